Background: an optimization exercise with open tools, aiming at small area. Do not read the settings as production practice. Only simulation tests tie the RTL to the original design; equivalence was not proved. Order is by start time. A run may have started before the one above it ended, and the first run may already hold edits. Not every run is shown, and edits may drop behaviour that the tests do not exercise. The clock cells of runs 6 and 7 come from the design's own scripts or RTL, not from TritonCTS. The flow treats the clock pin as an ideal source. Dropping or thinning the clock tree relies on that and would not hold on a real chip. Power figures rest on the tool's default switching activity, not on a simulated workload.

## design.v

```verilog
`timescale 1ns / 1ps
module parking_meter(
    input add1,  
    input add2,  
    input add3,  
    input add4,  
    input rst1,  
    input rst2,  
    input clk,   
    input rst,   
    output reg [6:0] led_seg,  
    output reg a1,
    output reg a2,
    output reg a3,
    output reg a4,
    output reg [3:0] val1,
    output reg [3:0] val2,
    output reg [3:0] val3,
    output reg [3:0] val4
    );
    parameter ZERO = 2'b00;      
    parameter LT_180 = 2'b01;    
    parameter GTE_180 = 2'b10;   
    reg [2:0] current_state;
    reg [2:0] next_state;
    reg [13:0] tm;  
    reg [6:0] count_100;  
    reg [1:0] digit_idx;  
    reg display_on;  
    always @ (posedge clk)
    begin
        if (rst) begin
			current_state <= ZERO;
        end else begin
            current_state <= next_state;
		end
    end
    always @ (*)
    begin
        if (tm == 0)
            next_state = ZERO;
        else if (tm < 180)
            next_state = LT_180;
        else 
            next_state = GTE_180;
    end
    always @ (posedge clk)
    begin
        if (rst) begin
            tm <= 0;
            count_100 <= 0;
            display_on <= 0;
            digit_idx <= 0;
        end else if (add1) begin
            if (tm + 60 < 9999)
                tm <= tm + 60;
            else 
                tm <= 9999;
        end else if (add2) begin
            if (tm + 120 < 9999) 
                tm <= tm + 120;
            else 
                tm <= 9999;
        end else if (add3) begin
            if (tm + 180 < 9999) 
                tm <= tm + 180;
            else 
                tm <= 9999;
        end else if (add4) begin
            if (tm + 300 < 9999) 
                tm <= tm + 300;
            else 
                tm <= 9999;
        end else if (rst1) begin
            tm <= 16;
        end else if (rst2) begin
            tm <= 150;
        end else begin
            if (count_100 == 100) begin
                count_100 <= 0;
                if (tm > 0) tm <= tm - 1;
                else tm <= tm;
            end else begin
                count_100 <= count_100 + 1;
            end
        end
        if (current_state == ZERO) begin    
            if (count_100 <= 12)
                digit_idx <= 0;
            else if (count_100 <= 25)
                digit_idx <= 1;
            else if (count_100 <= 37)
                digit_idx <= 2;
            else if (count_100 <= 50)
                digit_idx <= 3;
            else 
                digit_idx <= 0;
        end
        else begin  
            if (count_100 <= 25)
                digit_idx <= 0;
            else if (count_100 <= 50)
                digit_idx <= 1;
            else if (count_100 <= 75)
                digit_idx <= 2;
            else 
                digit_idx <= 3;            
        end
        if (current_state == ZERO) begin
            if (count_100 <= 50)
                display_on <= 1;
            else 
                display_on <= 0;
        end else if (current_state == LT_180) begin
            if (tm % 2 == 0)
                display_on <= 1;
            else 
                display_on <= 0;
        end else begin  
            display_on <= 1;
        end
    end
    always @(*)
    begin
        val1 = tm % 10;
        val2 = (tm / 10) % 10;
        val3 = (tm / 100) % 10;
        val4 = (tm / 1000) % 10;
        a1 = 0;
        a2 = 0;
        a3 = 0;
        a4 = 0;
        if (display_on) begin
            case (digit_idx)
                0:  begin
                    a1 = 1;
                    led_seg = illuminate(val1);
                end
                1:  begin
                    a2 = 1;
                    led_seg = illuminate(val2);
                end
                2:  begin
                    a3 = 1;
                    led_seg = illuminate(val3);
                end
                3:  begin
                    a4 = 1;
                    led_seg = illuminate(val4);
                end
                default: led_seg = 7'b0000001;
            endcase
        end else begin
            led_seg = 7'b0000001;
        end
    end
    function [6:0] illuminate (input [3:0] digit);
    begin
        case (digit)
            1: illuminate = 7'b1001111;
            2: illuminate = 7'b0010010;
            3: illuminate = 7'b0000110;
            4: illuminate = 7'b1001100;
            5: illuminate = 7'b0100100;
            6: illuminate = 7'b0100000;
            7: illuminate = 7'b0001111;
            8: illuminate = 7'b0000000;
            9: illuminate = 7'b0000100;
            default: illuminate = 7'b0000001;  
        endcase
    end 
    endfunction
endmodule
```

## run.sh

```bash
#!/bin/bash
# synth_recipe.tcl (not shown) runs the flow's synth.tcl, then flattens the netlist and writes it again
# the make line also repeats each setting of config.mk as NAME=value (left out here)
make -C /OpenROAD-flow-scripts/flow DESIGN_CONFIG=/design/flow/config.mk WORK_HOME=/design/flow/orfs CLKGATE_MAP_FILE= SYNTH_SCRIPT=/design/flow/synth_recipe.tcl finish
```

## config.mk

```make
export PLATFORM = sky130hd
export DESIGN_NAME = parking_meter
export DESIGN_NICKNAME = parking_meter
export VERILOG_FILES = /design/flow/design.v
export SDC_FILE = /design/flow/constraint.sdc
export NUM_CORES = 4
export LEC_CHECK = 0
export CAP_MARGIN = 20
export CORE_MARGIN = 2
export CORE_UTILIZATION = 40
export SLEW_MARGIN = 20
```

## constraint.sdc

```tcl
create_clock -name core_clock -period 20.0 [get_ports {clk}]
set_input_delay 4.0000 -clock core_clock [delete_from_list [all_inputs] [get_ports {clk}]]
set_output_delay 4.0000 -clock core_clock [all_outputs]
set_load 0.01 [all_outputs]
```

==> impl.org, run 1 <==
** Drt
- DRC :: 0
- The routed design has 36140 µm of wire.
- Mean routed wirelength per cell :: 19.43 µm
- In the routed layout, each cell is associated on average with a via count of 6.620.
- For this block, the via count after detailed routing is 12310.
- Number of nets with antenna violations after detailed routing :: 0
- Iteration-0 DRC count of the detailed router :: 1117
- Detailed-router iteration count before antenna repair :: 5

** Floorplanning
- Area of the die :: 27020 µm²
- Core footprint :: 25250 µm²
- The floorplan step set the die width to 164.4 µm.
- Ports placed on the boundary :: 35
- Initial core utilization :: 40.75%
- The die is 164.4 µm tall.
- The floorplan has 58 rows.

** STA
- Number of failing hold endpoints at the final stage :: 0
- In this run the tightest slew margin relative to its limit is 30.45%.
- Setup repair after global routing left no endpoint under its margin.
- The number of pins exceeding their max-slew limit in the final report was 0.
- Clock skew on the completed layout was measured at 0.01449 ns.
- Maximum clock frequency :: 60.83 MHz
- Slew at the pin with the worst max-slew slack :: 1.035 ns
- Post-Route Setup TNS :: 0 ns
- On the final layout, the worst hold slack is 0.5190 ns.
- Share of the clock period used by the worst path after layout :: 82.20%
- Minimum period implied by the final worst setup slack :: 16.44 ns
- Setup Viol. Count Final :: 0

** Yosys
- The mapped netlist covers 10290 µm².
- Synthesized area divided by synthesized cell count :: 6.529 µm²
- Synthesis handed over a netlist of 1576 instances.
- Most common flop cell mapped by yosys :: dfxtp_1
- The synthesized netlist contains 122 unique library cells.
- For this run, the number of Yosys warnings is 1.
- In the synthesized netlist the async set-or-reset flop fraction comes to 0%.
- Synthesis inferred 26 register bits.
- For this run, the register share of the synthesized area comes to 5.058%.
- When the netlist entered floorplanning its net count stood at 1637.
- In this run, synthesis inferred 0 flip-flops with an integrated enable.

** Power
- Logic pwr share :: 92.8%
- Power spread over the standard cell area amounts to 154.6 nW/µm².
- Worst VDD drop :: 0.1395 mV
- In this run the static leakage power is 3.931 nW.
- Net switching share of the total power :: 57.29%
- Clock Power Share :: 3.7%
- Internal power comes to 0.7162 mW.
- Sequential share of power :: 3.5%
- Summed over all nets, the switching power comes to 0.9608 mW.

** Placement
- Input and output buffers added on the ports amount to 34.
- Cell Area, Placed :: 10720 µm²
- Detailed placement ended at an HPWL of 27260 µm.
- Routability-driven placement finished with a final weighted congestion of 0.9746.

** Clocking
- Counting along the longest clock path gives a buffer depth of 2.
- The clock drives 26 sinks.
- CTS built an H-tree with a depth of 1.
- Clock latency of the later-clocked register in the worst-skew pair :: 0.28 ns
- Buffers added to address setup during post-CTS repair amount to 0.
- Gates resized during post-CTS repair numbered 0.
- CTS tree :: done
- In this run, CTS created clock tree buffers numbering 3.
- After clock tree synthesis, the clock-pin slew on the worst setup and hold paths is 0.08 ns.
- Clock Tree Root :: clkbuf_16
- Hold_buf cts :: 0

** Finish
- Area delta synth->final :: 5.399%
- Fraction of final layout cells with drive strength greater than 1 :: 7.320%
- The net count of the finished layout is 1592.
- ANT cells :: 0
- The layout has 2699 filler cells.
- Sequential cell area :: 520.5 µm²
- Non-Filler Cell Area, Final :: 10850 µm²
- In the final layout, the multi-input gates occupy 9104 µm².

** Setup path
- Data on the critical path is required at its endpoint by 16.00 ns.
- Class of the most critical setup path :: flip-flop to output port
- In this run the critical register-to-register path is captured at tm[11].
- The setup check on the worst reg-to-reg path leaves a slack of 14.97 ns.
- Arrival time at the worst endpoint :: 12.44 ns
- Longest individual stage delay on the worst path :: 0.97 ns
- Cells on worst reg2reg path :: 19
- Crit-path max FO :: 42
- In this run the critical register-to-register path is launched from tm[4].
- CP max stage cell :: nor4_4
- The worst setup path is captured at an output port.
- Crit path launch type :: flip-flop

** GRT
- Global routing used 25.78% of the available tracks across all layers.
- The first global-routing pass estimated 57350 µm of wire.
- Maximum number of pins on one net before global-route repair :: 46
- The number of global-route vias before repair came to 11030.
- The number of antenna violations at the first check in global routing is 1.
- Overall overflow remaining after global route :: 0

** Worst hold path
- The tightest min-delay check is of the flip-flop to flip-flop type.
- For hold timing, the worst endpoint is display_on.
- Worst hold path cell count :: 1
- Worst hold path startpoint :: current_state[1]

** Run
- The tool flagged a number of max-cap violations equal to 0.

** Status
- Status :: timing/DRC/antenna clean
per-layer routing:
metal	vias to the layer above	part of all wire, %	GRT usage [%]
met4	2	3.6	9.209
li1	5863	-	-
met2	528	45	42.72
met1	5823	45	35.07
met5	-	0.033	0
met3	98	6.3	2.034
through the flow:
step | utilization [%] | total power [mW] | cells | setup slack [ns]
after floorplan | - | 1.224 | 1576 | 7.165
after global placement | 42.46 | 1.593 | 1855 | 4.234
after detailed placement | 42.46 | 1.592 | 1855 | 3.790
after CTS | 42.88 | 1.663 | 1859 | 3.426
after global routing | 42.94 | 1.839 | 1860 | 2.604
final | 42.94 | 1.677 | 1860 | 3.560
power groups by stage:
| stage | Combinational [mW] | Clock, mW | Sequential (mW) |
|---|---|---|---|
| after global placement | 1.53 | 0 | 0.0596 |
| after global routing | 1.72 | 0.0648 | 0.0590 |
| after detailed placement | 1.53 | 0 | 0.0597 |
| final | 1.56 | 0.0622 | 0.0586 |
| after floorplan | 1.16 | 0 | 0.0599 |
| after CTS | 1.54 | 0.0637 | 0.0585 |
cell usage in the layout (no fill, tap or decap), types with 29 or more instances in the layout:
master	count
a211oi_1	29
a21oi_1	126
clkdlybuf4s50_1	34
ha_1	53
inv_1	50
nand2_1	154
nand3_1	59
nor2_1	183
nor3_1	57
o21ai_0	117
xnor2_1	61
Yosys cell counts (17+ instances only):
| cell | n | area [µm²] |
|---|---|---|
| nand2_1 | 154 | 578.1 |
| o21ai_0 | 117 | 585.6 |
| a21oi_1 | 126 | 630.6 |
| nand3_1 | 59 | 295.3 |
| xnor2_1 | 61 | 534.3 |
| and3_1 | 20 | 125.1 |
| nor3_1 | 58 | 290.3 |
| dfxtp_1 | 26 | 520.5 |
| mux2i_1 | 23 | 230.2 |
| inv_1 | 50 | 187.7 |
| ha_1 | 53 | 663.1 |
| clkbuf_1 | 63 | 236.5 |
| a21o_1 | 17 | 127.6 |
| nor2_1 | 183 | 686.9 |
| a211oi_1 | 29 | 217.7 |
| and2_1 | 23 | 143.9 |
| a31oi_1 | 21 | 131.4 |
| nor2b_1 | 17 | 106.4 |
| nand4_1 | 21 | 131.4 |
flip-flops by register name (all words and copies together) (netlist names):
signal,flops
display_on,1
count_100,7
tm,14
current_state,2
digit_idx,2
logic make-up (layout without fill, tap and decap cells):
| group | after synthesis | in the layout | synth area share, % |
|---|---|---|---|
| flip-flops | 26 | 26 | 5.058 |
| adder cells (fa/ha/maj) | 64 | 64 | 7.527 |
| XOR/XNOR | 79 | 79 | 6.943 |
| AND/OR/NAND/NOR | 645 | 645 | 31.47 |
| buffers and inverters | 163 | 117 | 6.578 |
| multiplexers | 33 | 33 | 3.368 |
| AO/OA/AOI/OAI | 566 | 566 | 39.06 |
how the worst max path moves through the flow:
stage                     startpoint          to  slack [ns]
after CTS                     tm[11]  led_seg[2]        3.43
final                         tm[11]  led_seg[2]        3.56
after floorplan               tm[12]  led_seg[2]        7.16
after global routing          tm[11]  led_seg[2]        2.60
after detailed placement      tm[11]  led_seg[2]        3.79
after global placement        tm[11]  led_seg[2]        4.23
area by class of cell:
cell class	instances	area share, %
multi-input combinational	1387	83.94
tap	330	3.807
inverter	61	2.123
clock inverter	1	0.2769
sequential	26	4.799
timing repair buffer	52	4.361
clock buffer	3	0.6922
critical path, delay by kind of cell, from the launching register on:
| kind | cells | cell delay, ns |
|---|---|---|
| compound gates | 13 | 3.16 |
| xor+xnor | 1 | 0.28 |
| fa+ha+maj | 2 | 0.61 |
| buf+inv | 3 | 1.04 |
| flops | 1 | 0.31 |
| mux | 4 | 1.05 |
| simple gates | 12 | 5.66 |
==> inputs of run 2 (changes only) <==
==> design.v (replaced) <==
module parking_meter(
    input add1,  
    input add2,  
    input add3,  
    input add4,  
    input rst1,  
    input rst2,  
    input clk,
    input rst,
    output reg [6:0] led_seg,  
    output reg a1,
    output reg a2,
    output reg a3,
    output reg a4,
    output [3:0] val1,
    output [3:0] val2,
    output [3:0] val3,
    output [3:0] val4
    );
    reg [3:0] d0, d1, d2, d3;    
    reg [1:0] q;
    reg       h;
    reg [3:0] r;
    reg       st_zero;           
    reg       st_low;            
    assign val1 = d0;
    assign val2 = d1;
    assign val3 = d2;
    assign val4 = d3;
    wire tm_zero = (d0 == 0) && (d1 == 0) && (d2 == 0) && (d3 == 0);
    wire tm_lt180 = (d3 == 0) && ((d2 == 0) || (d2 == 1 && d1 <= 7));
    wire any_add = add1 | add2 | add3 | add4;
    reg [3:0] a_t;
    reg [1:0] b_h;
    always @(*) begin
        if (add1)      begin a_t = 4'd6; b_h = 2'd0; end
        else if (add2) begin a_t = 4'd2; b_h = 2'd1; end
        else if (add3) begin a_t = 4'd8; b_h = 2'd1; end
        else           begin a_t = 4'd0; b_h = 2'd3; end
    end
    wire [4:0] s1 = d1 + a_t;
    wire       c1 = (s1 >= 10);
    wire [3:0] n1 = c1 ? s1 - 10 : s1[3:0];
    wire [4:0] s2 = d2 + b_h + c1;
    wire       c2 = (s2 >= 10);
    wire [3:0] n2 = c2 ? s2 - 10 : s2[3:0];
    wire [4:0] s3 = d3 + c2;
    wire       sat = (s3 >= 10);
    function [3:0] bcd_dec(input [3:0] d);
    begin
        bcd_dec[0] = ~d[0];
        bcd_dec[1] = d[0] ? d[1] : (~d[1] & (d[2] | d[3]));
        bcd_dec[2] = (d[0] | d[1]) ? d[2] : (~d[2] & d[3]);
        bcd_dec[3] = (d[0] | d[1] | d[2]) ? d[3] : ~d[3];
    end
    endfunction
    wire b0 = (d0 == 0);
    wire b1 = b0 && (d1 == 0);
    wire b2 = b1 && (d2 == 0);
    wire [3:0] m0 = bcd_dec(d0);
    wire [3:0] m1 = b0 ? bcd_dec(d1) : d1;
    wire [3:0] m2 = b1 ? bcd_dec(d2) : d2;
    wire [3:0] m3 = b2 ? bcd_dec(d3) : d3;
    wire r_end = r[3] & r[2];            
    wire wrap = r_end & h & q[1] & q[0];  
    always @(posedge clk) begin
        if (rst) begin
            st_zero <= 1;
            st_low <= 0;
        end else begin
            st_zero <= tm_zero;
            st_low <= !tm_zero && tm_lt180;
        end
        if (rst) begin
            {d3, d2, d1, d0} <= 16'h0000;
            {q, h, r} <= 0;
        end else if (any_add) begin
            if (sat) {d3, d2, d1, d0} <= 16'h9999;
            else {d3, d2, d1} <= {s3[3:0], n2, n1};
        end else if (rst1) begin
            {d3, d2, d1, d0} <= 16'h0016;
        end else if (rst2) begin
            {d3, d2, d1, d0} <= 16'h0150;
        end else begin
            if (wrap && !tm_zero) {d3, d2, d1, d0} <= {m3, m2, m1, m0};
            if (r_end) begin
                {q, h} <= {q, h} + 1;
                r <= {3'b000, h & ~wrap};
            end else begin
                r <= r + 1;
            end
        end
        if (st_zero) begin
            a1 <= ~q[1] & ~q[0] & ~h;
            a2 <= ~q[1] & ~q[0] &  h;
            a3 <= ~q[1] &  q[0] & ~h;
            a4 <= ~q[1] &  q[0] &  h;
        end else begin
            a1 <= (~st_low | ~d0[0]) & (q == 0);
            a2 <= (~st_low | ~d0[0]) & (q == 1);
            a3 <= (~st_low | ~d0[0]) & (q == 2);
            a4 <= (~st_low | ~d0[0]) & (q == 3);
        end
    end
    wire [3:0] x = ({4{a1}} & d0) | ({4{a2}} & d1) | ({4{a3}} & d2) | ({4{a4}} & d3);
    always @(*) begin
        led_seg[6] = ~(x[3] | x[1] | (x[2] & x[0]) | (~x[2] & ~x[0]));
        led_seg[5] = ~(~x[2] | (~x[1] & ~x[0]) | (x[1] & x[0]));
        led_seg[4] = ~(x[2] | ~x[1] | x[0]);
        led_seg[3] = ~(x[3] | (~x[2] & ~x[0]) | (~x[2] & x[1]) | (x[1] & ~x[0]) | (x[2] & ~x[1] & x[0]));
        led_seg[2] = ~((~x[2] & ~x[0]) | (x[1] & ~x[0]));
        led_seg[1] = ~(x[3] | (~x[1] & ~x[0]) | (x[2] & ~x[1]) | (x[2] & ~x[0]));
        led_seg[0] = ~(x[3] | (x[2] & ~x[1]) | (~x[2] & x[1]) | (x[1] & ~x[0]));
    end
endmodule
==> run 2 against run 1 <==
Sequential power rose by 35%. Fmax grew 66%. Largest power group unchanged. First-iteration DRC count shrank 88%. Clock skew shrank 0.0089 ns. Final cell count down 79%. Synthesized cell count shrank 81%. Global-route usage shrank 5.4 points. Final area decreased by 74%.
==> impl.org, run 2 <==
** Finish
- In the layout the commonest cells are nor2_1, clkdlybuf4s50_1, dfxtp_1.
- ANT cells :: 0
- Cells with a size suffix above 1 make up 6.116% of the layout.
- Summing all flip-flop and latch instances after layout gives 580.6 µm².
- Most common cell after layout, fill and taps aside :: nor2_1
- Summing all multi-input logic gate instances after layout gives 1548 µm².
- The filler cells instantiated in the layout total 556.
- Relative to the synthesized area, the layout overhead comes to 23.09%.
- Final net count :: 348

** Power
- Dividing total power by cell area gives a power density of 99.87 nW/µm².
- The clock network burns 26.7% of the power.
- Power consumption :: 0.2764 mW
- Logic pwr share :: 44.7%
- Switching pwr :: 0.1024 mW
- Leak pwr :: 1.022 nW
- Net switching share of the total power :: 37.04%
- Per report_power, the sequential group accounts for 28.7% of the total.
- Worst VDD drop :: 0.05440 mV
- Cell internal power was estimated by the tool at 0.1740 mW.

** Placement
- Routability-driven placement finished with a final weighted congestion of 0.8606.
- Count of input and output buffers :: 34
- Detail Placement HPWL :: 4287 µm

** Yosys
- In this run the mean area of a mapped cell was 7.596 µm².
- Top-area cell type share of the netlist area :: 25.82%
- The largest total area in the synthesized netlist belongs to dfxtp_1.
- By count the netlist is led by nor2_1, dfxtp_1, nand2_1, a21oi_1, o21ai_0.
- The mapped netlist covers 2248 µm².
- Most common cell in the netlist :: nor2_1
- Warnings, synthesis :: 1
- By area the synthesized netlist is led by dfxtp_1, ha_1, nor2_1, a21oi_1, o21ai_0.
- Flip-flop and latch count after synthesis :: 29
- Sequential cells were found to cover 25.82% of the synthesized design area.
- For this run, asynchronously set or reset flops after synthesis account for 0%.
- Synthesis produced 296 cells.
- The most used flip-flop cell after synthesis is dfxtp_1.
- Counting every net in the synthesized netlist gives 318.
- Count of unique library cells instantiated by Yosys :: 59
- Count of flip-flops with a built-in enable after synthesis :: 0

** Drt
- Total via count after detailed routing :: 2273
- Final WL :: 5921 µm
- Iteration-0 DRC count of the detailed router :: 137
- Post-detailed-route via-to-cell ratio :: 5.697
- In the routed design, unresolved DRC markers number 0.
- Dividing the detail-routed wire length by the instance count gives 14.84 µm.
- The detail route stage leaves a number of antenna-violating nets equal to 0.
- The first detailed-routing pass ran for 4 iterations.

** Setup path
- Count of buffer and inverter cells on the critical path :: 3
- Along the worst path, the maximum fanout reaches 9.
- The largest single stage delay on the critical path is 0.63 ns.
- At the worst endpoint, the arrival time is 10.14 ns.
- For this design, the slowest cell found on the critical path is a221oi_1.
- Crit-path leading delay family :: adder cells
- CP Cell Sequence :: clkdlybuf4s50_1 > or2_1 > ha_1 > inv_1 > fa_1 > ha_1 > o21ai_0 > a221oi_1 > fa_1 > fa_1 > xor2_1 > ha_1 > o31ai_1 > a32oi_1 > inv_1 > ha_1 > ha_1 > nand2b_1 > a31oi_1 > a211oi_2 > nor2_1 > or3b_1 > a21oi_1
- Critical Path Sink Type :: flip-flop
- Class of the most critical setup path :: input port to flip-flop
- The most numerous cell type found on the critical path is ha_1.
- Required time at the endpoint of the critical path :: 20.22 ns
- Crit path launch type :: input port

** Clocking
- Hold_buf cts :: 0
- The clock net in this run drives a total of 29 sinks.
- The later pin in the worst-skew pair is clocked with a latency of 0.28 ns.
- In this run, post-CTS repair resized a total of 0 instances.
- The clock tree synthesis step divided the H-tree into 2 levels.
- In this run the deepest clock path goes through 2 buffers.
- The tree is rooted in a clkbuf_8.
- After clock tree synthesis, the clock-pin slew on the worst setup and hold paths is 0.07 ns.
- CTS tree :: done
- TritonCTS created 5 clock buffers.
- Post-CTS timing repair inserted 0 buffers for setup.

** GRT
- The number of antenna violations at the first check in global routing was 0.
- Entering global routing, the biggest net connects 30 pins.
- The number of global-route vias before repair was 2201.
- Wire length of the first global-routing pass :: 10320 µm
- Overall overflow remaining after global route :: 0
- Total routing resource utilization after global routing :: 20.40%

** Floorplanning
- In this run the standard cell core region covers 5473 µm².
- The floorplan step defined a die boundary enclosing 6237 µm².
- Pin placement for this block handled 35 I/O pins.
- Initial core utilization :: 41.08%
- Horizontal die dimension :: 78.98 µm
- Site Rows :: 27
- In this run the vertical extent of the chip is 78.98 µm.

** Run
- MaxCap Viol Count :: 0

** STA
- In this run the tightest slew margin relative to its limit is 40.33%.
- Maximum clock frequency :: 100.8 MHz
- Post-Route Setup TNS :: 0 ns
- Counting I/O delays and the setup requirement, the final critical path takes 9.922 ns.
- The number of hold-slack violations in the final timing report came to 0.
- Setup repair after global routing left no endpoint under its margin.
- Across the routed clock network, the largest skew measured is 0.005593 ns.
- The number of pins exceeding their max-slew limit in the final report is 0.
- At the pin with the least slew margin, the transition time is 0.8951 ns.
- Share of the clock period used by the worst path after layout :: 49.61%
- Setup violations remaining at the end of the flow were counted as 0.

** Worst hold path
- Class of the most critical hold timing path :: flip-flop to flip-flop

** Status
- The flow ran to the end and the layout has no timing, DRC or antenna violations.
## run 2: cell types whose count changed in the layout (fill, tap and decap cells not counted), sizes merged, moves of 23 or more
cell and delta:
ha -42, nand2 -131, a21oi -106, nand3 -54, a211oi -23, o21ai -105, inv -37, xnor2 -59
nor3 -46, nor2 -153
## run 2: logic make-up after synthesis
kind of cell	synth area share [%]
AND/OR/NAND/NOR	27.71
XOR/XNOR	3.116
buffers and inverters	5.342
AO/OA/AOI/OAI	27.88
multiplexers	1.336
adder cells (fa/ha/maj)	8.792
flip-flops	25.82
## run 2: layer usage
metal / up-vias / track usage, % / part of all wire [%] / wire length, µm
met5: - / 0 / 0 / 0
met1: 1045 / 27.43 / 47 / 2800
met3: 9 / 4.545 / 5.1 / 301
met2: 68 / 32.20 / 46 / 2748
met4: 0 / 7.069 / 1.2 / 72
li1: 1151 / - / - / -
## run 2: power by group through the flow
stage,clock network (mW),logic [mW],registers [mW]
finish,0.0737,0.123,0.0792
global route,0.0781,0.139,0.0808
CTS,0.0750,0.124,0.0793
detailed placement,0,0.123,0.0807
global placement,0,0.121,0.0806
floorplan,0,0.0910,0.0763
## run 2: cell type report
cell class | instances | share of cell area, %
clock buffer | 5 | 2.486
inverter | 18 | 2.441
multi-input combinational | 237 | 55.92
sequential | 29 | 20.98
timing repair buffer | 35 | 12.57
clock inverter | 3 | 2.351
tap | 72 | 3.255
## run 2: metrics by stage
| step | instances | setup WS [ns] | instance area [µm²] | util, % | hold WS (ns) |
|---|---|---|---|---|---|
| floorplan | 296 | 11.15 | 2248 | - | 0.4487 |
| global placement | 391 | 10.11 | 2634 | 48.13 | 0.4631 |
| detailed placement | 391 | 9.893 | 2634 | 48.13 | 0.4692 |
| CTS | 399 | 10.16 | 2768 | 50.57 | 0.4793 |
| global route | 399 | 9.570 | 2768 | 50.57 | 0.5047 |
| finish | 399 | 10.08 | 2768 | 50.57 | 0.4751 |
## run 2: worst paths after layout
| kind | end | from | cells past startpoint | slack, ns |
|---|---|---|---|---|
| setup / recovery | d1[0] | add1 | 23 | 10.08 |
| hold reg to reg | r[1] | r[1] | 2 | 0.48 |
| hold / removal | r[1] | r[1] | 2 | 0.48 |
| setup reg to reg | d1[0] | d1[1] | 21 | 14.04 |
## run 2: worst reg2reg max path: cells and delay by family, from the launching register on
kind	cells	cell delay, ns
adders and majority gates	8	2.49
AOI/OAI and AO/OA	7	1.82
and+or+nand+nor	3	0.82
DFF	1	0.48
xor gates and xnor gates	1	0.17
buffers and inverters	2	0.13
==> inputs of run 3 (changes only) <==
==> flow/run.sh (new file) <==
#!/bin/bash
# Own layout flow: the standard flow with three changes.
#  1. Synthesis maps the logic for area: ABC gets an area script (see abc_area.script here)
#     instead of ORFS's delay script, and the adder-extraction step is skipped. Everything
#     else in the standard synthesis (synth_recipe.tcl) is kept, so the registers are the same.
#  2. Port buffers are the smallest buffer, sky130_fd_sc_hd__buf_1.
#  3. CTS uses small clock buffers and no dummy loads.
# Each tool's output goes to a log file in the work folder.
set -euo pipefail
W=$(pwd)
F=$W/flow

# synthesis script: the standard flow's, with the abc command given the area script
{
  echo "proc abc {args} {"
  echo "  set i [lsearch -exact \$args -script]"
  echo "  if {\$i >= 0} { set args [lreplace \$args \$i [expr {\$i+1}] -script $F/abc_area.script] }"
  echo "  set j [lsearch -exact \$args -D]"
  echo "  if {\$j >= 0} { set args [lreplace \$args \$j [expr {\$j+1}]] }"
  echo "  yosys abc {*}\$args"
  echo "}"
  cat "$W/synth_recipe.tcl"
} > "$W/area_synth.tcl"
sed "s#SYNTH_SCRIPT=[^ ]*#SYNTH_SCRIPT=$W/area_synth.tcl ADDER_MAP_FILE=#" "$W/standard.sh" > "$W/area_standard.sh"

export BUFFER_PORTS_ARGS="-buffer_cell sky130_fd_sc_hd__buf_1"
export CTS_ARGS="-sink_clustering_enable -repair_clock_nets -dont_use_dummy_load -sink_clustering_size 40 -sink_clustering_max_diameter 300 -root_buf sky130_fd_sc_hd__clkbuf_8 -buf_list sky130_fd_sc_hd__clkbuf_8"

bash "$W/area_standard.sh" finish > "$W/flow_make.log" 2>&1
==> flow/abc_area.script (new file) <==
strash
&get -n
&deepsyn -T 15
&put
dch -f
amap
==> standard.sh (new file) <==
#!/bin/bash
# synth_recipe.tcl (not shown) runs the flow's synth.tcl, then flattens the netlist and writes it again
# the make line also repeats each setting of config.mk as NAME=value (left out here)
make -C /OpenROAD-flow-scripts/flow DESIGN_CONFIG=/design/flow/config.mk WORK_HOME=/design/flow/orfs CLKGATE_MAP_FILE= SYNTH_SCRIPT=/design/flow/synth_recipe.tcl "${@:-finish}"
--- a/config.mk
+++ b/config.mk
@@ -9,3 +9,3 @@
 export CORE_MARGIN = 2
-export CORE_UTILIZATION = 40
+export CORE_UTILIZATION = 75
 export SLEW_MARGIN = 20
removed: run.sh
==> run 3 against run 2 <==
Fmax rose by 27%. Via count fell by 4.7%. Power fell by 45%. Core utilization rose by 39 points. Combinational power fell by 68%. Die area fell by 57%. Largest power group is now registers.
==> impl.org, run 3 <==
** Status
- The run finished with no timing, DRC or antenna violations.

** Yosys
- Multiplexer share of the synthesized area :: 0%
- Synthesized area divided by synthesized cell count :: 6.646 µm²
- Most common cell in the netlist :: nor2_1
- Synth cell count leaders :: nor2_1, clkinv_1, dfxtp_1, nand2_1, o21ai_0
- In this run the biggest area consumer among cell types represents 33.60% of the synthesized area.
- Post-synthesis cell count :: 260
- Synthesized-area fraction occupied by xor and xnor cells :: 0.5069%
- For this run, the number of Yosys warnings is 1.
- After synthesis, the share of flip-flops with an asynchronous set or reset is 0%.
- The number of different library cells used by synthesis comes to 29.
- In this run, synthesis inferred 0 flip-flops with an integrated enable.
- The number of nets handed over by synthesis was 268.
- Area leader, netlist :: dfxtp_1
- Dominant combinational cell family by area after synthesis :: compound AO/OA/AOI/OAI gates
- Sequential area share after synthesis :: 33.60%
- By area the synthesized netlist is led by dfxtp_1, nor2_1, clkinv_1, o21ai_0, nand2_1.
- In the synthesized netlist the dominant register cell turns out to be dfxtp_1.
- The synthesized netlist devotes 29.18% of its cell area to compound gates.
- Flip-flop and latch count after synthesis :: 29
- Simple-gate share of the synthesized area :: 27.59%
- Area of the mapped netlist :: 1728 µm²
- The synthesized netlist devotes 0% of its cell area to adder and majority cells.

** GRT
- Wire length of the first global-routing pass :: 8597 µm
- Overall overflow remaining after global route :: 0
- GRT met2 Usage :: 71.73%
- GR Util met1 :: 53.15%
- Total routing resource utilization after global routing :: 44.14%
- After global routing, the most crowded layer is met2.
- Antenna violations before repair :: 0
- Via count of the first global-routing pass :: 1875
- Entering global routing, the biggest net connects 11 pins.
- In the global route stage, met3 resource usage came out at 12.07%.

** Clocking
- TritonCTS built the clock tree.
- Clock-pin slew on the worst setup and hold paths :: 0.07 ns
- TritonCTS created 5 clock buffers.
- Counting every sink on the clock net gives 29.
- Post CTS Setup Buffer Count :: 0
- Clock latency on the worst-skew pair, taken at its later pin, is 0.29 ns.
- Clock Tree Root :: clkbuf_8
- Gates resized during post-CTS repair numbered 0.
- Number of H-tree branching levels :: 2
- Longest Clk Path Bufs :: 2
- Hold_buf cts :: 0

** Setup path
- Crit path launch type :: input port
- STA classifies the critical path endpoint as a flip-flop.
- STA puts the critical path data required time at 20.11 ns.
- The worst setup path is of the input port to flip-flop kind.
- Crit-path max FO :: 7
- Arrival time at the worst endpoint :: 7.92 ns

** Power
- Net switching share of the total power :: 35.68%
- In this run the power spent charging and discharging nets is 0.05399 mW.
- The clock network accounts for 28.2% of the total power.
- Sequential share of power :: 45.7%
- IR analysis of the VDD net gives a maximum drop of 0.06898 mV.
- In this run the power density over the cells is 77.23 nW/µm².
- Internal power of the cells :: 0.09732 mW
- Logic pwr share :: 26.1%
- Leak pwr :: 0.7088 nW

** STA
- The worst path uses 39.07% of the clock period.
- Slew at the pin with the worst max-slew slack :: 0.7652 ns
- The number of pins exceeding their max-slew limit in the final report came to 0.
- Setup violations remaining at the end of the flow were counted as 0.
- Headroom to the max-slew limit came out at 48.52%.
- Maximum clock frequency :: 128.0 MHz
- Minimum period implied by the final worst setup slack :: 7.815 ns
- Summed over all failing endpoints, the final setup total negative slack is 0 ns.
- The number of hold-slack violations in the final timing report was 0.
- Setup repair after global routing missed its margin :: no
- The clock arrives with 0.01590 ns of skew.

** Finish
- Area used by multi-input combinational logic :: 989.7 µm²
- FILL cells :: 116
- Share of the core filled with cells :: 89.43%
- Summing all flip-flop and latch instances after layout gives 580.6 µm².
- Relative to the synthesized area, the layout overhead comes to 13.40%.
- At the end of the flow, the number of nets in the layout was 309.
- The library cells used most frequently in the layout, excluding fill and tap cells, are nor2_1, clkinv_1, buf_1.
- The library cell used most frequently in the layout, excluding fill and tap cells, is nor2_1.
- Cells with a size suffix above 1 make up 1.672% of the layout.
- 0 antenna diodes ended up in the layout.

** Floorplanning
- In this run the core area contains 17 standard-cell rows.
- The die is 52 µm tall.
- Ports placed on the boundary :: 35
- In this run the standard cell core region covers 2191 µm².
- Once the floorplan was initialized, standard cells occupied 78.87% of the core.
- The die covers 2704 µm².
- Horizontal die dimension :: 52 µm

** Placement
- Buffers placed on the I/O ports in this run total 34.
- GP Congestion :: 1.052
- The HPWL after detailed placement is 3834 µm.

** Run
- MaxCap Viol Count :: 0

** Drt
- The first detailed-routing pass took 8 iterations.
- Final WL :: 5584 µm
- Total via count after detailed routing :: 2167
- In this run, the number of DRC markers left after iteration 0 of detailed routing was 239.
- Dividing the detail-routed via count by the number of cells gives 6.627.
- The detail route stage leaves a number of antenna-violating nets equal to 0.
- After detailed routing, the average wire length per cell comes to 17.08 µm.
- After detailed routing, the number of remaining DRC violations is 0.

** Worst hold path
- In this run the worst hold path is classified as flip-flop to flip-flop.
-- run 3: cell count changes in the layout (fill, tap and decap cells not counted), moves of 5 or more --
| cell | change |
|---|---|
| clkinv_1 | +42 |
| buf_1 | +34 |
| clkdlybuf4s50_1 | -34 |
| nor2_1 | +22 |
| inv_1 | -18 |
| ha_1 | -11 |
| a21oi_1 | -9 |
| a22oi_1 | -7 |
| o22ai_1 | +6 |
| a222oi_1 | +5 |
| or2_0 | +5 |
-- run 3: power by group through the flow --
stage                     Clock (mW)  Combinational [mW]  Sequential (mW)
final                         0.0427              0.0395           0.0691
after CTS                     0.0423              0.0381           0.0686
after detailed placement           0              0.0372           0.0697
after global placement             0              0.0366           0.0695
after floorplan                    0              0.0254           0.0696
after global routing          0.0440              0.0430           0.0693
-- run 3: layer usage --
| metal | part of all wire (%) | vias up | wire length, µm |
|---|---|---|---|
| met5 | 0 | - | 0 |
| met4 | 5.2 | 0 | 289 |
| met3 | 16 | 38 | 889 |
| met1 | 36 | 932 | 2012 |
| met2 | 43 | 196 | 2392 |
| li1 | - | 1001 | - |
-- run 3: through the flow --
step	hold slack [ns]	cells	total power [mW]	setup WS, ns	cell area, µm²
2_1_floorplan	0.4407	260	0.09494	13.37	1728
3_3_place_gp	0.4576	322	0.1060	12.98	1891
3_5_place_dp	0.4823	322	0.1070	12.77	1891
4_1_cts	0.5025	327	0.1490	12.49	1959
5_1_grt	0.5054	327	0.1564	12.10	1959
6_report	0.5070	327	0.1513	12.19	1959
-- run 3: kinds of logic (layout without fill, tap and decap cells) --
logic type / after synthesis / after routing
compound gates: 76 / 76
buf+inv: 42 / 81
simple gates: 112 / 112
flops: 29 / 29
xor+xnor: 1 / 1
-- run 3: critical path: stages --
cell and delay (ns):
buf_1 0.18, nor2_1 0.21, clkinv_1 0.14, nor2_1 0.16, clkinv_1 0.12, nor2_1 0.32
clkinv_1 0.15, or2_0 0.29, nor2_1 0.23, clkinv_1 0.23, nor2_1 0.31, nand2_1 0.09
o21ai_0 0.52, clkinv_1 0.33, a222oi_1 0.64
-- run 3: final cells by class --
class,instances,area share (%)
Multi-Input combinational cell,189,50.51
Sequential cell,29,29.63
Inverter,42,8.046
Timing Repair Buffer,34,6.513
Clock buffer,5,3.512
Tap cell,28,1.788
-- run 3: final timing paths --
| path | start | endpoint | slack, ns | cells past startpoint |
|---|---|---|---|---|
| setup / recovery | add1 | d3[0] | 12.19 | 15 |
| hold / removal | r[1] | r[1] | 0.51 | 2 |
| setup reg to reg | d0[2] | d3[0] | 15.84 | 14 |
| hold reg to reg | r[1] | r[1] | 0.51 | 2 |
==> inputs of run 4 (changes only) <==
==> design.v (replaced) <==
module parking_meter(
    input add1,  
    input add2,  
    input add3,  
    input add4,  
    input rst1,  
    input rst2,  
    input clk,
    input rst,
    output reg [6:0] led_seg,  
    output reg a1,
    output reg a2,
    output reg a3,
    output reg a4,
    output [3:0] val1,
    output [3:0] val2,
    output [3:0] val3,
    output [3:0] val4
    );
    reg [3:0] d0, d1, d2, d3;    
    reg [1:0] q;
    reg       h;
    reg [3:0] r;
    reg       st_zero;           
    reg       st_low;            
    assign val1 = d0;
    assign val2 = d1;
    assign val3 = d2;
    assign val4 = d3;
    wire z0 = (d0 == 4'd0);
    wire z1 = (d1 == 4'd0);
    wire z2 = (d2 == 4'd0);
    wire z3 = (d3 == 4'd0);
    wire tm_zero = z0 & z1 & z2 & z3;
    wire tm_lt180 = z3 & ~d2[3] & ~d2[2] & ~d2[1] & (~d2[0] | ~d1[3]);
    wire any_add = add1 | add2 | add3 | add4;
    wire ld_add  = ~rst & any_add;
    wire ld_16   = ~rst & ~any_add & rst1;
    wire ld_150  = ~rst & ~any_add & ~rst1 & rst2;
    wire counting = ~rst & ~any_add & ~rst1 & ~rst2;
    wire [2:0] t = d1[3:1];
    reg  [2:0] tn;
    reg        c1;
    always @(*) begin
        if (add1) begin          
            c1 = t[1] | t[2];
            tn = {t[0] & ~t[1], ~t[0] & ~t[1], (t[0] & t[1]) | (~t[0] & ~t[1] & ~t[2])};
        end else if (add2) begin  
            c1 = t[2];
            tn = {t[1] & t[0], t[1] ^ t[0], ~t[0] & ~t[2]};
        end else if (add3) begin  
            c1 = t[0] | t[1] | t[2];
            tn = {~t[0] & ~t[1] & ~t[2], (t[1] & t[0]) | t[2], ~t[0] & (t[1] | t[2])};
        end else begin           
            c1 = 1'b0;
            tn = t;
        end
    end
    wire [1:0] k = add1 ? {1'b0, c1} : (add2 | add3) ? {c1, ~c1} : 2'd3;
    wire [4:0] s2 = d2 + k;
    wire       c2 = (s2 >= 10);
    wire [3:0] n2 = c2 ? s2 - 10 : s2[3:0];
    wire [3:0] n3 = c2 ? d3 + 1 : d3;
    wire       sat = c2 & d3[3] & d3[0];
    wire ld_9   = ld_add & sat;
    wire ld_sum = ld_add & ~sat;
    function [3:0] dec_flip(input [3:0] d, input z);
    begin
        dec_flip[0] = 1'b1;
        dec_flip[1] = ~d[0] & ~z;
        dec_flip[2] = ~d[0] & ~d[1] & ~z;
        dec_flip[3] = ~d[0] & ~d[1] & ~d[2];
    end
    endfunction
    wire r_end = r[3] & r[2];             
    wire wrap = r_end & h & q[1] & q[0];   
    wire e0 = counting & wrap & ~tm_zero;
    wire e1 = e0 & z0;
    wire e2 = e1 & z1;
    wire e3 = e2 & z2;
    always @(posedge clk) begin
        st_zero <= rst | tm_zero;
        st_low <= ~rst & ~tm_zero & tm_lt180;
        d0 <= ({4{ld_9}} & 4'd9) | ({4{ld_16}} & 4'd6)
            | ({4{ld_sum | counting}} & (d0 ^ ({4{e0}} & dec_flip(d0, z0))));
        d1 <= ({4{ld_9}} & 4'd9) | ({4{ld_16}} & 4'd1) | ({4{ld_150}} & 4'd5)
            | ({4{ld_sum}} & {tn, d1[0]})
            | ({4{counting}} & (d1 ^ ({4{e1}} & dec_flip(d1, z1))));
        d2 <= ({4{ld_9}} & 4'd9) | ({4{ld_150}} & 4'd1)
            | ({4{ld_sum}} & n2)
            | ({4{counting}} & (d2 ^ ({4{e2}} & dec_flip(d2, z2))));
        d3 <= ({4{ld_9}} & 4'd9)
            | ({4{ld_sum}} & n3)
            | ({4{counting}} & (d3 ^ ({4{e3}} & dec_flip(d3, z3))));
        if (rst) begin
            {q, h, r} <= 7'd0;
        end else if (counting) begin
            if (r_end) begin
                {q, h} <= {q, h} + 3'd1;
                r <= {3'b000, h & ~wrap};
            end else begin
                r <= r + 4'd1;
            end
        end
        if (st_zero) begin
            a1 <= ~q[1] & ~q[0] & ~h;
            a2 <= ~q[1] & ~q[0] &  h;
            a3 <= ~q[1] &  q[0] & ~h;
            a4 <= ~q[1] &  q[0] &  h;
        end else begin
            a1 <= (~st_low | ~d0[0]) & (q == 2'd0);
            a2 <= (~st_low | ~d0[0]) & (q == 2'd1);
            a3 <= (~st_low | ~d0[0]) & (q == 2'd2);
            a4 <= (~st_low | ~d0[0]) & (q == 2'd3);
        end
    end
    wire [3:0] x = ({4{a1}} & d0) | ({4{a2}} & d1) | ({4{a3}} & d2) | ({4{a4}} & d3);
    always @(*) begin
        led_seg[6] = ~(x[3] | x[1] | (x[2] & x[0]) | (~x[2] & ~x[0]));
        led_seg[5] = ~(~x[2] | (~x[1] & ~x[0]) | (x[1] & x[0]));
        led_seg[4] = ~(x[2] | ~x[1] | x[0]);
        led_seg[3] = ~(x[3] | (~x[2] & ~x[0]) | (~x[2] & x[1]) | (x[1] & ~x[0]) | (x[2] & ~x[1] & x[0]));
        led_seg[2] = ~((~x[2] & ~x[0]) | (x[1] & ~x[0]));
        led_seg[1] = ~(x[3] | (~x[1] & ~x[0]) | (x[2] & ~x[1]) | (x[2] & ~x[0]));
        led_seg[0] = ~(x[3] | (x[2] & ~x[1]) | (~x[2] & x[1]) | (x[1] & ~x[0]));
    end
endmodule
--- a/flow/run.sh
+++ b/flow/run.sh
@@ -26,3 +26,3 @@
 export BUFFER_PORTS_ARGS="-buffer_cell sky130_fd_sc_hd__buf_1"
-export CTS_ARGS="-sink_clustering_enable -repair_clock_nets -dont_use_dummy_load -sink_clustering_size 40 -sink_clustering_max_diameter 300 -root_buf sky130_fd_sc_hd__clkbuf_8 -buf_list sky130_fd_sc_hd__clkbuf_8"
+export CTS_ARGS="-sink_clustering_enable -repair_clock_nets -dont_use_dummy_load -root_buf sky130_fd_sc_hd__clkbuf_4 -buf_list sky130_fd_sc_hd__clkbuf_4"
 
==> flow/abc_area.script (replaced) <==
strash
&get -n
&deepsyn -I 10 -J 100 -T 1000
&put
dch -f
amap
--- a/config.mk
+++ b/config.mk
@@ -8,4 +8,4 @@
 export CAP_MARGIN = 20
-export CORE_MARGIN = 2
-export CORE_UTILIZATION = 75
+export CORE_AREA = 2.3 2.72 59.34 59.84
+export DIE_AREA = 0 0 61.64 62.56
 export SLEW_MARGIN = 20
==> run 4 against run 3 <==
Still clean. Synthesized cell count decreased by 11%. First-iteration DRC count decreased by 14%. Critical endpoint is now d2[2]. Clock skew increased by 0.0059 ns. Final area decreased by 7.9%.
==> impl.org, run 4 <==
** Drt
- Iteration-0 DRC count of the detailed router :: 205
- Total via count after detailed routing :: 1781
- The routed design has 4175 µm of wire.
- Mean routed wirelength per cell :: 13.17 µm
- In the routed design, unresolved DRC markers number 0.
- Number of nets with antenna violations after detailed routing :: 0
- Before antenna repair, the detailed router went through 6 iterations.
- Dividing the detail-routed via count by the number of cells gives 5.618.

** STA
- Share of the clock period used by the worst path after layout :: 41.22%
- Setup repair after global routing left no endpoint under its margin.
- After layout, the worst setup slack is 11.76 ns.
- Maximum clock frequency :: 121.3 MHz
- Max Clock Skew :: 0.02183 ns
- The number of pins exceeding their max-slew limit in the final report was 0.
- Final hold analysis gives a worst-case slack of 0.4869 ns.
- The routed design could run at a clock period as short as 8.245 ns.
- For the pin with the worst max-slew slack, the measured transition is 0.5031 ns.
- Number of failing hold endpoints at the final stage :: 0
- Headroom to the max-slew limit came out at 66.11%.
- After routing, the total negative slack on setup checks comes to 0 ns.
- Setup violations remaining at the end of the flow were counted as 0.

** Yosys
- The top cell type by area accounts for 36.68% of the synthesized area.
- The synthesized netlist devotes 25.45% of its cell area to compound gates.
- Share of synthesized registers carrying an async set or reset :: 0%
- Dominant combinational cell family by area after synthesis :: simple AND/OR/NAND/NOR gates
- Count of unique library cells instantiated by Yosys :: 36
- Simple-gate share of the synthesized area :: 29.33%
- Most common flop cell mapped by yosys :: dfxtp_1
- Synth cell count leaders :: nor2_1, clkinv_1, dfxtp_1, nand2_1, o21ai_0
- Warnings, synthesis :: 1
- Post-synthesis cell count :: 232
- Sequential area share after synthesis :: 36.68%
- Counting flops and latches in the post-synthesis netlist gives 29.
- Top cells by area in the synthesized netlist :: dfxtp_1, nor2_1, clkinv_1, o21ai_0, nand2_1
- Synthesized area divided by synthesized cell count :: 6.822 µm²
- The biggest area contributor in the post-synthesis netlist is dfxtp_1.
- Counting every net in the synthesized netlist gives 240.
- Synthesized-area fraction occupied by xor and xnor cells :: 0%
- Adder-Cell Fraction of Synth Area :: 0%
- Measured against the total synthesized area, the mux share comes to 0%.
- Area of the mapped netlist :: 1583 µm²
- Counting flops with a built-in enable in the synthesized netlist gives 0.
- Most common cell in the netlist :: nor2_1

** Finish
- Leaving out fill and tap cells, the most frequent cell in the layout is nor2_1.
- The finished cells cover 1805 µm².
- Fill cells in the final layout number 345.
- Share of the core filled with cells :: 55.41%
- The top cell types in the final layout, fill and taps aside, are nor2_1, clkinv_1, buf_1.
- Of the cells placed in the final design, the portion with a size suffix greater than 1 is 1.845%.
- The net count of the finished layout is 281.
- ANT cells :: 0
- Area delta synth->final :: 14.07%
- Post-Layout Cell Count :: 317

** Floorplanning
- Horizontal die dimension :: 61.64 µm
- Area of the die :: 3856 µm²
- Core footprint :: 3258 µm²
- Ports placed on the boundary :: 35
- Initial core utilization :: 48.58%
- The initialized floorplan defines 21 standard-cell rows.
- Vertical extent of the die :: 62.56 µm

** Clocking
- The clock tree synthesis step divided the H-tree into 2 levels.
- Clock latency on the worst-skew pair, taken at its later pin, is 0.33 ns.
- Clock Tree Root :: clkbuf_4
- CTS tree :: done
- In this run, post-CTS repair resized a total of 0 instances.
- Post CTS Setup Buffer Count :: 0
- Hold repair after CTS inserted 0 buffers.
- No sink is reached through more buffers than the 2 on the longest clock path.
- The number of clock buffers added by TritonCTS is 5.
- Clock-pin slew was measured on the worst setup and hold paths at 0.09 ns.
- Clock Sinks :: 29

** GRT
- Antenna violations before repair :: 0
- Overall overflow remaining after global route :: 0
- Wire length of the first global-routing pass :: 7086 µm
- Entering global routing, the biggest net connects 10 pins.
- Across every metal layer, demand over resource in global routing totals 23.89%.
- Via count of the first global-routing pass :: 1590

** Status
- The flow ran to the end and the layout has no timing, DRC or antenna violations.

** Setup path
- Data on the critical path arrives at its endpoint at 8.45 ns.
- Critical Path Sink Type :: flip-flop
- Crit path launch type :: input port
- Crit-path max FO :: 6
- Class of the most critical setup path :: input port to flip-flop
- Required time at the endpoint of the critical path :: 20.20 ns

** Power
- Summed over all nets, the switching power comes to 0.04072 mW.
- Sequential share of power :: 54.6%
- Net switching is 32.93% of the power.
- Internal power of the cells :: 0.08293 mW
- Power per unit of standard cell area :: 68.49 nW/µm²
- In this run the static leakage power is 0.6322 nW.
- Worst VDD drop :: 0.03039 mV
- Logic pwr share :: 21.1%
- Summing internal, switching and leakage power gives 0.1237 mW.
- The clock network burns 24.4% of the power.

** Run
- MaxCap Viol Count :: 0

** Placement
- Cell Area, Placed :: 1768 µm²
- Once placement completed, the tool counted placed cells totaling 312.
- Detail Placement HPWL :: 3268 µm
- Worst slack after detailed placement :: 11.52 ns
- Routability-driven placement finished with a final weighted congestion of 0.9247.
- Count of input and output buffers :: 34

** Worst hold path
- Class of the most critical hold timing path :: flip-flop to flip-flop
[run 4: cell count changes in the layout (fill, tap and decap cells not counted), sizes merged, moves of 5 or more]
cell	change
a21oi	-5
a31oi	+5
clkinv	-6
nand2	-6
nor2b	+5
[run 4: kinds of logic after synthesis]
family	count (synthesis)
compound gates	60
buf+inv	36
flops	29
simple gates	107
[run 4: final timing paths]
check,cells past startpoint,from,slack [ns],endpoint
worst max-delay path,26,add1,11.76,d2[2]
worst min-delay path,1,h,0.49,h
worst max register to register,17,d1[2],16.48,d2[2]
worst min register to register,1,h,0.49,h
[run 4: cell type report]
type | count | area (µm²) | area share [%]
inverter | 36 | 135.1 | 7.484
clock buffer | 5 | 37.54 | 2.079
timing repair buffer | 34 | 127.6 | 7.069
multi-input combinational | 167 | 867.1 | 48.03
tap | 46 | 57.56 | 3.188
sequential | 29 | 580.6 | 32.16
[run 4: power by group through the flow]
stage	clock, mW	sequential, mW	combinational (mW)
after global routing	0.0329	0.0681	0.0299
after global placement	0	0.0689	0.0263
after floorplan	0	0.0681	0.0171
final	0.0301	0.0675	0.0261
after detailed placement	0	0.0688	0.0257
after CTS	0.0306	0.0674	0.0259
[run 4: per-layer routing]
| metal | share of wire [%] | global-route usage (%) | vias to the layer above |
|---|---|---|---|
| met3 | 9.5 | 6.418 | 7 |
| li1 | - | - | 888 |
| met5 | 0 | 0 | - |
| met1 | 47 | 34.23 | 788 |
| met4 | 1.7 | 7.713 | 0 |
| met2 | 42 | 34.34 | 98 |
[run 4: worst max-delay path: stages]
cell and delay [ns]:
buf_1 0.13, nor2_1 0.19, clkinv_1 0.11, nor2_1 0.15, clkinv_1 0.13, or3_1 0.38, nor2_1 0.13, clkinv_1 0.09
nor2_1 0.33, nand3_1 0.21, nor2_1 0.23, nand2_1 0.10, nor2_1 0.18, clkinv_1 0.11, nor2_1 0.15, nand2_1 0.08
or2_0 0.25, nor2_1 0.22, nand4_1 0.21, nor2_1 0.18, clkinv_1 0.10, nor2_1 0.17, nor2_1 0.09, o22ai_1 0.20
nand2_1 0.08, a222oi_1 0.24
==> inputs of run 5 (changes only) <==
--- a/config.mk
+++ b/config.mk
@@ -8,4 +8,4 @@
 export CAP_MARGIN = 20
-export CORE_AREA = 2.3 2.72 59.34 59.84
-export DIE_AREA = 0 0 61.64 62.56
+export CORE_AREA = 2.3 2.72 57.5 59.84
+export DIE_AREA = 0 0 59.8 62.56
 export SLEW_MARGIN = 20
==> run 5 against run 4 <==
Combinational power about the same. Fmax increased by 0.75%. Critical path depth unchanged. Synthesized area unchanged. First-iteration DRC count decreased by 23%. Setup slack improved by 0.062 ns. Sequential power about the same. Hold slack improved by 0.013 ns. Die area decreased by 3.0%. Clock skew decreased by 0.0053 ns. Non-clock buffer count unchanged. Clock power about the same.
==> impl.org, run 5 <==
** Status
- The run finished with no timing, DRC or antenna violations.

** Finish
- The net count of the finished layout is 281.
- Non-Filler Cell Area, Final :: 1790 µm²
- Area delta synth->final :: 13.12%
- Most common cell after layout, fill and taps aside :: nor2_1
- The number of antenna diodes in the final layout is 0.
- In the layout the commonest cells are nor2_1, clkinv_1, buf_1.
- Fraction of final layout cells with drive strength greater than 1 :: 1.845%

** Yosys
- The synthesized design devotes to its leading area cell type 36.68% of total area.
- Top cells by area in the synthesized netlist :: dfxtp_1, nor2_1, clkinv_1, o21ai_0, nand2_1
- The most used flip-flop cell after synthesis is dfxtp_1.
- Post-synthesis cell count :: 232
- The average instance in the mapped netlist occupies 6.822 µm².
- Complex-gate fraction of the synthesized area :: 25.45%
- Measured against the total synthesized area, the mux share comes to 0%.
- For this run, the number of Yosys warnings is 1.
- Counting distinct cell types in the post-synthesis netlist gives 36.
- Counting flops with an async set or reset pin after synthesis yields a share of 0%.
- Area of the mapped netlist :: 1583 µm²
- Summing the areas of all and, or, nand and nor instances in the mapped netlist gives 29.33% of the synthesized area.
- In this run, synthesis produced a sequential element count of 29.
- For this run, the register share of the synthesized area comes to 36.68%.
- Net Count, Synth :: 240
- Synth cell count leaders :: nor2_1, clkinv_1, dfxtp_1, nand2_1, o21ai_0
- After Yosys synthesis, XOR and XNOR cells account for 0% of the synthesized area.
- Dominant combinational cell family by area after synthesis :: simple AND/OR/NAND/NOR gates
- Adder-Cell Fraction of Synth Area :: 0%
- Most common cell in the netlist :: nor2_1
- Area leader, netlist :: dfxtp_1
- In this run, synthesis inferred 0 flip-flops with an integrated enable.

** STA
- The routed design could run at a clock period as short as 8.183 ns.
- Between clock sinks in the finished design, the worst skew comes to 0.01653 ns.
- Share of the clock period used by the worst path after layout :: 40.92%
- For the pin with the worst max-slew slack, the measured transition is 0.4866 ns.
- Number of failing hold endpoints at the final stage :: 0
- In the final timing run, aggregate negative setup slack is 0 ns.
- Setup repair after global routing left no endpoint under its margin.
- Static timing analysis puts the maximum clock frequency at 122.2 MHz.
- Setup Viol. Count Final :: 0
- The number of pins exceeding their max-slew limit in the final report came to 0.
- Relative slew slack :: 67.22%

** Floorplanning
- For this design the top-level I/O count stands at 35.
- Site Rows :: 21
- The floorplan step set the die height to 62.56 µm.
- The die is 59.80 µm wide.
- Area of the die :: 3741 µm²
- In this run the standard cell core region covers 3153 µm².
- For this configuration, the core starts out at a cell density of 50.20%.

** Drt
- Post-detailed-route via-to-cell ratio :: 5.662
- The count of nets left with antenna violations once routing finished came out at 0.
- The detailed router finished its first iteration with 158 violations.
- Detailed-router iteration count before antenna repair :: 5
- Mean routed wirelength per cell :: 13.36 µm
- Total via count after detailed routing :: 1727
- DRC :: 0
- The routed design has 4075 µm of wire.

** Setup path
- Required time at the endpoint of the critical path :: 20.22 ns
- Critical Path Sink Type :: flip-flop
- Arrival time at the worst endpoint :: 8.40 ns
- Crit-path max FO :: 6
- The worst setup path is launched from an input port.
- Class of the most critical setup path :: input port to flip-flop

** Power
- In this run the power density over the cells is 68.87 nW/µm².
- Power consumption :: 0.1233 mW
- Across the VDD grid, the largest voltage drop is 0.04475 mV.
- Leak pwr :: 0.6322 nW

** Placement
- The congestion estimate from routability-driven global placement came to 0.8918.
- In this run the tool buffered the top-level ports with 34 buffer cells.
- Detail Placement HPWL :: 3229 µm
- Cell Area, Placed :: 1753 µm²

** Run
- Across the run, the number of max-cap violations was 0.

** Clocking
- Number of H-tree branching levels :: 2
- Hold_buf cts :: 0
- Post CTS Setup Buffer Count :: 0
- After clock tree synthesis, the clock-pin slew on the worst setup and hold paths is 0.09 ns.
- Clock Sinks :: 29
- Clock latency on the worst-skew pair, taken at its later pin, is 0.33 ns.
- CTS placed an instance of clkbuf_4 at the clock tree root.
- TritonCTS created 5 clock buffers.
- CTS tree :: done
- Post-CTS Resized :: 0
- Longest Clk Path Bufs :: 2

** GRT
- Via count of the first global-routing pass :: 1598
- Global routing used 33.59% of the available met1 tracks.
- Global routing used 6.418% of the available met3 tracks.
- Top Usage Layer GRT :: met2
- Global routing finished with a remaining overflow of 0.
- Total routing resource utilization after global routing :: 24.47%
- The number of antenna violations at the first check in global routing came to 0.
- Maximum number of pins on one net before global-route repair :: 10
- The first global-routing pass estimated 7127 µm of wire.
- GRT met2 Usage :: 37.50%

** Worst hold path
- Class of the most critical hold timing path :: flip-flop to flip-flop
[run 5: cell counts in the layout (fill, tap and decap cells not counted)]
Identical to the previous run, type by type.
[run 5: kinds of logic (layout without fill, tap and decap cells)]
| group | count (synthesis) | after routing |
|---|---|---|
| AO/OA/AOI/OAI | 60 | 60 |
| buffers and inverters | 36 | 75 |
| flip-flops | 29 | 29 |
| AND/OR/NAND/NOR | 107 | 107 |
[run 5: power by group]
part	total [mW]	internal [mW]	leakage [nW]	switching (mW)
registers	0.0674	0.0617	0.236	0.00564
logic	0.0259	0.00946	0.373	0.0165
clock network	0.0300	0.0117	0.0230	0.0183
[run 5: metal layers]
| layer | part of all wire (%) | routed length (µm) |
|---|---|---|
| met1 | 46 | 1858 |
| met2 | 45 | 1817 |
| met3 | 8.8 | 357 |
| met4 | 1.0 | 41 |
| met5 | 0 | 0 |
[run 5: critical path, cell delays in order]
cell	delay (ns)
buf_1	0.13
nor2_1	0.17
clkinv_1	0.11
nor2_1	0.13
clkinv_1	0.13
or3_1	0.38
nor2_1	0.15
clkinv_1	0.10
nor2_1	0.32
nand3_1	0.20
nor2_1	0.22
nand2_1	0.10
nor2_1	0.18
clkinv_1	0.11
nor2_1	0.16
nand2_1	0.09
or2_0	0.25
nor2_1	0.23
nand4_1	0.22
nor2_1	0.18
clkinv_1	0.10
nor2_1	0.16
nor2_1	0.09
o22ai_1	0.20
nand2_1	0.08
a222oi_1	0.22
[run 5: area by class of cell]
type                       instances  area (µm²)
timing repair buffer              34       127.6
inverter                          36       135.1
fill                             326        1363
tap                               34       42.54
multi-input combinational        167       867.1
clock buffer                       5       37.54
sequential                        29       580.6
[run 5: per-stage QoR]
step           hold slack [ns]  util [%]  std cells  setup slack (ns)
2_1_floorplan           0.4451         -        232             12.24
3_3_place_gp            0.4708     55.60        300             11.74
3_5_place_dp            0.4812     55.60        300             11.52
4_1_cts                 0.5029     56.79        305             11.83
5_1_grt                 0.5222     56.79        305             11.09
6_report                0.4995     56.79        305             11.82
[run 5: final timing paths]
path,start,end,slack [ns],depth (start not counted)
worst min register to register,r[2],r[2],0.50,2
worst min-delay path,r[2],r[2],0.50,2
worst max-delay path,add1,d2[2],11.82,26
worst max register to register,d1[2],d2[2],16.61,17
==> inputs of run 6 (changes only) <==
--- a/flow/run.sh
+++ b/flow/run.sh
@@ -1,8 +1,9 @@
 #!/bin/bash
-# Own layout flow: the standard flow with three changes.
-#  1. Synthesis maps the logic for area: ABC gets an area script (see abc_area.script here)
-#     instead of ORFS's delay script, and the adder-extraction step is skipped. Everything
-#     else in the standard synthesis (synth_recipe.tcl) is kept, so the registers are the same.
+# Own layout flow: the standard flow (standard.sh) with these changes.
+#  1. Synthesis maps the logic for area: ABC runs abc_area.script (here) instead of
+#     ORFS's delay script, and the adder-extraction step is skipped. The rest of the
+#     standard synthesis (synth_recipe.tcl) is kept, so the registers are the same.
 #  2. Port buffers are the smallest buffer, sky130_fd_sc_hd__buf_1.
-#  3. CTS uses small clock buffers and no dummy loads.
+#  3. After CTS, clock_post_cts.tcl (here) replaces the clock tree by one
+#     clkbuf_16 that drives every flip-flop.
 # Each tool's output goes to a log file in the work folder.
@@ -27,2 +28,3 @@
 export CTS_ARGS="-sink_clustering_enable -repair_clock_nets -dont_use_dummy_load -root_buf sky130_fd_sc_hd__clkbuf_4 -buf_list sky130_fd_sc_hd__clkbuf_4"
+export POST_CTS_TCL="$F/clock_post_cts.tcl"
 
==> flow/abc_area.script (replaced) <==
strash
&get -n
&deepsyn -I 10 -J 100 -T 1000
&put
dch -f
amap
strash
dch -f
amap
==> flow/clock_post_cts.tcl (new file) <==
# Run by ORFS after CTS (POST_CTS_TCL): replace the clock tree that CTS built by a
# single clkbuf_16. The clock port drives that one buffer, and it drives the clock
# pin of every flip-flop, so every register's clock arrives through the same buffer.
# The buffer is put at the flip-flops' centroid, then placement is legalized again.
set block [ord::get_db_block]
set clk [$block findNet clk]
set master [[ord::get_db] findMaster sky130_fd_sc_hd__clkbuf_16]
# the tree: every buffer the clock port reaches through buffers; the sinks: the rest
set tree {}
set sinks {}
set front [list $clk]
while {[llength $front]} {
  set net [lindex $front 0]
  set front [lrange $front 1 end]
  foreach it [$net getITerms] {
    if {![$it isInputSignal]} continue
    set inst [$it getInst]
    if {[string match "sky130_fd_sc_hd__clkbuf_*" [[$inst getMaster] getName]]} {
      lappend tree $inst
      foreach o [$inst getITerms] {
        if {[$o isOutputSignal] && [$o getNet] ne "NULL"} { lappend front [$o getNet] }
      }
    } else {
      lappend sinks $it
    }
  }
}
set xs 0
set ys 0
foreach it $sinks {
  set b [[$it getInst] getBBox]
  set xs [expr {$xs + ([$b xMin] + [$b xMax]) / 2}]
  set ys [expr {$ys + ([$b yMin] + [$b yMax]) / 2}]
  $it disconnect
}
foreach inst $tree {
  set nets {}
  foreach o [$inst getITerms] {
    if {[$o isOutputSignal] && [$o getNet] ne "NULL"} { lappend nets [$o getNet] }
  }
  odb::dbInst_destroy $inst
  foreach net $nets {
    if {[llength [$net getITerms]] == 0} { odb::dbNet_destroy $net }
  }
}
set net [odb::dbNet_create $block clknet_root]
$net setSigType CLOCK
foreach it $sinks { $it connect $net }
set inst [odb::dbInst_create $block $master clkbuf_root]
[$inst findITerm A] connect $clk
[$inst findITerm X] connect $net
set n [llength $sinks]
$inst setLocation [expr {$xs / $n}] [expr {$ys / $n}]
$inst setPlacementStatus PLACED
puts "clock_post_cts: removed [llength $tree] clock-tree buffers; clkbuf_root drives $n clock pins"
detailed_placement
check_placement -verbose
estimate_parasitics -placement
report_clock_skew
==> run 6 against run 5 <==
Routed wire length down 3.4%. Clock power decreased by 21%. Critical endpoint unchanged. Via count decreased by 2.1%. Critical path depth is 2 lower. Highest routed layer unchanged. Still clean.
==> impl.org, run 6 <==
** Yosys
- dfxtp_1 takes more of the synthesized area than any other cell.
- Top cells by area in the synthesized netlist :: dfxtp_1, nor2_1, clkinv_1, o21ai_0, nand2_1
- Yosys mapped a number of flops with a built-in enable equal to 0.
- Net Count, Synth :: 229
- Count of unique library cells instantiated by Yosys :: 33
- Summed over its instances, the top area cell type makes up 37.27% of the synthesized netlist area.
- Area of the mapped netlist :: 1558 µm²
- Post-synthesis cell count :: 221
- Synth cell count leaders :: nor2_1, clkinv_1, dfxtp_1, nand2_1, o21ai_0
- For this run, the register share of the synthesized area comes to 37.27%.
- Flip-flop and latch count after synthesis :: 29
- Synthesized area divided by synthesized cell count :: 7.049 µm²
- Share of synthesized registers carrying an async set or reset :: 0%
- Most common cell in the netlist :: nor2_1
- Most common flop cell mapped by yosys :: dfxtp_1
- Warnings, synthesis :: 1

** STA
- The smallest clock period supported by the final layout is computed as 8.235 ns.
- Share of the clock period used by the worst path after layout :: 41.18%
- Min setup slack post-route :: 11.77 ns
- Pins over their slew limit :: 0
- The number of hold-slack violations in the final timing report was 0.
- Setup violations remaining at the end of the flow were counted as 0.
- Measured against its own limit, the worst slew margin works out to 61.04%.
- For the final database, setup skew stands at 0.003036 ns.
- Setup repair after global routing missed its margin :: no
- Post-Route Setup TNS :: 0 ns
- Maximum clock frequency :: 121.4 MHz
- Slew at the pin with the worst max-slew slack :: 0.5845 ns

** Setup path
- Reg2reg end :: d3[2]
- STA puts the critical path data required time at 20.08 ns.
- In this run the register-to-register setup slack is 16.38 ns.
- Class of the most critical setup path :: input port to flip-flop
- Data arrives at the worst endpoint at 8.31 ns.
- Crit path launch type :: input port
- In this run the worst setup path terminates at d2[2].
- The worst register-to-register path begins at d1[3].
- Tracing the worst setup path back leads to its startpoint at add1.
- Along the worst path, the maximum fanout reaches 6.
- Critical Path Sink Type :: flip-flop
- The number of cells on the worst reg-to-reg path is 19.

** GRT
- Global routing used 22.08% of the available tracks.
- Via count of the first global-routing pass :: 1537
- Overall overflow remaining after global route :: 0
- Antenna violations before repair :: 0
- Wire length of the first global-routing pass :: 6755 µm
- Entering global routing, the biggest net connects 30 pins.

** Power
- Worst VDD drop :: 0.04302 mV
- Power consumption :: 0.1142 mW
- Power per unit of standard cell area :: 65.14 nW/µm²
- Leak pwr :: 0.6147 nW

** Placement
- Input and output buffers added on the ports amount to 34.
- GP Congestion :: 0.8965
- Cell Area, Placed :: 1728 µm²
- Total placed cells including tap cells :: 289
- Worst slack after detailed placement :: 11.62 ns
- Summed over all nets, the half-perimeter wirelength after detailed placement is 3246 µm.

** Finish
- The final layout contains 267 nets.
- ANT cells :: 0
- Post-Layout Cell Count :: 290
- Of the cells placed in the final design, the portion with a size suffix greater than 1 is 0.3906%.
- Non-Filler Cell Area, Final :: 1753 µm²
- Commonest cells after routing, fill and taps aside :: nor2_1, buf_1, clkinv_1, dfxtp_1, nand2_1
- Leaving out fill and tap cells, the most frequent cell in the layout is nor2_1.
- Relative to the synthesized area, the layout overhead comes to 12.53%.

** Drt
- Dividing the detail-routed via count by the number of cells gives 5.831.
- Mean routed wirelength per cell :: 13.58 µm
- Number of nets with antenna violations after detailed routing :: 0
- DRC :: 0
- After the first detailed-routing iteration, the DRC count stood at 90.
- Final WL :: 3938 µm
- The first detailed-routing pass took 4 iterations.
- Total via count after detailed routing :: 1691

** Clocking
- Clock Sinks :: 29
- Clock-pin slew on the worst setup and hold paths :: 0.11 ns
- Clock latency of the later-clocked register in the worst-skew pair :: 0.17 ns

** Floorplanning
- The die is 59.80 µm wide.
- Site Rows :: 21
- Ports placed on the boundary :: 35
- In this run the vertical extent of the chip is 62.56 µm.
- For this configuration, the core starts out at a cell density of 49.40%.
- The die covers 3741 µm².
- The core region is 3153 µm².

** Worst hold path
- Class of the most critical hold timing path :: flip-flop to flip-flop

** Run
- Max-cap violations in this run came to 0.

** Status
- The flow ran to the end and the layout has no timing, DRC or antenna violations.
run 6: cell types whose count changed in the layout (fill, tap and decap cells not counted), moves of 2 or more:
cell      before  now
a21oi_1        8   12
clkbuf_4       5    0
o21ai_0       18   20
or4_1          1    3
or3_1          1    5
nor2b_1        6    4
nor2_1        58   42
nand2_1       19   21
clkinv_1      36   29
run 6: cell type report:
cell class / count / area [µm²]
Multi-Input combinational cell: 163 / 868.3
Timing Repair Buffer: 34 / 127.6
Fill cell: 347 / 1400
Sequential cell: 29 / 580.6
Buffer: 1 / 25.02
Inverter: 29 / 108.9
Tap cell: 34 / 42.54
run 6: kinds of logic (layout without fill, tap and decap cells):
group / count (synthesis) / after routing / share of synthesized area (%)
AND/OR/NAND/NOR: 97 / 97 / 28.11
flip-flops: 29 / 29 / 37.27
buffers and inverters: 29 / 64 / 6.988
AO/OA/AOI/OAI: 66 / 66 / 27.63
run 6: where the power goes:
group	internal [mW]	switching, mW	total [mW]
Combinational	0.00844	0.0151	0.0236
Sequential	0.0615	0.00533	0.0668
Clock	0.00929	0.0145	0.0238
run 6: critical path, cell delays in order:
cell      delay, ns
buf_1          0.11
nor2_1         0.18
clkinv_1       0.11
nor2_1         0.17
clkinv_1       0.14
or3_1          0.38
nor2_1         0.14
clkinv_1       0.10
nor2_1         0.32
and3_1         0.25
nand2_1        0.09
nor2_1         0.19
nand2_1        0.12
nor2_1         0.15
nand2_1        0.13
or3_1          0.44
or2_0          0.30
nor2_1         0.15
clkinv_1       0.09
nor2_1         0.17
nor2_1         0.09
o22ai_1        0.20
nand2_1        0.07
a222oi_1       0.22
run 6: how the worst min path moves through the flow:
stage	cells after the start	end	startpoint	slack, ns
floorplan	1	a1	q[0]	0.43
global placement	1	r[1]	r[1]	0.45
detailed placement	1	r[1]	r[1]	0.45
global route	1	r[1]	r[1]	0.50
finish	1	a1	q[0]	0.47
run 6: per-layer routing:
metal / wire length [µm] / GRT usage (%) / part of all wire, %
met1: 1858 / 30.57 / 47
met2: 1879 / 36.82 / 48
met3: 169 / 2.692 / 4.3
met4: 31 / 3.611 / 0.79
met5: 0 / 0 / 0
run 6: metrics by stage:
step / hold slack [ns] / util [%]
floorplan: 0.4325 / -
global placement: 0.4521 / 54.80
detailed placement: 0.4545 / 54.80
global route: 0.5038 / 55.60
finish: 0.4727 / 55.60
==> inputs of run 7 (changes only) <==
==> flow/abc_area.script (replaced) <==
strash
&get -n
&deepsyn -I 10 -J 100 -T 1000
&put
dch -f
amap -m
strash
dch -f
amap -m
==> run 7 against run 6 <==
Synthesized cell count increased by 0.90%. Final area decreased by 0.21%. Sequential cell count stayed put. First-iteration DRC count increased by 50%. Power fell by 5.3%. Sequential power shrank 3.3%. Synthesized area is 0.24% lower. Clock skew is 0.00082 ns higher. Critical path depth is the same. Global-route usage is 0.18 points lower. Critical endpoint unchanged.
==> impl.org, run 7 <==
** Drt
- DRC :: 0
- The routed layout has 1649 vias.
- For this run, the detailed router's first-pass iteration total came to 4.
- The count of nets left with antenna violations once routing finished came out at 0.
- Dividing the detail-routed wire length by the instance count gives 13.26 µm.
- Dividing the detail-routed via count by the number of cells gives 5.647.
- In this run, the number of DRC markers left after iteration 0 of detailed routing was 135.
- After detailed routing, the total wire length is 3871 µm.

** Yosys
- By area, the combinational part of the netlist is dominated by compound AO/OA/AOI/OAI gates.
- Most common flop cell mapped by yosys :: dfxtp_1
- Area of the mapped netlist :: 1554 µm²
- Complex-gate fraction of the synthesized area :: 27.86%
- Top-area cell type share of the netlist area :: 37.36%
- Share of synthesized registers carrying an async set or reset :: 0%
- Synthesized-area fraction occupied by xor and xnor cells :: 0%
- The synthesized netlist devotes 27.29% of its cell area to simple gates.
- Sequential area share after synthesis :: 37.36%
- The synthesized design contains 29 register bits.
- Count of flip-flops with a built-in enable after synthesis :: 0
- The synthesized netlist devotes 0% of its cell area to adder and majority cells.
- Post-synthesis cell count :: 223
- Yosys attributes the largest share of cell area to dfxtp_1, nor2_1, clkinv_1, o21ai_0, nand2_1.
- The portion of synthesized area spent on multiplexers is 0%.
- The largest total area in the synthesized netlist belongs to dfxtp_1.
- Synth cell count leaders :: nor2_1, clkinv_1, dfxtp_1, o21ai_0, nand2_1
- Dividing the synthesized area by the synthesized cell count gives 6.969 µm².
- In the post-synthesis netlist, the cell with the most instances is nor2_1.
- The netlist uses 31 different library cells.
- For this run, the number of Yosys warnings is 1.
- Net Count, Synth :: 231

** Floorplanning
- The die is 62.56 µm tall.
- Core footprint :: 3153 µm²
- The initialized floorplan defines 21 standard-cell rows.
- Initial core utilization :: 49.29%
- Pin placement for this block handled 35 I/O pins.
- Area of the die :: 3741 µm²
- Horizontal die dimension :: 59.80 µm

** Setup path
- Count of buffer and inverter cells on the critical path :: 7
- Critical Path Sink Type :: flip-flop
- Crit-path leading delay family :: simple AND/OR/NAND/NOR gates
- Slack of the worst reg-to-reg path :: 16.34 ns
- Cell type with the highest occurrence count on the critical path :: nor2_1
- CP max stage cell :: or3_1
- Cells on worst reg2reg path :: 18
- Reg2reg end :: d2[2]
- The worst setup path is launched from an input port.
- CP Cell Sequence :: buf_1 > nor2_1 > clkinv_1 > nor2_1 > clkinv_1 > or3_1 > nor2_1 > clkinv_1 > nor2_1 > and3_1 > nand2_1 > nor2_1 > nand2_1 > nor2_1 > nand2_1 > nor3_1 > clkinv_1 > nor2_1 > clkinv_1 > nor3_1 > clkinv_1 > o21ai_0 > a221oi_1 > a221oi_1
- In this run the critical register-to-register path is launched from d1[3].
- Of all nets on the critical path, the largest fanout is 7.
- Required time at the endpoint of the critical path :: 20.08 ns
- In this design, the stage delay of the slowest critical-path cell is 0.38 ns.
- Arrival time at the worst endpoint :: 8.53 ns
- The setup path with the least slack is of type input port to flip-flop.

** Power
- Power per unit of standard cell area :: 61.85 nW/µm²
- Leak pwr :: 0.6000 nW
- Worst VDD drop :: 0.03585 mV

** Clocking
- Clock-pin slew was measured on the worst setup and hold paths at 0.10 ns.
- Clock Sinks :: 29
- Clock latency of the later-clocked register in the worst-skew pair :: 0.16 ns

** Finish
- Final net count :: 269
- Area delta synth->final :: 12.56%
- The top cell types in the final layout, fill and taps aside, are nor2_1, buf_1, clkinv_1.
- The count of cells in the finished layout, fillers not included, comes to 292.
- Cells with a size suffix above 1 make up 0.3876% of the layout.
- The number of antenna diodes in the final layout is 0.
- After filler insertion, the fill cell instance count of the layout stands at 302.
- The library cell used most frequently in the layout, excluding fill and tap cells, is nor2_1.

** STA
- Max Clock Skew :: 0.003861 ns
- Setup Viol. Count Final :: 0
- Setup repair after global routing left no endpoint under its margin.
- Summed over all failing endpoints, the final setup total negative slack is 0 ns.
- The number of pins exceeding their max-slew limit in the final report is 0.
- Maximum clock frequency :: 118.3 MHz
- At the pin with the least slew margin, the transition time is 0.5670 ns.
- Of the available clock period, the critical path in the final layout requires 42.26%.
- The worst path in the final design needs a cycle of 8.451 ns, including I/O delays and setup.
- Number of failing hold endpoints at the final stage :: 0
- Measured against its own limit, the worst slew margin works out to 62.20%.

** Run
- MaxCap Viol Count :: 0

** Worst hold path
- The tightest min-delay check is of the flip-flop to flip-flop type.
- WHS Endpoint :: a1
- Worst hold path cell count :: 1
- Worst hold path startpoint :: q[0]

** Placement
- GP Congestion :: 0.9335
- Total placed cells including tap cells :: 291
- Buffers placed on the I/O ports in this run total 34.
- Detail Placement HPWL :: 3154 µm

** GRT
- Maximum number of pins on one net before global-route repair :: 30
- Overall overflow remaining after global route :: 0
- Wire length of the first global-routing pass :: 6610 µm
- Antenna violations before repair :: 0
- Total routing resource utilization after global routing :: 21.90%
- The number of global-route vias before repair is 1503.

** Status
- The run finished with no timing, DRC or antenna violations.
run 7: cell types whose count changed in the layout (fill, tap and decap cells not counted), moves of 3 or more:
| cell | previous run | this run |
|---|---|---|
| nand2_1 | 21 | 16 |
| nand3_1 | 4 | 7 |
| nor2_1 | 42 | 47 |
| o21ai_0 | 20 | 23 |
| or3_1 | 5 | 2 |
run 7: stage by stage:
| step | util [%] | worst slack [ns] | hold WS [ns] | instance area, µm² | power, mW |
|---|---|---|---|---|---|
| 2_1_floorplan | - | 12.17 | 0.4325 | 1554 | 0.07894 |
| 5_1_grt | 55.48 | 10.75 | 0.5184 | 1749 | 0.1150 |
| 3_3_place_gp | 54.68 | 11.67 | 0.4478 | 1724 | 0.08676 |
| 3_5_place_dp | 54.68 | 11.43 | 0.4502 | 1724 | 0.08612 |
| 6_report | 55.48 | 11.55 | 0.4662 | 1749 | 0.1082 |
run 7: cell families after synthesis:
| family | after synthesis |
|---|---|
| and+or+nand+nor | 96 |
| AOI/OAI and AO/OA | 67 |
| buffers and inverters | 31 |
| DFF | 29 |
run 7: how the worst max path moves through the flow:
stage / end / cells after the start / startpoint
3_3_place_gp: d2[2] / 24 / add1
5_1_grt: d2[2] / 24 / add1
2_1_floorplan: d2[2] / 23 / add2
3_5_place_dp: d2[2] / 24 / add1
6_report: d2[2] / 24 / add1
run 7: power by group:
group	switching (mW)	leakage, nW	internal [mW]
clock	0.0139	0.0123	0.00927
combinational	0.0133	0.352	0.00715
sequential	0.00404	0.236	0.0606
total	0.0312	0.600	0.0770
run 7: metal layers:
metal	track usage [%]	part of all wire, %	vias to the layer above
li1	-	-	874
met1	30.46	50	725
met2	35.60	43	46
met3	3.520	5.6	4
met4	3.889	0.88	0
met5	0	0	-
run 7: layout make-up:
type                            instances  area, µm²  share of cell area (%)
Buffer                                  1      25.02                   1.431
Inverter                               31      116.4                   6.652
Multi-Input combinational cell        163      857.1                   49.00
Sequential cell                        29      580.6                   33.19
Tap cell                               34      42.54                   2.432
Timing Repair Buffer                   34      127.6                   7.296

==> re-timing with driven ports <==
The flow's constraints put no driver on any port. The routed layouts listed below were extracted and timed again, unchanged, in two steps.
Step 1 assumes that a clkbuf_16 drives the clock port and a buf_2 every other input.
Step 2 also shifts input and output timing later by t, the mid clock arrival at the registers, as if the neighbouring blocks saw the same clock.
a / b / c = no drivers / after step 1 / after step 2; a / b = the first two.
run | t, ns | setup slack, ns | latest minus earliest clock arrival (ns)
run 1 | 0.312 | 3.560 / 3.522 / 3.834 | 0.014 / 0.014
run 2 | 0.309 | 10.078 / 10.083 / 9.774 | 0.006 / 0.006
run 3 | 0.308 | 12.185 / 12.185 / 11.877 | 0.016 / 0.016
run 4 | 0.340 | 11.755 / 11.759 / 11.419 | 0.021 / 0.022
run 5 | 0.345 | 11.817 / 11.820 / 11.475 | 0.017 / 0.016
run 6 | 0.191 | 11.765 / 11.772 / 11.581 | 0.003 / 0.003
run 7 | 0.195 | 11.549 / 11.560 / 11.365 | 0.004 / 0.004
After both steps every run listed still meets setup and hold. The setup slack of run 5, which loses most, moves by +0.003 ns with the drivers and by -0.342 ns with both steps.
